This design comes from an exercise in tuning for small area on the open sky130 flow, not from production work. Only simulation tests tie the RTL to the original design; equivalence was not proved. The runs stand in the order in which they began. Some may have run side by side, so a run need not build on the results above it, and the first need not be the original design. Not every run is shown, and edits may drop behaviour that the tests do not exercise. Power figures rest on the tool's default switching activity, not on a simulated workload.

$ cat design.v
`timescale 1ns/1ps
module EdgeDetector(
	input Signal,
	input CLOCK_50,
	output reg Edge
	);
	reg CurrentInput, OneClockDelay;
	always @(posedge CLOCK_50) begin
		CurrentInput <= Signal;
		OneClockDelay <= CurrentInput;
	end
	always @(posedge CLOCK_50) begin
	 	Edge <= (CurrentInput & ~OneClockDelay) ? 1'b1 : 1'b0;
	end
endmodule
`timescale 1ns/1ps
module HEXDisplay(
	input [3:0] HexInput,
	output reg [7:0] DisplayOut
	);
	always @(*) begin
		case(HexInput)
			4'b0000: DisplayOut = ~8'b00111111;
			4'b0001: DisplayOut = ~8'b00000110;
			4'b0010: DisplayOut = ~8'b01011011;
			4'b0011: DisplayOut = ~8'b01001111;
			4'b0100: DisplayOut = ~8'b01100110;
			4'b0101: DisplayOut = ~8'b01101101;
			4'b0110: DisplayOut = ~8'b01111101;
			4'b0111: DisplayOut = ~8'b00000111;
			4'b1000: DisplayOut = ~8'b01111111;
			4'b1001: DisplayOut = ~8'b01100111;
			4'b1010: DisplayOut = ~8'b01110111;
			4'b1011: DisplayOut = ~8'b01111100;
			4'b1100: DisplayOut = ~8'b00111001;
			4'b1101: DisplayOut = ~8'b01011110;
			4'b1110: DisplayOut = ~8'b01111001;
			4'b1111: DisplayOut = ~8'b01110001;
			default: DisplayOut = ~8'b01101010;
		endcase
	end
endmodule
`timescale 1ns/1ps
module Timer_20_48us(
	input CLOCK_50, Reset,
	output reg [25:0] Count, Rollover
	);
	always @(posedge CLOCK_50) begin
		Rollover <= 1'b0;
		if (Reset) begin
			Count <= 26'b0;
			Rollover <= 1'b0;
		end else
			Count <= Count + 26'b1;
		if (Count >= 1024) begin
			Rollover <= 1'b1;
			Count <= 26'b0;
		end
	end
endmodule
`timescale 1ns/1ps
module BouncingLED(
	input CLOCK_50,
	input [2:0] KEY,
	output reg [9:0] LEDR,
	output [7:0] HEX0,
	output [7:0] HEX1,
	output [7:0] HEX2,
	output [7:0] HEX3
	);
	reg [1:0] KEY_sync, KEY_A, KEY_B;
	wire KEY_0, KEY_1;
	assign KEY_0 = KEY_sync[0];
	assign KEY_1 = KEY_sync[1];
	reg signed [31:0] velocity;
	localparam signed [31:0] delta_velocity_low = 32'sd3355; 
	localparam signed [31:0] delta_velocity_high = 32'sd3356; 
	reg [7:0] seconds_passed;
	wire time_step;
	reg time_step_reg;
	reg delta_switch_flag;
	wire [7:0] position_msb;
	assign position_msb = position[31:24];
	wire [7:0] velocity_msb;
	assign velocity_msb = velocity[31:24];
	localparam signed [31:0] FLOOR = 32'sd0;
	localparam signed [31:0] CEIL = 32'sd10;
	reg signed [31:0] position;
	always @(posedge CLOCK_50) begin
		KEY_sync <= KEY_B;
		KEY_B <= KEY_A;
		KEY_A <= KEY;
	end
	wire KEY_1_Edge;
	always @(posedge CLOCK_50) begin
		time_step_reg <= time_step;
		if (!KEY_0) begin  
			position <= 32'sd1000;
			velocity <= 32'sh03000000;
			delta_switch_flag <= 1'b0;
		end
		if (KEY_1_Edge)  
			velocity <= (velocity <= 32'sb0) ? 32'sh03000000 : velocity + 32'sh03000000;  
		if (time_step_reg) begin
			if (delta_switch_flag) begin
				velocity <= velocity - delta_velocity_low;
				delta_switch_flag <= !delta_switch_flag;
			end else begin
				velocity <= velocity - delta_velocity_high;
				delta_switch_flag <= ~delta_switch_flag;
			end
			position <= position + (velocity >>> 16);  
			if ((position <= FLOOR) && (velocity < 0)) begin
				velocity <= -((velocity >>> 2) * 3);  
				position <= 32'sh00000100;
			end
			if (position < 32'sb0)
				position <= 32'sb0;
			if ((position_msb >= CEIL) && (velocity > 0)) begin
				velocity <= -(velocity);
				position[31:24] <= CEIL - 1'b1;
			end
		end		
	end
	always @(*) begin  
		if (position < 32'sd1677721 * 1)
			LEDR[9:0] = 10'b0000000001;
		else if (position < 32'sd1677721 * 2)
			LEDR[9:0] = 10'b0000000010;
		else if (position < 32'sd1677721 * 3)
			LEDR[9:0] = 10'b0000000100;
		else if (position < 32'sd1677721 * 4)
			LEDR[9:0] = 10'b0000001000;
		else if (position < 32'sd1677721 * 5)
			LEDR[9:0] = 10'b0000010000;
		else if (position < 32'sd1677721 * 6)
			LEDR[9:0] = 10'b0000100000;
		else if (position < 32'sd1677721 * 7)
			LEDR[9:0] = 10'b0001000000;
		else if (position < 32'sd1677721 * 8)
			LEDR[9:0] = 10'b0010000000;
		else if (position < 32'sd1677721 * 9)
			LEDR[9:0] = 10'b0100000000;
		else
			LEDR[9:0] = 10'b1000000000;
	end
	EdgeDetector Key1_EdgeDetector(
		.CLOCK_50(CLOCK_50),
		.Signal(KEY_1),
		.Edge(KEY_1_Edge)
	);
	Timer_20_48us Timer_20_48us(
		.CLOCK_50(CLOCK_50),
		.Rollover(time_step),
		.Reset(!KEY[0])
		);
	HEXDisplay HEX0Display(
		.HexInput(position_msb[3:0]),
		.DisplayOut(HEX0)
		);
	HEXDisplay HEX1Display(
		.HexInput(position_msb[7:4]),
		.DisplayOut(HEX1)
		);
	HEXDisplay HEX2Display(
		.HexInput(velocity_msb[3:0]),
		.DisplayOut(HEX2)
		);
	HEXDisplay HEX3Display(
		.HexInput(velocity_msb[7:4]),
		.DisplayOut(HEX3)
		);
endmodule
$ cat run.sh
#!/bin/bash
# synth_recipe.tcl (not shown) runs the flow's synth.tcl, then flattens the netlist and writes it again
# the make line also repeats each setting of config.mk as NAME=value (left out here)
make -C /OpenROAD-flow-scripts/flow DESIGN_CONFIG=/design/flow/config.mk WORK_HOME=/design/flow/orfs CLKGATE_MAP_FILE= SYNTH_SCRIPT=/design/flow/synth_recipe.tcl finish
$ cat config.mk
export PLATFORM = sky130hd
export DESIGN_NAME = BouncingLED
export DESIGN_NICKNAME = BouncingLED
export VERILOG_FILES = /design/flow/design.v
export SDC_FILE = /design/flow/constraint.sdc
export NUM_CORES = 4
export LEC_CHECK = 0
export CAP_MARGIN = 20
export CORE_MARGIN = 2
export CORE_UTILIZATION = 40
export SLEW_MARGIN = 20
$ cat constraint.sdc
create_clock -name core_clock -period 10.0 [get_ports {CLOCK_50}]
set_input_delay 2.0000 -clock core_clock [delete_from_list [all_inputs] [get_ports {CLOCK_50}]]
set_output_delay 2.0000 -clock core_clock [all_outputs]
set_load 0.01 [all_outputs]
==> impl_metrics.env, run 1 <==
export IMPL_setup_tns_ns=0
export IMPL_worst_pin_slew_ns=1.11
export IMPL_root_buffer="clkbuf_16"
export IMPL_cp_slowest_cell="or4b_2"
export IMPL_slew_violations=0
export IMPL_cts_buffers=17
export IMPL_grt_max_degree=45
export IMPL_grt_pass1_wl_um=53900
export IMPL_synth_compound_area_share_pct=22.5
export IMPL_ys_ff_latch=130
export IMPL_async_reset_ff_share_pct=0
export IMPL_start_util_pct=40.8
export IMPL_synth_area_mm2=0.0126
export IMPL_n_fill_cell=3017
export IMPL_ys_flop_type="edfxtp_1"
export IMPL_netlist_instances=1513
export IMPL_viasPerCell=5.63
export IMPL_rsz0062_at_grt="false"
export IMPL_yosysWarnings=5
export IMPL_syn2layout_area_growth_pct=11.3
export IMPL_synth_distinct_cells=85
export IMPL_insertion_delay_ns=0.43
export IMPL_slowest_delay_ns=0.68
export IMPL_yosys_area_share_simple_pct=18.1
export IMPL_rows=64
export IMPL_crit_type="flop to output pin"
export IMPL_track_usage_pct=20.1
export IMPL_drive_gt1_share_pct=4.82
export IMPL_register_area_mm2=0.00325
export IMPL_critPathLaunchType="flop"
export IMPL_antenna_found_initial=0
export IMPL_final_setup_skew_ns=0.0213
export IMPL_drc=0
export IMPL_crit_path_max_fanout=15
export IMPL_hold_class="flop to flop"
export IMPL_synthMuxAreaShare_pct=1.48
export IMPL_fmax_mhz=174
export IMPL_core_mm2=0.0307
export IMPL_path_common_cell="nand3_1"
export IMPL_cp_cell_sequence="or4_4 -> or2_2 -> or4b_2 -> nand3_1 -> nand3_1 -> a211oi_1 -> clkdlybuf4s50_1"
export IMPL_gr_total_overflow=0
export IMPL_max_cap_violations=0
export IMPL_num_vias=11000
export IMPL_multiInputGateArea_mm2=0.00864
export IMPL_hold_viol=0
export IMPL_finalWirelength_um=32700
export IMPL_clkSlewWorstSetupHoldPaths_ns=0.06
export IMPL_avgSynthCellArea_um2=8.30
export IMPL_io_pins=46
export IMPL_dr_first_iter_drc_count=918
export IMPL_finalNetCount=1734
export IMPL_die_w_um=181
export IMPL_synthAdderAreaFrac_pct=18.8
export IMPL_portBuffers=40
export IMPL_fin_crit_sh_pct=57.6
export IMPL_synth_edf_count=65
export IMPL_status="complete, no violations"
export IMPL_cts_max_path_buffers=2
export IMPL_ys_seq_area_share_pct=25.9
export IMPL_drtPass1Iterations=5
export IMPL_post_drt_wl_per_cell_um=16.8
export IMPL_setup_viol=0
export IMPL_diodes=0
export IMPL_postRouteAntennaNets=0
export IMPL_clock_sinks=130
export IMPL_synth_top_family_by_area="compound AO/OA/AOI/OAI gates"
export IMPL_layout_min_cycle_time_ns=5.76
export IMPL_htree_levels=4
export IMPL_relSlewSlack_pct=25.8
export IMPL_cp_end_kind="output pin"
export IMPL_die_y_um=181
export IMPL_final_cell_area_mm2=0.0140
export IMPL_routabilityCongestion=0.956
export IMPL_dieArea_mm2=0.0328
export IMPL_synthXorXnorAreaFrac_pct=7.25
export IMPL_placed_area_mm2=0.0134
export IMPL_largestRegisters="position: 32 flops, velocity: 32 flops, Timer_20_48us.Count: 26 flops"
export IMPL_cts_tree="built"
export IMPL_cts_setup_buffers=0
export IMPL_ctsHoldBuffers=0
export IMPL_arrival_ns=3.76
export IMPL_worstPathRequired_ns=8.00
export IMPL_dp_hpwl_um=24600
export IMPL_cts_resized=0
export IMPL_grt_pass1_vias=10400
## worst paths after layout
check / start / to / slack (ns) / depth (start not counted)
hold reg to reg: KEY_B[0] / KEY_sync[0] / 0.33 / 0
hold / removal: KEY_B[0] / KEY_sync[0] / 0.33 / 0
setup / recovery: position[31] / LEDR[4] / 4.24 / 7
setup reg to reg: velocity[5] / HEX2[1] / 4.48 / 18
## worst max-delay path, delay by kind of cell, from the launching register on
kind | cells | cell delay, ns
buffers and inverters | 1 | 0.57
AND/OR/NAND/NOR | 5 | 1.89
flip-flops | 1 | 0.63
AO/OA/AOI/OAI | 1 | 0.25
## cells in the final DEF, fill, tap and decap left out, types with 8 or more instances in the layout
master | netlist | routed
nor3_1 | 32 | 32
o21ai_0 | 73 | 73
o21a_1 | 17 | 17
conb_1 | 2 | 19
clkbuf_16 | 0 | 17
o211ai_1 | 21 | 21
buf_4 | 4 | 14
a211oi_1 | 26 | 26
mux2i_1 | 13 | 13
nor2_1 | 140 | 139
ha_1 | 185 | 185
o31ai_1 | 9 | 9
o21bai_1 | 11 | 11
nor2b_1 | 15 | 15
nor4_1 | 8 | 8
a21o_1 | 38 | 38
a21boi_0 | 11 | 11
and3_1 | 22 | 22
nand2_1 | 103 | 103
xnor2_1 | 75 | 75
nand4_1 | 32 | 32
and2_1 | 12 | 12
clkdlybuf4s50_1 | 0 | 40
and4_1 | 8 | 8
o221ai_1 | 8 | 8
dfxtp_1 | 65 | 65
inv_1 | 132 | 132
a31oi_1 | 20 | 20
edfxtp_1 | 65 | 65
o22ai_1 | 18 | 18
nand2b_1 | 12 | 12
a21oi_1 | 86 | 86
nand3_1 | 45 | 45
xor2_1 | 29 | 29
## area by class of cell
type,count,area share (%)
multi-input combinational,1207,61.8
sequential,130,23.3
timing repair buffer,54,3.62
inverter,133,3.57
tap,396,3.55
clock buffer,17,3.04
clock inverter,15,1.14
## cells in the mapped netlist (5+ instances only)
cell type	instances	area share, %
a211oi_1	26	1.6
a21boi_0	11	0.66
a21o_1	38	2.3
a21oi_1	86	3.4
a221oi_1	6	0.42
a31oi_1	20	1.0
and2_1	12	0.60
and3_1	22	1.1
and4_1	8	0.56
buf_2	5	0.20
clkbuf_1	47	1.4
dfxtp_1	65	10
edfxtp_1	65	16
ha_1	185	18
inv_1	132	3.9
mux2_2	5	0.45
mux2i_1	13	1.0
nand2_1	103	3.1
nand2b_1	12	0.60
nand3_1	45	1.8
nand4_1	32	1.6
nor2_1	140	4.2
nor2b_1	15	0.75
nor3_1	32	1.3
nor3b_1	6	0.36
nor4_1	8	0.40
o2111ai_1	5	0.35
o211a_1	6	0.48
o211ai_1	21	1.3
o21a_1	17	1.0
o21ai_0	73	2.9
o21bai_1	11	0.66
o221ai_1	8	0.56
o22ai_1	18	0.90
o311a_1	5	0.40
o31ai_1	9	0.54
or2_2	6	0.30
xnor2_1	75	5.2
xor2_1	29	2.0
## cell families after synthesis
logic type | after synthesis
simple gates | 464
compound gates | 415
mux | 18
fa+ha+maj | 187
flops | 130
buf+inv | 193
xor+xnor | 104
other cells | 2
## metrics by stage
step	hold WS (ns)	instances	utilization [%]	setup WS [ns]
3_3_place_gp	0.310	1920	43.6	4.58
6_report	0.326	1952	45.5	4.24
4_1_cts	0.327	1952	45.5	4.21
3_5_place_dp	0.312	1920	43.6	4.58
2_1_floorplan	0.310	1530	-	5.47
5_1_grt	0.335	1952	45.5	4.05
## routing by layer
metal / track usage, % / share of wire (%)
met1: 28.6 / 50
met4: 5.11 / 1.5
met3: 3.08 / 4.5
met2: 31.7 / 44
met5: 0 / 0
Power of run 1 is not shown: default switching activity piles up to over one toggle a cycle in this logic, so the estimate is an artifact.
==> run 2: changes to the inputs <==
==> design.v (replaced) <==
`timescale 1ns/1ps
module EdgeDetector(
	input Signal,
	input CLOCK_50,
	output reg Edge
	);
	reg CurrentInput, OneClockDelay;
	always @(posedge CLOCK_50) begin
		CurrentInput <= Signal;
		OneClockDelay <= CurrentInput;
	end
	always @(posedge CLOCK_50) begin
	 	Edge <= (CurrentInput & ~OneClockDelay) ? 1'b1 : 1'b0;
	end
endmodule
`timescale 1ns/1ps
module HEXDisplay(
	input [3:0] HexInput,
	output [7:0] DisplayOut
	);
	localparam [15:0] LUT7 = 16'hffff;
	localparam [15:0] LUT6 = 16'h1083;
	localparam [15:0] LUT5 = 16'h208e;
	localparam [15:0] LUT4 = 16'h02ba;
	localparam [15:0] LUT3 = 16'h8692;
	localparam [15:0] LUT2 = 16'hd004;
	localparam [15:0] LUT1 = 16'hd860;
	localparam [15:0] LUT0 = 16'h2812;
	assign DisplayOut[0] = LUT0[HexInput];
	assign DisplayOut[1] = LUT1[HexInput];
	assign DisplayOut[2] = LUT2[HexInput];
	assign DisplayOut[3] = LUT3[HexInput];
	assign DisplayOut[4] = LUT4[HexInput];
	assign DisplayOut[5] = LUT5[HexInput];
	assign DisplayOut[6] = LUT6[HexInput];
	assign DisplayOut[7] = LUT7[HexInput];
endmodule
`timescale 1ns/1ps
module Timer_20_48us(
	input CLOCK_50, Reset,
	output reg Rollover
	);
	reg [10:0] Count;
	always @(posedge CLOCK_50) begin
		Rollover <= Count[10];
		if (Reset | Count[10])
			Count <= 11'b0;
		else
			Count <= Count + 11'b1;
	end
endmodule
`timescale 1ns/1ps
module BouncingLED(
	input CLOCK_50,
	input [2:0] KEY,
	output reg [9:0] LEDR,
	output [7:0] HEX0,
	output [7:0] HEX1,
	output [7:0] HEX2,
	output [7:0] HEX3
	);
	reg [1:0] KEY_sync, KEY_A, KEY_B;
	wire KEY_0 = KEY_sync[0];
	wire KEY_1 = KEY_sync[1];
	reg [31:0] velocity;
	reg [28:0] position;
	reg delta_switch_flag;
	reg time_step_reg;
	wire time_step;
	wire KEY_1_Edge;
	always @(posedge CLOCK_50) begin
		KEY_sync <= KEY_B;
		KEY_B <= KEY_A;
		KEY_A <= KEY[1:0];
	end
	wire v_neg  = velocity[31];
	wire v_zero = (velocity == 32'd0);
	wire v_pos  = ~v_neg & ~v_zero;
	wire p_neg  = position[28];
	wire p_zero = (position == 29'd0);
	wire ceil   = position[27] & position[25] & v_pos;
	wire floor_ = (p_neg | p_zero) & v_neg;
	wire [31:0] v_sra2 = {{2{velocity[31]}}, velocity[31:2]};
	wire [31:0] v_floor = -((v_sra2 << 1) + v_sra2);
	wire [28:0] p_sum = position + {{13{velocity[31]}}, velocity[31:16]};
	always @(posedge CLOCK_50) begin
		time_step_reg <= time_step;
		if (time_step_reg) begin
			delta_switch_flag <= ~delta_switch_flag;
			if (ceil)
				velocity <= -velocity;
			else if (floor_)
				velocity <= v_floor;
			else
				velocity <= velocity - (delta_switch_flag ? 32'd3355 : 32'd3356);
			if (p_neg)
				position <= v_pos ? 29'h09000000 : 29'd0;
			else if (p_zero & v_neg)
				position <= 29'h100;
			else if (ceil)
				position <= {5'b01001, p_sum[23:0]};
			else
				position <= p_sum;
		end else begin
			if (KEY_1_Edge)
				velocity <= (v_neg | v_zero) ? 32'h03000000 : velocity + 32'h03000000;
			else if (!KEY_0)
				velocity <= 32'h03000000;
			if (!KEY_0) begin
				position <= 29'd1000;
				delta_switch_flag <= 1'b0;
			end
		end
	end
	always @(*) begin
		if (p_neg)
			LEDR = 10'b0000000001;
		else if (position[28:24] != 5'd0)
			LEDR = 10'b1000000000;
		else if (position[23:0] < 24'd1677721 * 1)
			LEDR = 10'b0000000001;
		else if (position[23:0] < 24'd1677721 * 2)
			LEDR = 10'b0000000010;
		else if (position[23:0] < 24'd1677721 * 3)
			LEDR = 10'b0000000100;
		else if (position[23:0] < 24'd1677721 * 4)
			LEDR = 10'b0000001000;
		else if (position[23:0] < 24'd1677721 * 5)
			LEDR = 10'b0000010000;
		else if (position[23:0] < 24'd1677721 * 6)
			LEDR = 10'b0000100000;
		else if (position[23:0] < 24'd1677721 * 7)
			LEDR = 10'b0001000000;
		else if (position[23:0] < 24'd1677721 * 8)
			LEDR = 10'b0010000000;
		else if (position[23:0] < 24'd1677721 * 9)
			LEDR = 10'b0100000000;
		else
			LEDR = 10'b1000000000;
	end
	EdgeDetector Key1_EdgeDetector(
		.CLOCK_50(CLOCK_50),
		.Signal(KEY_1),
		.Edge(KEY_1_Edge)
	);
	Timer_20_48us Timer_20_48us(
		.CLOCK_50(CLOCK_50),
		.Rollover(time_step),
		.Reset(!KEY[0])
	);
	HEXDisplay HEX0Display(.HexInput(position[27:24]), .DisplayOut(HEX0));
	HEXDisplay HEX1Display(.HexInput({4{position[28]}}), .DisplayOut(HEX1));
	HEXDisplay HEX2Display(.HexInput(velocity[27:24]), .DisplayOut(HEX2));
	HEXDisplay HEX3Display(.HexInput(velocity[31:28]), .DisplayOut(HEX3));
endmodule
==> impl_metrics.env, run 2 <==
export IMPL_gr_total_overflow=0
export IMPL_die_w_um=157
export IMPL_finalWirelength_um=24800
export IMPL_track_usage_pct=20.1
export IMPL_dr_first_iter_drc_count=709
export IMPL_drtPass1Iterations=5
export IMPL_layout_min_cycle_time_ns=5.01
export IMPL_synth_edf_count=62
export IMPL_grt_use_met3_pct=2.12
export IMPL_syn2layout_area_growth_pct=10.2
export IMPL_routabilityCongestion=0.868
export IMPL_max_flop_register="velocity"
export IMPL_arrival_ns=3.01
export IMPL_insertion_delay_ns=0.35
export IMPL_hold_slack_ns=0.329
export IMPL_min_path_cells=0
export IMPL_ctsHoldBuffers=0
export IMPL_critPathLaunchType="flop"
export IMPL_crit_path_max_fanout=7
export IMPL_layout_common_cells="ha_1 (124), nor2_1 (116), nand2_1 (82)"
export IMPL_antenna_found_initial=0
export IMPL_placed_area_mm2=0.0101
export IMPL_die_y_um=157
export IMPL_htree_levels=3
export IMPL_min_to="KEY_sync[1]"
export IMPL_cts_resized=0
export IMPL_met1_usage_pct=28.1
export IMPL_avgSynthCellArea_um2=8.21
export IMPL_setup_viol=0
export IMPL_cts_tree="built"
export IMPL_cp_end_kind="output pin"
export IMPL_largestRegisters="velocity: 32 flops, position: 29 flops, Timer_20_48us.Count: 11 flops"
export IMPL_yosys_area_top_type_share_pct=19.8
export IMPL_netlist_top_cells_count="ha_1 (124), nor2_1 (117), nand2_1 (82), a21oi_1 (77), inv_1 (68)"
export IMPL_start_util_pct=40.5
export IMPL_dp_hpwl_um=18700
export IMPL_viasPerCell=5.80
export IMPL_synth_distinct_cells=85
export IMPL_synth_area_leader_cell="edfxtp_1"
export IMPL_pwr_density_cell_mw_per_mm2=122
export IMPL_post_drt_wl_per_cell_um=16.7
export IMPL_worst_pin_slew_ns=1.07
export IMPL_clock_sinks=84
export IMPL_yosysWarnings=3
export IMPL_hold_viol=0
export IMPL_ys_ff_latch=84
export IMPL_cts_buffers=9
export IMPL_netlist_instances=1147
export IMPL_rows=56
export IMPL_rr_startpoint="velocity[26]"
export IMPL_ys_flop_type="edfxtp_1"
export IMPL_rsz0062_at_grt="false"
export IMPL_largest_register_ffs=32
export IMPL_drive_gt1_share_pct=3.76
export IMPL_grt_busiest_layer="met2"
export IMPL_drc=0
export IMPL_crit_type="flop to output pin"
export IMPL_worstPathRequired_ns=8.00
export IMPL_cts_setup_buffers=0
export IMPL_cts_max_path_buffers=2
export IMPL_synth_area_top_cells="edfxtp_1 (20%), ha_1 (16%), xnor2_1 (5.4%)"
export IMPL_fmax_mhz=200
export IMPL_finalNetCount=1295
export IMPL_ir_worst_vdd_mv=0.0808
export IMPL_layout_commonest_cell="ha_1"
export IMPL_grt_max_degree=32
export IMPL_hold_class="flop to flop"
export IMPL_power_mw=1.26
export IMPL_synth_area_mm2=0.00941
export IMPL_io_pins=46
export IMPL_grt_pass1_vias=8002
export IMPL_num_vias=8630
export IMPL_rr_worst_depth=11
export IMPL_max_cap_violations=0
export IMPL_postRouteAntennaNets=0
export IMPL_yosysMostFrequentCell="ha_1"
export IMPL_dieArea_mm2=0.0248
export IMPL_total_leakage_power_nw=4.20
export IMPL_clkSlewWorstSetupHoldPaths_ns=0.07
export IMPL_status="complete, no violations"
export IMPL_final_setup_worst_slack_ns=4.99
export IMPL_min_from="KEY_B[1]"
export IMPL_core_mm2=0.0233
export IMPL_worstReg2RegEnd="velocity[9]"
export IMPL_gr_usage_met2_pct=33.0
export IMPL_portBuffers=37
export IMPL_async_reset_ff_share_pct=0
export IMPL_final_cell_area_mm2=0.0104
export IMPL_ff2ff_setup_slack_ns=5.90
export IMPL_fin_crit_sh_pct=50.1
export IMPL_slew_violations=0
export IMPL_root_buffer="clkbuf_16"
export IMPL_ys_seq_area_share_pct=24.5
export IMPL_place_ws_ns=5.40
export IMPL_n_fill_cell=2384
export IMPL_diodes=0
export IMPL_setup_tns_ns=0
export IMPL_final_setup_skew_ns=0.00732
export IMPL_relSlewSlack_pct=28.4
export IMPL_grt_pass1_wl_um=40500
run 2: cell count changes after synthesis, moves of 8 or more:
cell      previous run  this run
inv_1              132        68
ha_1               185       124
dfxtp_1             65        22
nor2_1             140       117
nand2_1            103        82
clkbuf_1            47        28
a211oi_1            26         8
nand4_1             32        14
xnor2_1             75        58
a21oi_1             86        77
nand3_1             45        36
o211ai_1            21        13
run 2: logic make-up (layout without fill, tap and decap cells):
group | Yosys count | after routing | synth area share, %
and+or+nand+nor | 374 | 374 | 19.3
AOI/OAI and AO/OA | 352 | 352 | 25.1
adders and majority gates | 126 | 126 | 16.9
buffers and inverters | 113 | 131 | 5.01
xor gates and xnor gates | 86 | 86 | 8.00
DFF | 84 | 84 | 24.5
muxes | 10 | 10 | 1.06
other | 2 | 7 | 0.0798
run 2: layer usage:
layer / part of all wire [%] / up-vias
li1: - / 4286
met1: 48 / 4104
met2: 46 / 222
met3: 4.4 / 18
met4: 1.4 / 0
met5: 0 / -
run 2: cell type report:
| class | count | area [µm²] | area share [%] |
|---|---|---|---|
| Tap cell | 319 | 399 | 3.85 |
| Clock buffer | 11 | 275 | 2.65 |
| Timing Repair Buffer | 44 | 423 | 4.08 |
| Multi-Input combinational cell | 955 | 6660 | 64.3 |
| Sequential cell | 84 | 2300 | 22.2 |
| Inverter | 71 | 267 | 2.57 |
| Clock inverter | 5 | 38.8 | 0.374 |
run 2: critical path: stages (launching register included):
cell             delay [ns]
edfxtp_1               0.52
nor4_1                 0.54
a31oi_1                0.15
nor3_1                 0.26
o21a_1                 0.17
o21a_1                 0.14
o21ai_0                0.13
a211oi_1               0.19
clkdlybuf4s50_1        0.57
run 2: how the worst max path moves through the flow:
stage                      start  endpoint  slack, ns
floorplan           position[12]   LEDR[5]       6.08
detailed placement   position[9]   LEDR[5]       5.40
CTS                  position[9]   LEDR[5]       5.01
global route         position[9]   LEDR[3]       4.76
global placement     position[1]   LEDR[1]       5.41
finish               position[9]   LEDR[5]       4.99
run 2: per-stage QoR:
stage,cells,util [%]
after floorplan,1152,-
after global placement,1473,43.2
after detailed placement,1473,43.2
after CTS,1489,44.6
after global routing,1489,44.6
final,1489,44.6
run 2: power breakdown:
part	switching, mW	total, mW	internal, mW
Combinational	0.278	0.485	0.208
Sequential	0.0289	0.420	0.391
Clock	0.157	0.357	0.201
Total	0.463	1.26	0.799
==> run 3: changes to the inputs <==
--- a/design.v
+++ b/design.v
@@ -40,13 +40,17 @@
 	input CLOCK_50, Reset,
 	output reg Rollover
 	);
-	reg [10:0] Count;
-	always @(posedge CLOCK_50) begin
-		Rollover <= Count[10];
-		if (Reset | Count[10])
-			Count <= 11'b0;
-		else
-			Count <= Count + 11'b1;
+	localparam [10:0] POL  = 11'b01010101010;
+	localparam [10:0] LAST = 11'h2bf;
+	reg [10:0] State;
+	wire [10:0] Count = State ^ POL;
+	wire last = (Count == LAST);
+	wire clear = Reset | last;
+	wire feedback = ~(Count[10] ^ Count[8]);
+	wire [10:0] next = clear ? 11'd0 : {Count[9:0], feedback};
+	always @(posedge CLOCK_50) begin
+		Rollover <= last;
+		State <= next ^ POL;
 	end
 endmodule
 `timescale 1ns/1ps
@@ -66,6 +70,7 @@
 	reg [28:0] position;
 	reg delta_switch_flag;
 	reg time_step_reg;
+	reg v_zero_q, p_zero_q;
 	wire time_step;
 	wire KEY_1_Edge;
 	always @(posedge CLOCK_50) begin
@@ -73,44 +78,102 @@
 		KEY_B <= KEY_A;
 		KEY_A <= KEY[1:0];
 	end
+	wire ts     = time_step_reg;
+	wire kick   = KEY_1_Edge;
 	wire v_neg  = velocity[31];
-	wire v_zero = (velocity == 32'd0);
-	wire v_pos  = ~v_neg & ~v_zero;
+	wire v_zero = ~|velocity;
 	wire p_neg  = position[28];
-	wire p_zero = (position == 29'd0);
-	wire ceil   = position[27] & position[25] & v_pos;
-	wire floor_ = (p_neg | p_zero) & v_neg;
+	wire p_zero = ~|position;
+	wire v_pos_t = ~v_neg & ~v_zero_q;
+	wire ceil   = position[27] & position[25] & v_pos_t;
+	wire floor_ = (p_neg | p_zero_q) & v_neg;
+	wire bounce = ceil | floor_;
+	wire neg_b  = ts & bounce;
+	wire sel_v  = ~neg_b;
+	wire sel_x  = ts & floor_;
 	wire [31:0] v_sra2 = {{2{velocity[31]}}, velocity[31:2]};
-	wire [31:0] v_floor = -((v_sra2 << 1) + v_sra2);
-	wire [28:0] p_sum = position + {{13{velocity[31]}}, velocity[31:16]};
+	wire [31:0] add_a = ({32{sel_v}} & velocity) | ({32{sel_x}} & v_sra2);
+	wire [31:0] b_const = ts ? 32'hFFFFF2E4 : (kick ? 32'h03000000 : 32'd0);
+	wire [31:0] add_b = neg_b ? {~velocity[31:2], floor_ ? 2'b11 : ~velocity[1:0]} : b_const;
+	wire add_c = ts & (bounce | delta_switch_flag);
+	wire [31:0] na = ~add_a;
+	wire [31:0] nb = ~add_b;
+	wire [31:0] ns;
+	wire [32:0] nc;
+	assign nc[0] = ~add_c;
+	assign nc[16] = 1'b1;
+	genvar i;
+	generate
+		for (i = 0; i < 32; i = i + 1) begin : vadd
+			assign ns[i] = na[i] ^ nb[i] ^ nc[i];
+			if (i != 15)
+				assign nc[i+1] = (na[i] & nb[i]) | (nc[i] & (na[i] ^ nb[i]));
+		end
+	endgenerate
+	wire c16 = ~((na[15] & nb[15]) | (nc[15] & (na[15] ^ nb[15])));
+	wire [31:0] v_sum;
+	assign v_sum[15:0] = ~ns[15:0];
+	wire [15:0] v_ones;
+	assign v_ones[0] = 1'b1;
+	generate
+		for (i = 0; i < 16; i = i + 1) begin : vinc
+			assign v_sum[16+i] = ~ns[16+i] ^ (c16 & v_ones[i]);
+			if (i < 15)
+				assign v_ones[i+1] = v_ones[i] & ~ns[16+i];
+		end
+	endgenerate
+	wire set_3 = ~ts & (kick ? (v_neg | v_zero) : ~KEY_0);
+	wire [15:0] p_b = {16{ts}} & velocity[31:16];
+	wire [15:0] p_lo;
+	wire [16:0] p_c;
+	assign p_c[0] = 1'b0;
+	generate
+		for (i = 0; i < 16; i = i + 1) begin : padd
+			assign p_lo[i] = position[i] ^ p_b[i] ^ p_c[i];
+			assign p_c[i+1] = (position[i] & p_b[i]) | (p_c[i] & (position[i] ^ p_b[i]));
+		end
+	endgenerate
+	wire p_sign = ts & velocity[31];
+	wire p_up = p_c[16] & ~p_sign;
+	wire p_dn = ~p_c[16] & p_sign;
+	wire [13:0] p_ones, p_zeros;
+	assign p_ones[0] = 1'b1;
+	assign p_zeros[0] = 1'b1;
+	wire [12:0] p_hi;
+	generate
+		for (i = 0; i < 13; i = i + 1) begin : phi
+			assign p_hi[i] = position[16+i] ^ ((p_up & p_ones[i]) | (p_dn & p_zeros[i]));
+			assign p_ones[i+1] = p_ones[i] & position[16+i];
+			assign p_zeros[i+1] = p_zeros[i] & ~position[16+i];
+		end
+	endgenerate
+	wire [28:0] p_sum = {p_hi, p_lo};
+	reg [28:0] p_next;
+	always @(*) begin
+		if (ts) begin
+			if (p_neg)
+				p_next = v_pos_t ? 29'h09000000 : 29'd0;
+			else if (p_zero_q & v_neg)
+				p_next = 29'h100;
+			else if (ceil)
+				p_next = {5'b01001, p_sum[23:0]};
+			else
+				p_next = p_sum;
+		end else if (!KEY_0)
+			p_next = 29'd1000;
+		else
+			p_next = p_sum;
+	end
 	always @(posedge CLOCK_50) begin
 		time_step_reg <= time_step;
-		if (time_step_reg) begin
+		velocity <= set_3 ? 32'h03000000 : v_sum;
+		position <= p_next;
+		v_zero_q <= ~ts & ~kick & KEY_0 & v_zero;
+		p_zero_q <= ~ts & KEY_0 & p_zero;
+		if (ts)
 			delta_switch_flag <= ~delta_switch_flag;
-			if (ceil)
-				velocity <= -velocity;
-			else if (floor_)
-				velocity <= v_floor;
-			else
-				velocity <= velocity - (delta_switch_flag ? 32'd3355 : 32'd3356);
-			if (p_neg)
-				position <= v_pos ? 29'h09000000 : 29'd0;
-			else if (p_zero & v_neg)
-				position <= 29'h100;
-			else if (ceil)
-				position <= {5'b01001, p_sum[23:0]};
-			else
-				position <= p_sum;
-		end else begin
-			if (KEY_1_Edge)
-				velocity <= (v_neg | v_zero) ? 32'h03000000 : velocity + 32'h03000000;
-			else if (!KEY_0)
-				velocity <= 32'h03000000;
-			if (!KEY_0) begin
-				position <= 29'd1000;
-				delta_switch_flag <= 1'b0;
-			end
-		end
+		else if (!KEY_0)
+			delta_switch_flag <= 1'b0;
 	end
 	always @(*) begin
 		if (p_neg)
==> impl_metrics.env, run 3 <==
export IMPL_crit_type="flop to flop"
export IMPL_final_cell_area_mm2=0.00672
export IMPL_max_cap_violations=0
export IMPL_setup_tns_ns=0
export IMPL_final_setup_skew_ns=0.00958
export IMPL_finalNetCount=786
export IMPL_yosysWarnings=3
export IMPL_async_reset_ff_share_pct=0
export IMPL_rows=44
export IMPL_core_mm2=0.0146
export IMPL_drive_gt1_share_pct=5.68
export IMPL_avgSynthCellArea_um2=8.57
export IMPL_fin_crit_sh_pct=88.7
export IMPL_synth_area_mm2=0.00606
export IMPL_num_vias=4994
export IMPL_cp_end_kind="flop"
export IMPL_cts_max_path_buffers=2
export IMPL_portBuffers=37
export IMPL_routabilityCongestion=0.872
export IMPL_clock_sinks=86
export IMPL_grt_pass1_wl_um=24900
export IMPL_largestRegisters="velocity: 32 flops, position: 29 flops, Timer_20_48us.State: 11 flops"
export IMPL_syn2layout_area_growth_pct=10.9
export IMPL_cts_tree="built"
export IMPL_grt_pass1_vias=4982
export IMPL_yosysMostFrequentCell="nor2_1"
export IMPL_grt_max_degree=30
export IMPL_synth_edf_count=1
export IMPL_largest_register_ffs=32
export IMPL_hold_slack_ns=0.328
export IMPL_viasPerCell=5.51
export IMPL_synth_distinct_cells=62
export IMPL_hold_class="flop to flop"
export IMPL_finalWirelength_um=14600
export IMPL_arrival_ns=9.11
export IMPL_clkSlewWorstSetupHoldPaths_ns=0.07
export IMPL_synth_area_leader_cell="dfxtp_1"
export IMPL_dp_hpwl_um=10900
export IMPL_dieArea_mm2=0.0161
export IMPL_relSlewSlack_pct=41.3
export IMPL_ys_ff_latch=86
export IMPL_rsz0062_at_grt="false"
export IMPL_die_w_um=127
export IMPL_netlist_top_cells_count="nor2_1 (86), dfxtp_1 (85), nand2_1 (61), a21oi_1 (49), inv_1 (47)"
export IMPL_drc=0
export IMPL_critPathLaunchType="flop"
export IMPL_htree_levels=3
export IMPL_pwr_density_cell_mw_per_mm2=116
export IMPL_min_from="KEY_B[0]"
export IMPL_postRouteAntennaNets=0
export IMPL_total_leakage_power_nw=2.54
export IMPL_cts_buffers=9
export IMPL_insertion_delay_ns=0.36
export IMPL_ir_worst_vdd_mv=0.0851
export IMPL_io_pins=46
export IMPL_rr_startpoint="position[27]"
export IMPL_slew_violations=0
export IMPL_root_buffer="clkbuf_16"
export IMPL_synth_area_top_cells="dfxtp_1 (28%), fa_1 (15%), nor2_1 (5.3%)"
export IMPL_max_flop_register="velocity"
export IMPL_yosys_area_top_type_share_pct=28.1
export IMPL_layout_min_cycle_time_ns=8.87
export IMPL_antenna_found_initial=0
export IMPL_setup_worst_path_start="position[27]"
export IMPL_placed_area_mm2=0.00644
export IMPL_crit_path_max_fanout=26
export IMPL_track_usage_pct=19.1
export IMPL_netlist_instances=707
export IMPL_worst_pin_slew_ns=0.872
export IMPL_ys_seq_area_share_pct=28.6
export IMPL_diodes=0
export IMPL_fmax_mhz=113
export IMPL_start_util_pct=41.4
export IMPL_ctsHoldBuffers=0
export IMPL_gr_total_overflow=0
export IMPL_cts_resized=0
export IMPL_worstPathRequired_ns=10.24
export IMPL_post_drt_wl_per_cell_um=16.1
export IMPL_dr_first_iter_drc_count=292
export IMPL_setup_viol=0
export IMPL_die_y_um=127
export IMPL_final_util_pct=45.9
export IMPL_drtPass1Iterations=5
export IMPL_cts_setup_buffers=0
export IMPL_layout_common_cells="dfxtp_1 (85), nor2_1 (85), nand2_1 (61)"
export IMPL_ys_flop_type="dfxtp_1"
export IMPL_hold_viol=0
export IMPL_status="complete, no violations"
==> run 3: worst paths after layout <==
kind | to | slack [ns] | cells past startpoint
setup / recovery | velocity[31] | 1.13 | 24
hold / removal | KEY_sync[0] | 0.33 | 0
setup reg to reg | velocity[31] | 1.13 | 24
hold reg to reg | KEY_sync[0] | 0.33 | 0
==> run 3: power breakdown <==
part,internal [mW],switching (mW),total [mW]
registers,0.349,0.0120,0.361
logic,0.0429,0.0478,0.0907
clock network,0.173,0.154,0.327
total,0.565,0.214,0.779
==> run 3: critical path, stage by stage, from the launching register on <==
cell	delay (ns)
dfxtp_1	0.59
inv_1	0.24
o41ai_4	0.23
buf_4	0.34
nand2_1	0.46
a22o_1	0.40
ha_1	0.21
fa_1	0.39
fa_1	0.43
fa_1	0.41
fa_1	0.41
fa_1	0.40
fa_1	0.43
fa_1	0.41
fa_1	0.39
fa_1	0.39
fa_1	0.39
fa_1	0.39
fa_1	0.39
fa_1	0.36
inv_1	0.07
fa_1	0.46
nor4b_4	0.34
xnor2_1	0.15
nor2_1	0.05
==> run 3: cell type report <==
class                           instances  area (µm²)
Fill cell                            1428        7930
Multi-Input combinational cell        527        3860
Sequential cell                        86        1730
Timing Repair Buffer                   45         430
Tap cell                              184         230
Clock buffer                           10         229
Inverter                               48         180
Clock inverter                          6        52.6
==> run 3: kinds of logic (layout without fill, tap and decap cells) <==
group / after synthesis / in the layout / share of synthesized area [%]
compound gates: 159 / 159 / 17.6
xor+xnor: 26 / 26 / 3.76
other cells: 2 / 7 / 0.124
buf+inv: 99 / 109 / 7.95
mux: 8 / 8 / 1.32
flops: 86 / 86 / 28.6
fa+ha+maj: 65 / 65 / 19.0
simple gates: 262 / 262 / 21.6
==> run 3: per-stage QoR <==
stage                     power, mW  setup WS (ns)  std cells
after floorplan               0.424           2.26        712
after global placement        0.459           1.34        890
after detailed placement      0.460           1.22        890
after CTS                     0.789           1.13        906
after global routing          0.814          0.652        906
final                         0.779           1.13        906
==> run 3: routing by layer <==
layer / vias to the layer above / wire length (µm) / track usage (%)
li1: 2441 / - / -
met1: 2412 / 6940 / 25.5
met2: 112 / 6720 / 30.6
met3: 29 / 659 / 4.10
met4: 0 / 306 / 7.18
met5: - / 0 / 0
==> run 4: changes to the inputs <==
--- a/design.v
+++ b/design.v
@@ -18,22 +18,27 @@
 	input [3:0] HexInput,
 	output [7:0] DisplayOut
 	);
-	localparam [15:0] LUT7 = 16'hffff;
-	localparam [15:0] LUT6 = 16'h1083;
-	localparam [15:0] LUT5 = 16'h208e;
-	localparam [15:0] LUT4 = 16'h02ba;
-	localparam [15:0] LUT3 = 16'h8692;
-	localparam [15:0] LUT2 = 16'hd004;
-	localparam [15:0] LUT1 = 16'hd860;
-	localparam [15:0] LUT0 = 16'h2812;
-	assign DisplayOut[0] = LUT0[HexInput];
-	assign DisplayOut[1] = LUT1[HexInput];
-	assign DisplayOut[2] = LUT2[HexInput];
-	assign DisplayOut[3] = LUT3[HexInput];
-	assign DisplayOut[4] = LUT4[HexInput];
-	assign DisplayOut[5] = LUT5[HexInput];
-	assign DisplayOut[6] = LUT6[HexInput];
-	assign DisplayOut[7] = LUT7[HexInput];
+	assign DisplayOut[0] = ~((~HexInput[0] & ~HexInput[2]) | (HexInput[0] & HexInput[2] & ~HexInput[3]) | (HexInput[1] & HexInput[2]) | (~HexInput[1] & ~HexInput[2] & HexInput[3]) | (~HexInput[0] & HexInput[3]) | (HexInput[1] & ~HexInput[3]));
+	assign DisplayOut[1] = (~HexInput[0] & HexInput[2] & HexInput[3]) | (HexInput[0] & ~HexInput[1] & HexInput[2] & ~HexInput[3]) | (~HexInput[0] & HexInput[1] & HexInput[2]) | (HexInput[0] & HexInput[1] & HexInput[3]);
+	assign DisplayOut[2] = (~HexInput[0] & HexInput[1] & ~HexInput[2] & ~HexInput[3]) | (HexInput[1] & HexInput[2] & HexInput[3]) | (~HexInput[0] & HexInput[2] & HexInput[3]);
+	assign DisplayOut[3] = (HexInput[0] & HexInput[1] & HexInput[2]) | (~HexInput[0] & ~HexInput[1] & HexInput[2] & ~HexInput[3]) | (~HexInput[0] & HexInput[1] & ~HexInput[2] & HexInput[3]) | (HexInput[0] & ~HexInput[1] & ~HexInput[2]);
+	assign DisplayOut[4] = (HexInput[0] & ~HexInput[3]) | (~HexInput[1] & HexInput[2] & ~HexInput[3]) | (HexInput[0] & ~HexInput[1] & ~HexInput[2]);
+	assign DisplayOut[5] = ~((~HexInput[2] & HexInput[3]) | (HexInput[1] & HexInput[3]) | (~HexInput[0] & HexInput[2]) | (~HexInput[0] & ~HexInput[1]) | (~HexInput[1] & HexInput[2] & ~HexInput[3]));
+	assign DisplayOut[6] = (~HexInput[0] & ~HexInput[1] & HexInput[2] & HexInput[3]) | (HexInput[0] & HexInput[1] & HexInput[2] & ~HexInput[3]) | (~HexInput[1] & ~HexInput[2] & ~HexInput[3]);
+	assign DisplayOut[7] = 1'b1;
+endmodule
+module HEXDisplayPos(
+	input [3:0] HexInput,
+	output [7:0] DisplayOut
+	);
+	assign DisplayOut[0] = ~((HexInput[1]) | (HexInput[0] & HexInput[2]) | (~HexInput[0] & ~HexInput[2]) | (HexInput[3]));
+	assign DisplayOut[1] = ~((HexInput[0] & HexInput[1] & ~HexInput[3]) | (~HexInput[2]) | (~HexInput[0] & ~HexInput[1]));
+	assign DisplayOut[2] = (~HexInput[0] & HexInput[1] & ~HexInput[2] & ~HexInput[3]) | (HexInput[2] & HexInput[3]);
+	assign DisplayOut[3] = (HexInput[1] & HexInput[3]) | (~HexInput[0] & ~HexInput[1] & HexInput[2]) | (HexInput[0] & ~HexInput[1] & ~HexInput[2]) | (HexInput[0] & HexInput[1] & HexInput[2]);
+	assign DisplayOut[4] = (HexInput[0] & ~HexInput[1]) | (HexInput[0] & ~HexInput[3]) | (~HexInput[1] & HexInput[2]);
+	assign DisplayOut[5] = ~((~HexInput[0] & HexInput[2]) | (~HexInput[0] & ~HexInput[1]) | (HexInput[3]) | (~HexInput[1] & HexInput[2]));
+	assign DisplayOut[6] = (HexInput[0] & HexInput[1] & HexInput[2] & ~HexInput[3]) | (~HexInput[1] & ~HexInput[2] & ~HexInput[3]);
+	assign DisplayOut[7] = 1'b1;
 endmodule
 `timescale 1ns/1ps
 module Timer_20_48us(
@@ -67,7 +72,7 @@
 	wire KEY_0 = KEY_sync[0];
 	wire KEY_1 = KEY_sync[1];
 	reg [31:0] velocity;
-	reg [28:0] position;
+	reg [27:0] position;
 	reg delta_switch_flag;
 	reg time_step_reg;
 	reg v_zero_q, p_zero_q;
@@ -82,7 +87,7 @@
 	wire kick   = KEY_1_Edge;
 	wire v_neg  = velocity[31];
 	wire v_zero = ~|velocity;
-	wire p_neg  = position[28];
+	wire p_neg  = position[27] & position[26];
 	wire p_zero = ~|position;
 	wire v_pos_t = ~v_neg & ~v_zero_q;
 	wire ceil   = position[27] & position[25] & v_pos_t;
@@ -136,31 +141,31 @@
 	wire p_sign = ts & velocity[31];
 	wire p_up = p_c[16] & ~p_sign;
 	wire p_dn = ~p_c[16] & p_sign;
-	wire [13:0] p_ones, p_zeros;
+	wire [12:0] p_ones, p_zeros;
 	assign p_ones[0] = 1'b1;
 	assign p_zeros[0] = 1'b1;
-	wire [12:0] p_hi;
-	generate
-		for (i = 0; i < 13; i = i + 1) begin : phi
+	wire [11:0] p_hi;
+	generate
+		for (i = 0; i < 12; i = i + 1) begin : phi
 			assign p_hi[i] = position[16+i] ^ ((p_up & p_ones[i]) | (p_dn & p_zeros[i]));
 			assign p_ones[i+1] = p_ones[i] & position[16+i];
 			assign p_zeros[i+1] = p_zeros[i] & ~position[16+i];
 		end
 	endgenerate
-	wire [28:0] p_sum = {p_hi, p_lo};
-	reg [28:0] p_next;
+	wire [27:0] p_sum = {p_hi, p_lo};
+	reg [27:0] p_next;
 	always @(*) begin
 		if (ts) begin
 			if (p_neg)
-				p_next = v_pos_t ? 29'h09000000 : 29'd0;
+				p_next = v_pos_t ? 28'h9000000 : 28'd0;
 			else if (p_zero_q & v_neg)
-				p_next = 29'h100;
+				p_next = 28'h100;
 			else if (ceil)
-				p_next = {5'b01001, p_sum[23:0]};
+				p_next = {4'b1001, p_sum[23:0]};
 			else
 				p_next = p_sum;
 		end else if (!KEY_0)
-			p_next = 29'd1000;
+			p_next = 28'd1000;
 		else
 			p_next = p_sum;
 	end
@@ -178,7 +183,7 @@
 	always @(*) begin
 		if (p_neg)
 			LEDR = 10'b0000000001;
-		else if (position[28:24] != 5'd0)
+		else if (position[27:24] != 4'd0)
 			LEDR = 10'b1000000000;
 		else if (position[23:0] < 24'd1677721 * 1)
 			LEDR = 10'b0000000001;
@@ -211,8 +216,8 @@
 		.Rollover(time_step),
 		.Reset(!KEY[0])
 	);
-	HEXDisplay HEX0Display(.HexInput(position[27:24]), .DisplayOut(HEX0));
-	HEXDisplay HEX1Display(.HexInput({4{position[28]}}), .DisplayOut(HEX1));
+	HEXDisplayPos HEX0Display(.HexInput(position[27:24]), .DisplayOut(HEX0));
+	HEXDisplay HEX1Display(.HexInput({4{p_neg}}), .DisplayOut(HEX1));
 	HEXDisplay HEX2Display(.HexInput(velocity[27:24]), .DisplayOut(HEX2));
 	HEXDisplay HEX3Display(.HexInput(velocity[31:28]), .DisplayOut(HEX3));
 endmodule
--- a/config.mk
+++ b/config.mk
@@ -7,5 +7,6 @@
 export LEC_CHECK = 0
 export CAP_MARGIN = 20
 export CORE_MARGIN = 2
-export CORE_UTILIZATION = 40
+export CORE_UTILIZATION = 60
+export CTS_BUF_LIST = sky130_fd_sc_hd__clkbuf_8
 export SLEW_MARGIN = 20
==> impl_metrics.env, run 4 <==
export IMPL_diodes=0
export IMPL_drtPass1Iterations=6
export IMPL_avgSynthCellArea_um2=8.42
export IMPL_fmax_mhz=119
export IMPL_critPathLaunchType="flop"
export IMPL_cts_tree="built"
export IMPL_worst_pin_slew_ns=0.764
export IMPL_insertion_delay_ns=0.36
export IMPL_hold_slack_ns=0.337
export IMPL_min_to="Key1_EdgeDetector.CurrentInput"
export IMPL_cts_resized=0
export IMPL_dr_first_iter_drc_count=407
export IMPL_netlist_instances=684
export IMPL_hold_viol=0
export IMPL_fin_crit_sh_pct=84.0
export IMPL_pwr_density_cell_mw_per_mm2=108
export IMPL_placed_area_mm2=0.00605
export IMPL_cts_setup_buffers=0
export IMPL_yosys_area_top_type_share_pct=29.2
export IMPL_yosysMostFrequentCell="dfxtp_1"
export IMPL_synth_area_mm2=0.00576
export IMPL_ff2ff_setup_slack_ns=1.60
export IMPL_ys_flop_type="dfxtp_1"
export IMPL_clock_sinks=85
export IMPL_track_usage_pct=27.1
export IMPL_p_int_mw=0.480
export IMPL_rr_startpoint="position[25]"
export IMPL_yosysWarnings=3
export IMPL_ys_seq_area_share_pct=29.7
export IMPL_postRouteAntennaNets=0
export IMPL_rsz0062_at_grt="false"
export IMPL_rr_worst_depth=26
export IMPL_setup_viol=0
export IMPL_largest_register_ffs=32
export IMPL_portBuffers=37
export IMPL_synth_area_top_cells="dfxtp_1 (29%), fa_1 (16%), nor2_1 (5.0%)"
export IMPL_grt_pass1_vias=4626
export IMPL_synth_edf_count=1
export IMPL_min_from="KEY_sync[1]"
export IMPL_synth_distinct_cells=64
export IMPL_async_reset_ff_share_pct=0
export IMPL_synth_area_leader_cell="dfxtp_1"
export IMPL_layout_commonest_cell="dfxtp_1"
export IMPL_num_vias=4923
export IMPL_die_y_um=102
export IMPL_layout_min_cycle_time_ns=8.40
export IMPL_start_util_pct=62.0
export IMPL_cp_end_kind="flop"
export IMPL_drc=0
export IMPL_gr_total_overflow=0
export IMPL_finalWirelength_um=13000
export IMPL_final_setup_skew_ns=0.0117
export IMPL_dieArea_mm2=0.0104
export IMPL_n_fill_cell=819
export IMPL_layout_common_cells="dfxtp_1 (84), nor2_1 (75), nand2_1 (62)"
export IMPL_htree_levels=3
export IMPL_total_leakage_power_nw=2.39
export IMPL_syn2layout_area_growth_pct=8.61
export IMPL_ir_worst_vdd_mv=0.0914
export IMPL_crit_type="flop to flop"
export IMPL_hold_class="flop to flop"
export IMPL_root_buffer="clkbuf_8"
export IMPL_min_path_cells=0
export IMPL_p_switching_mw=0.196
export IMPL_switching_share_pct=28.9
export IMPL_crit_path_max_fanout=26
export IMPL_relSlewSlack_pct=49.1
export IMPL_pwr_share_clk_pct=36.0
export IMPL_status="complete, no violations"
export IMPL_cts_max_path_buffers=2
export IMPL_ctsHoldBuffers=0
export IMPL_worstReg2RegEnd="velocity[31]"
export IMPL_setup_tns_ns=0
export IMPL_final_cell_area_mm2=0.00625
export IMPL_slew_violations=0
export IMPL_max_cap_violations=0
export IMPL_io_pins=46
export IMPL_ys_ff_latch=85
export IMPL_routabilityCongestion=0.916
export IMPL_arrival_ns=8.64
export IMPL_worstPathRequired_ns=10.24
export IMPL_netlist_top_cells_count="dfxtp_1 (84), nor2_1 (76), nand2_1 (62), a21oi_1 (46), fa_1 (45)"
export IMPL_seqPwrFrac_pct=53.3
export IMPL_max_flop_register="velocity"
export IMPL_drive_gt1_share_pct=5.96
export IMPL_largestRegisters="velocity: 32 flops, position: 28 flops, Timer_20_48us.State: 11 flops"
export IMPL_viasPerCell=6.03
export IMPL_final_util_pct=67.3
export IMPL_clkSlewWorstSetupHoldPaths_ns=0.10
export IMPL_cts_buffers=9
export IMPL_core_mm2=0.00928
export IMPL_dp_hpwl_um=9330
export IMPL_rows=35
export IMPL_p_comb_share_pct=10.8
export IMPL_post_drt_wl_per_cell_um=15.9
export IMPL_die_w_um=102
export IMPL_finalNetCount=737
export IMPL_antenna_found_initial=0
export IMPL_grt_max_degree=37
export IMPL_grt_pass1_wl_um=22500
run 4: per-stage QoR:
stage          cells  power [mW]  worst slack, ns
3_3_place_gp     801       0.437             1.81
3_5_place_dp     801       0.440             1.69
4_1_cts          817       0.680             1.65
5_1_grt          817       0.707             1.03
6_report         817       0.676             1.60
2_1_floorplan    689       0.415             2.25
run 4: layer usage:
metal	track usage, %	part of all wire [%]	vias up
li1	-	-	2353
met1	39.6	45	2376
met2	42.3	47	179
met3	4.79	7.0	15
met4	6.26	1.2	0
met5	0	0	-
run 4: kinds of logic (layout without fill, tap and decap cells):
group,after synthesis,after routing,share of synthesized area [%]
mux,6,6,1.07
flops,85,85,29.7
buf+inv,99,98,7.74
fa+ha+maj,50,50,16.7
xor+xnor,25,25,3.80
simple gates,258,258,22.3
compound gates,159,159,18.5
other cells,2,7,0.130
run 4: how the worst max path moves through the flow:
stage          slack, ns           end           from
2_1_floorplan       2.25  position[27]  time_step_reg
3_3_place_gp        1.81  velocity[31]   position[25]
3_5_place_dp        1.69  velocity[31]   velocity[31]
4_1_cts             1.65  velocity[31]   position[25]
5_1_grt             1.03  velocity[31]   velocity[31]
6_report            1.60  velocity[31]   position[25]
run 4: power by group through the flow:
stage                     Sequential (mW)  Combinational [mW]  Clock [mW]
final                               0.360              0.0728       0.243
after global routing                0.362              0.0822       0.263
after CTS                           0.359              0.0729       0.248
after detailed placement            0.367              0.0725           0
after global placement              0.366              0.0708           0
after floorplan                     0.356              0.0595           0
run 4: cell type report:
cell class	count	area [µm²]	share of cell area (%)
clock inverters	7	76.3	1.22
repair buffers	42	408	6.52
flip-flops and latches	85	1710	27.4
clock buffers	9	124	1.98
multi-input cells	505	3620	57.9
well taps	129	161	2.58
inverters	40	150	2.40
run 4: critical path, stage by stage (launching register included):
cell,delay (ns)
dfxtp_1,0.65
nor3b_1,0.25
a21oi_1,0.07
o21ai_2,0.14
buf_4,0.30
nand2_1,0.14
a22o_1,0.20
ha_1,0.21
fa_1,0.38
fa_1,0.42
fa_1,0.41
fa_1,0.41
fa_1,0.40
fa_1,0.41
fa_1,0.43
fa_1,0.40
fa_1,0.39
fa_1,0.39
fa_1,0.41
fa_1,0.40
fa_1,0.36
inv_1,0.08
fa_1,0.43
nand2b_1,0.18
nor4_2,0.21
xnor2_1,0.15
nor2_1,0.05
==> run 5: changes to the inputs <==
==> flow/run.sh (new file) <==
#!/bin/bash
# The standard layout (standard.sh: the standard synthesis, then ORFS to
# finish) with two changes to how the layout is built: each port gets the
# smallest buffer, and clock tree synthesis adds no dummy loads.
# make's full output goes to make_finish.log in this folder; ORFS keeps each
# step's own log under orfs/logs/.
set -euo pipefail
bash standard.sh \
	"BUFFER_PORTS_ARGS=-buffer_cell sky130_fd_sc_hd__buf_1" \
	"CTS_ARGS=-sink_clustering_enable -repair_clock_nets -dont_use_dummy_load -buf_list sky130_fd_sc_hd__clkbuf_8 -sink_clustering_size 30 -sink_clustering_max_diameter 100" \
	finish > make_finish.log 2>&1
==> standard.sh (new file) <==
#!/bin/bash
# synth_recipe.tcl (not shown) runs the flow's synth.tcl, then flattens the netlist and writes it again
# the make line also repeats each setting of config.mk as NAME=value (left out here)
make -C /OpenROAD-flow-scripts/flow DESIGN_CONFIG=/design/flow/config.mk WORK_HOME=/design/flow/orfs CLKGATE_MAP_FILE= SYNTH_SCRIPT=/design/flow/synth_recipe.tcl "${@:-finish}"
--- a/config.mk
+++ b/config.mk
@@ -7,6 +7,6 @@
 export LEC_CHECK = 0
 export CAP_MARGIN = 20
 export CORE_MARGIN = 2
-export CORE_UTILIZATION = 60
+export CORE_UTILIZATION = 75
 export CTS_BUF_LIST = sky130_fd_sc_hd__clkbuf_8
 export SLEW_MARGIN = 20
removed: run.sh
==> impl_metrics.env, run 5 <==
export IMPL_max_flop_register="velocity"
export IMPL_rows=31
export IMPL_die_y_um=91.6
export IMPL_portBuffers=37
export IMPL_grt_max_degree=33
export IMPL_yosysMostFrequentCell="dfxtp_1"
export IMPL_largest_register_ffs=32
export IMPL_routabilityCongestion=0.942
export IMPL_die_w_um=91.6
export IMPL_cts_setup_buffers=0
export IMPL_slowest_delay_ns=0.83
export IMPL_ys_seq_area_share_pct=29.7
export IMPL_finalNetCount=737
export IMPL_rsz0062_at_grt="false"
export IMPL_setup_tns_ns=0
export IMPL_cts_resized=0
export IMPL_synthXorXnorAreaFrac_pct=3.80
export IMPL_ys_ff_latch=85
export IMPL_synth_edf_count=1
export IMPL_yosys_area_share_simple_pct=22.3
export IMPL_slew_violations=0
export IMPL_diodes=0
export IMPL_synth_area_mm2=0.00576
export IMPL_cts_max_path_buffers=2
export IMPL_crit_type="flop to flop"
export IMPL_root_buffer="clkbuf_8"
export IMPL_worst_pin_slew_ns=0.842
export IMPL_synth_distinct_cells=64
export IMPL_worstPathRequired_ns=10.22
export IMPL_final_setup_skew_ns=0.0262
export IMPL_path_common_cell="fa_1"
export IMPL_synthMuxAreaShare_pct=1.06
export IMPL_layout_common_cells="dfxtp_1 (84), nor2_1 (75), nand2_1 (62)"
export IMPL_grt_busiest_layer="met2"
export IMPL_avgSynthCellArea_um2=8.42
export IMPL_clkSlewWorstSetupHoldPaths_ns=0.07
export IMPL_io_pins=46
export IMPL_cts_tree="built"
export IMPL_netlist_top_cells_count="dfxtp_1 (84), nor2_1 (76), nand2_1 (62), a21oi_1 (46), fa_1 (45)"
export IMPL_synth_compound_area_share_pct=18.5
export IMPL_yosys_area_top_type_share_pct=29.2
export IMPL_cts_buffers=9
export IMPL_dr_first_iter_drc_count=452
export IMPL_hold_viol=0
export IMPL_start_util_pct=78.5
export IMPL_final_util_pct=80.6
export IMPL_drive_gt1_share_pct=4.99
export IMPL_synth_top_family_by_area="simple AND/OR/NAND/NOR gates"
export IMPL_total_leakage_power_nw=2.26
export IMPL_pwr_density_cell_mw_per_mm2=104
export IMPL_grt_pass1_vias=4906
export IMPL_relSlewSlack_pct=43.8
export IMPL_gr_total_overflow=0
export IMPL_postRouteAntennaNets=0
export IMPL_num_vias=5093
export IMPL_clock_sinks=85
export IMPL_met1_usage_pct=47.3
export IMPL_arrival_ns=8.71
export IMPL_antenna_found_initial=0
export IMPL_largestRegisters="velocity: 32 flops, position: 28 flops, Timer_20_48us.State: 11 flops"
export IMPL_ys_flop_type="dfxtp_1"
export IMPL_cp_end_kind="flop"
export IMPL_fin_crit_sh_pct=84.8
export IMPL_viasPerCell=6.53
export IMPL_ctsHoldBuffers=0
export IMPL_critPathLaunchType="flop"
export IMPL_synth_area_leader_cell="dfxtp_1"
export IMPL_post_drt_wl_per_cell_um=18.2
export IMPL_crit_path_max_fanout=31
export IMPL_dp_cells=771
export IMPL_power_mw=0.615
export IMPL_n_fill_cell=480
export IMPL_syn2layout_area_growth_pct=2.61
export IMPL_ff2ff_setup_slack_ns=1.52
export IMPL_track_usage_pct=35.2
export IMPL_status="complete, no violations"
export IMPL_setup_viol=0
export IMPL_fmax_mhz=118
export IMPL_grt_use_met3_pct=6.98
export IMPL_insertion_delay_ns=0.37
export IMPL_fin_cells=780
export IMPL_synthAdderAreaFrac_pct=16.7
export IMPL_dieArea_mm2=0.00839
export IMPL_gr_usage_met2_pct=57.0
export IMPL_core_mm2=0.00733
export IMPL_drtPass1Iterations=5
export IMPL_cp_slowest_cell="dfxtp_1"
export IMPL_yosysWarnings=3
export IMPL_hold_class="flop to flop"
export IMPL_async_reset_ff_share_pct=0
export IMPL_layout_min_cycle_time_ns=8.48
export IMPL_netlist_instances=684
export IMPL_layout_commonest_cell="dfxtp_1"
export IMPL_htree_levels=3
export IMPL_drc=0
export IMPL_grt_pass1_wl_um=23500
export IMPL_synth_area_top_cells="dfxtp_1 (29%), fa_1 (16%), nor2_1 (5.0%)"
export IMPL_hold_slack_ns=0.330
export IMPL_finalWirelength_um=14200
export IMPL_dp_hpwl_um=9970
export IMPL_ir_worst_vdd_mv=0.104
export IMPL_max_cap_violations=0
[run 5: cell counts after synthesis]
Identical to the previous run, type by type.
[run 5: through the flow]
| step | cell area (µm²) | worst slack [ns] |
|---|---|---|
| 6_report | 5910 | 1.52 |
| 3_5_place_dp | 5780 | 1.66 |
| 5_1_grt | 5910 | 1.01 |
| 2_1_floorplan | 5780 | 2.25 |
| 3_3_place_gp | 5780 | 1.94 |
| 4_1_cts | 5910 | 1.61 |
[run 5: area by class of cell]
class	instances	area, µm²	area share (%)
Tap cell	99	124	2.10
Multi-Input combinational cell	505	3620	61.3
Timing Repair Buffer	42	176	2.99
Clock buffer	9	124	2.10
Inverter	40	150	2.54
Sequential cell	85	1710	29.0
[run 5: final timing paths]
kind	depth (start not counted)	startpoint	endpoint
worst min-delay path	0	KEY_sync[1]	Key1_EdgeDetector.CurrentInput
worst min register to register	0	KEY_sync[1]	Key1_EdgeDetector.CurrentInput
worst max-delay path	32	velocity[31]	velocity[31]
worst max register to register	32	velocity[31]	velocity[31]
[run 5: logic make-up (layout without fill, tap and decap cells)]
kind of cell / after synthesis / after routing
multiplexers: 6 / 6
AO/OA/AOI/OAI: 159 / 159
XOR/XNOR: 25 / 25
adder cells (fa/ha/maj): 50 / 50
AND/OR/NAND/NOR: 258 / 258
buffers and inverters: 99 / 91
flip-flops: 85 / 85
other: 2 / 7
[run 5: report_power, final]
part           total (mW)  internal [mW]  switching, mW
logic              0.0633         0.0252         0.0381
registers           0.360          0.345         0.0145
clock network       0.192         0.0807          0.111
[run 5: critical path, delay by kind of cell, from the launching register on]
family / cells / cell delay [ns]
AOI/OAI and AO/OA: 3 / 0.45
xor gates and xnor gates: 1 / 0.16
adders and majority gates: 16 / 4.61
buffers and inverters: 6 / 0.76
DFF: 1 / 0.83
and+or+nand+nor: 6 / 1.54
[run 5: metal layers]
layer	part of all wire, %	up-vias	wire length, µm
met5	0	-	0
met1	41	2451	5850
met3	7.8	42	1110
li1	-	2345	-
met2	48	255	6830
met4	2.8	0	396
==> run 6: changes to the inputs <==
--- a/flow/run.sh
+++ b/flow/run.sh
@@ -7,5 +7,5 @@
 set -euo pipefail
 bash standard.sh \
 	"BUFFER_PORTS_ARGS=-buffer_cell sky130_fd_sc_hd__buf_1" \
-	"CTS_ARGS=-sink_clustering_enable -repair_clock_nets -dont_use_dummy_load -buf_list sky130_fd_sc_hd__clkbuf_8 -sink_clustering_size 30 -sink_clustering_max_diameter 100" \
+	"CTS_ARGS=-sink_clustering_enable -repair_clock_nets -dont_use_dummy_load -root_buf sky130_fd_sc_hd__clkbuf_8 -buf_list sky130_fd_sc_hd__clkbuf_4 -sink_clustering_size 12 -sink_clustering_max_diameter 60" \
 	finish > make_finish.log 2>&1
--- a/config.mk
+++ b/config.mk
@@ -7,6 +7,6 @@
 export LEC_CHECK = 0
 export CAP_MARGIN = 20
 export CORE_MARGIN = 2
-export CORE_UTILIZATION = 75
+export CORE_UTILIZATION = 60
 export CTS_BUF_LIST = sky130_fd_sc_hd__clkbuf_8
 export SLEW_MARGIN = 20
==> impl_metrics.env, run 6 <==
export IMPL_portBuffers=37
export IMPL_dieArea_mm2=0.0104
export IMPL_synth_edf_count=1
export IMPL_max_cap_violations=0
export IMPL_fin_crit_sh_pct=83.5
export IMPL_power_mw=0.612
export IMPL_layout_min_cycle_time_ns=8.35
export IMPL_synth_area_top_cells="dfxtp_1 (29%), fa_1 (16%), nor2_1 (5.0%)"
export IMPL_synth_area_leader_cell="dfxtp_1"
export IMPL_post_drt_wl_per_cell_um=16.3
export IMPL_cp_slowest_cell="dfxtp_1"
export IMPL_min_path_cells=0
export IMPL_fmax_mhz=120
export IMPL_cts_resized=0
export IMPL_fin_cells=810
export IMPL_num_vias=4859
export IMPL_min_from="KEY_A[0]"
export IMPL_worstPathRequired_ns=10.22
export IMPL_postRouteAntennaNets=0
export IMPL_netlist_top_cells_count="dfxtp_1 (84), nor2_1 (76), nand2_1 (62), a21oi_1 (46), fa_1 (45)"
export IMPL_relSlewSlack_pct=46.8
export IMPL_cp_cell_sequence="a21oi_1 -> o21ai_2 -> nand2_1 -> a22o_1 -> ha_1 -> fa_1 -> fa_1 -> fa_1 -> fa_1 -> fa_1 -> fa_1 -> fa_1 -> fa_1 -> fa_1 -> fa_1 -> fa_1 -> fa_1 -> fa_1 -> inv_1 -> fa_1 -> nand2b_1 -> nor4_2 -> xnor2_1 -> nor2_1"
export IMPL_dp_hpwl_um=9450
export IMPL_finalWirelength_um=13200
export IMPL_n_fill_cell=820
export IMPL_rr_startpoint="velocity[31]"
export IMPL_die_w_um=102
export IMPL_finalNetCount=737
export IMPL_routabilityCongestion=0.940
export IMPL_diodes=0
export IMPL_dp_cells=801
export IMPL_die_y_um=102
export IMPL_track_usage_pct=26.6
export IMPL_insertion_delay_ns=0.36
export IMPL_async_reset_ff_share_pct=0
export IMPL_pwr_density_cell_mw_per_mm2=103
export IMPL_slew_violations=0
export IMPL_rr_worst_depth=24
export IMPL_max_flop_register="velocity"
export IMPL_io_pins=46
export IMPL_worst_pin_slew_ns=0.799
export IMPL_synth_area_mm2=0.00576
export IMPL_antenna_found_initial=0
export IMPL_syn2layout_area_growth_pct=3.26
export IMPL_status="complete, no violations"
export IMPL_setup_tns_ns=0
export IMPL_slowest_delay_ns=0.81
export IMPL_dr_first_iter_drc_count=312
export IMPL_yosysWarnings=3
export IMPL_ys_ff_latch=85
export IMPL_cts_buffers=9
export IMPL_yosysMostFrequentCell="dfxtp_1"
export IMPL_cp_end_kind="flop"
export IMPL_critPathLaunchType="flop"
export IMPL_viasPerCell=6.00
export IMPL_cts_setup_buffers=0
export IMPL_crit_type="flop to flop"
export IMPL_synth_distinct_cells=64
export IMPL_netlist_instances=684
export IMPL_rsz0062_at_grt="false"
export IMPL_largestRegisters="velocity: 32 flops, position: 28 flops, Timer_20_48us.State: 11 flops"
export IMPL_worstReg2RegEnd="velocity[31]"
export IMPL_setup_viol=0
export IMPL_layout_common_cells="dfxtp_1 (84), nor2_1 (75), nand2_1 (62)"
export IMPL_hold_class="flop to flop"
export IMPL_hold_viol=0
export IMPL_rows=35
export IMPL_cts_tree="built"
export IMPL_yosys_area_top_type_share_pct=29.2
export IMPL_ff2ff_setup_slack_ns=1.65
export IMPL_ys_flop_type="dfxtp_1"
export IMPL_path_common_cell="fa_1"
export IMPL_setup_worst_path_start="velocity[31]"
export IMPL_grt_pass1_wl_um=22000
export IMPL_drive_gt1_share_pct=4.99
export IMPL_ir_worst_vdd_mv=0.0953
export IMPL_min_to="KEY_B[0]"
export IMPL_avgSynthCellArea_um2=8.42
export IMPL_clock_sinks=85
export IMPL_crit_path_max_fanout=22
export IMPL_drtPass1Iterations=5
export IMPL_grt_max_degree=33
export IMPL_htree_levels=3
export IMPL_total_leakage_power_nw=2.26
export IMPL_largest_register_ffs=32
export IMPL_drc=0
export IMPL_layout_commonest_cell="dfxtp_1"
export IMPL_cts_max_path_buffers=2
export IMPL_grt_pass1_vias=4537
export IMPL_clkSlewWorstSetupHoldPaths_ns=0.10
export IMPL_arrival_ns=8.57
export IMPL_final_setup_skew_ns=0.0308
export IMPL_start_util_pct=62.0
export IMPL_root_buffer="clkbuf_8"
export IMPL_core_mm2=0.00928
export IMPL_gr_total_overflow=0
export IMPL_ctsHoldBuffers=0
export IMPL_ys_seq_area_share_pct=29.7
[run 6: cell counts in the layout (fill, tap and decap cells not counted)]
Identical to the previous run, type by type.
[run 6: final cells by class]
cell class	count	area (µm²)	share of cell area (%)
clock buffers	9	124	2.08
inverters	40	150	2.53
multi-input cells	505	3620	60.9
flip-flops and latches	85	1710	28.8
well taps	129	161	2.72
repair buffers	42	176	2.97
[run 6: worst max path at each step]
stage / cells after the start / to
final: 24 / velocity[31]
after global routing: 32 / velocity[31]
after CTS: 24 / velocity[31]
after detailed placement: 32 / velocity[31]
after global placement: 24 / velocity[31]
after floorplan: 30 / position[27]
[run 6: metal layers]
| layer | routed length, µm | share of wire, % | global-route usage (%) |
|---|---|---|---|
| met1 | 6040 | 46 | 38.3 |
| met2 | 6230 | 47 | 42.8 |
| met3 | 832 | 6.3 | 4.51 |
| met4 | 110 | 0.83 | 5.54 |
| met5 | 0 | 0 | 0 |
[run 6: metrics by stage]
step	utilization [%]	setup WS, ns	hold slack, ns	area, µm²
6_report	64.0	1.65	0.313	5940
5_1_grt	64.0	1.16	0.314	5940
4_1_cts	64.0	1.72	0.320	5940
3_5_place_dp	62.7	1.76	0.314	5820
3_3_place_gp	62.7	1.87	0.311	5820
2_1_floorplan	-	2.25	0.310	5780
[run 6: critical path: cells and delay by family (launching register included)]
family / cells / cell delay, ns
AO/OA/AOI/OAI: 3 / 0.63
XOR/XNOR: 1 / 0.16
adder cells (fa/ha/maj): 15 / 5.85
buffers and inverters: 1 / 0.08
flip-flops: 1 / 0.81
AND/OR/NAND/NOR: 4 / 0.66
[run 6: cells by family after synthesis]
group	after synthesis	synth area share (%)
adders and majority gates	50	16.7
xor gates and xnor gates	25	3.80
muxes	6	1.07
AOI/OAI and AO/OA	159	18.5
other	2	0.130
DFF	85	29.7
and+or+nand+nor	258	22.3
buffers and inverters	99	7.74
[run 6: report_power, final]
part	total, mW	switching (mW)	leakage (nW)	internal [mW]
Sequential	0.360	0.0150	0.692	0.345
Clock	0.190	0.109	0.0647	0.0807
Combinational	0.0619	0.0368	1.50	0.0251
Total	0.612	0.161	2.26	0.451
==> run 7: changes to the inputs <==
--- a/flow/run.sh
+++ b/flow/run.sh
@@ -7,5 +7,5 @@
 set -euo pipefail
 bash standard.sh \
 	"BUFFER_PORTS_ARGS=-buffer_cell sky130_fd_sc_hd__buf_1" \
-	"CTS_ARGS=-sink_clustering_enable -repair_clock_nets -dont_use_dummy_load -root_buf sky130_fd_sc_hd__clkbuf_8 -buf_list sky130_fd_sc_hd__clkbuf_4 -sink_clustering_size 12 -sink_clustering_max_diameter 60" \
+	"CTS_ARGS=-sink_clustering_enable -repair_clock_nets -dont_use_dummy_load -buf_list sky130_fd_sc_hd__clkbuf_8" \
 	finish > make_finish.log 2>&1
==> impl_metrics.env, run 7 <==
export IMPL_yosys_area_top_type_share_pct=29.2
export IMPL_ff2ff_setup_slack_ns=1.65
export IMPL_grt_busiest_layer="met2"
export IMPL_final_util_pct=64.0
export IMPL_slew_violations=0
export IMPL_worstPathRequired_ns=10.22
export IMPL_synth_area_leader_cell="dfxtp_1"
export IMPL_status="complete, no violations"
export IMPL_synth_distinct_cells=64
export IMPL_track_usage_pct=26.6
export IMPL_fmax_mhz=120
export IMPL_die_y_um=102
export IMPL_dp_hpwl_um=9450
export IMPL_min_to="KEY_B[0]"
export IMPL_finalWirelength_um=13200
export IMPL_synth_area_mm2=0.00576
export IMPL_rows=35
export IMPL_core_mm2=0.00928
export IMPL_critPathLaunchType="flop"
export IMPL_max_cap_violations=0
export IMPL_multiInputGateArea_mm2=0.00362
export IMPL_io_pins=46
export IMPL_relSlewSlack_pct=46.8
export IMPL_yosysWarnings=3
export IMPL_place_ws_ns=1.76
export IMPL_yosysMostFrequentCell="dfxtp_1"
export IMPL_cts_setup_buffers=0
export IMPL_ys_seq_area_share_pct=29.7
export IMPL_drive_gt1_share_pct=4.99
export IMPL_min_from="KEY_A[0]"
export IMPL_drtPass1Iterations=5
export IMPL_worst_pin_slew_ns=0.799
export IMPL_synth_area_top_cells="dfxtp_1 (29%), fa_1 (16%), nor2_1 (5.0%)"
export IMPL_largestRegisters="velocity: 32 flops, position: 28 flops, Timer_20_48us.State: 11 flops"
export IMPL_layout_min_cycle_time_ns=8.35
export IMPL_gr_total_overflow=0
export IMPL_grt_pass1_vias=4537
export IMPL_cp_end_kind="flop"
export IMPL_cts_tree="built"
export IMPL_synth_edf_count=1
export IMPL_async_reset_ff_share_pct=0
export IMPL_cts_buffers=9
export IMPL_insertion_delay_ns=0.36
export IMPL_rr_worst_depth=24
export IMPL_rr_startpoint="velocity[31]"
export IMPL_largest_register_ffs=32
export IMPL_start_util_pct=62.0
export IMPL_clkSlewWorstSetupHoldPaths_ns=0.10
export IMPL_drc=0
export IMPL_worstReg2RegEnd="velocity[31]"
export IMPL_power_mw=0.612
export IMPL_setup_tns_ns=0
export IMPL_layout_common_cells="dfxtp_1 (84), nor2_1 (75), nand2_1 (62)"
export IMPL_clock_sinks=85
export IMPL_hold_viol=0
export IMPL_fin_crit_sh_pct=83.5
export IMPL_dieArea_mm2=0.0104
export IMPL_viasPerCell=6.00
export IMPL_ys_flop_type="dfxtp_1"
export IMPL_post_drt_wl_per_cell_um=16.3
export IMPL_crit_type="flop to flop"
export IMPL_setup_viol=0
export IMPL_htree_levels=3
export IMPL_cts_resized=0
export IMPL_portBuffers=37
export IMPL_grt_use_met3_pct=4.51
export IMPL_avgSynthCellArea_um2=8.42
export IMPL_gr_usage_met2_pct=42.8
export IMPL_cts_max_path_buffers=2
export IMPL_syn2layout_area_growth_pct=3.26
export IMPL_max_flop_register="velocity"
export IMPL_netlist_instances=684
export IMPL_hold_class="flop to flop"
export IMPL_n_fill_cell=820
export IMPL_antenna_found_initial=0
export IMPL_grt_pass1_wl_um=22000
export IMPL_hold_slack_ns=0.313
export IMPL_final_setup_skew_ns=0.0308
export IMPL_routabilityCongestion=0.940
export IMPL_arrival_ns=8.57
export IMPL_finalNetCount=737
export IMPL_ys_ff_latch=85
export IMPL_diodes=0
export IMPL_rsz0062_at_grt="false"
export IMPL_min_path_cells=0
export IMPL_ctsHoldBuffers=0
export IMPL_num_vias=4859
export IMPL_register_area_mm2=0.00171
export IMPL_met1_usage_pct=38.3
export IMPL_total_leakage_power_nw=2.26
export IMPL_crit_path_max_fanout=22
export IMPL_root_buffer="clkbuf_8"
export IMPL_grt_max_degree=33
export IMPL_final_setup_worst_slack_ns=1.65
export IMPL_pwr_density_cell_mw_per_mm2=103
export IMPL_layout_commonest_cell="dfxtp_1"
export IMPL_postRouteAntennaNets=0
export IMPL_die_w_um=102
export IMPL_ir_worst_vdd_mv=0.0953
export IMPL_dr_first_iter_drc_count=312
export IMPL_netlist_top_cells_count="dfxtp_1 (84), nor2_1 (76), nand2_1 (62), a21oi_1 (46), fa_1 (45)"
run 7: cell counts in the layout (fill, tap and decap cells not counted):
No cell type changed its count.
run 7: worst max path at each step:
stage                       start      endpoint  slack (ns)  cells after the start
global placement     velocity[31]  velocity[31]        1.87                     24
finish               velocity[31]  velocity[31]        1.65                     24
CTS                  velocity[31]  velocity[31]        1.72                     24
detailed placement   velocity[31]  velocity[31]        1.76                     32
global route         velocity[31]  velocity[31]        1.16                     32
floorplan           time_step_reg  position[27]        2.25                     30
run 7: cell type report:
| type | instances | share of cell area [%] |
|---|---|---|
| multi-input combinational | 505 | 60.9 |
| sequential | 85 | 28.8 |
| timing repair buffer | 42 | 2.97 |
| tap | 129 | 2.72 |
| inverter | 40 | 2.53 |
| clock buffer | 9 | 2.08 |
run 7: through the flow:
stage	instances	area (µm²)
2_1_floorplan	689	5780
3_3_place_gp	801	5820
4_1_cts	810	5940
6_report	810	5940
3_5_place_dp	801	5820
5_1_grt	810	5940
run 7: worst max-delay path, stage by stage (launching register included):
cell and delay, ns:
dfxtp_1 0.81, a21oi_1 0.17, o21ai_2 0.21, nand2_1 0.23, a22o_1 0.25, ha_1 0.21
fa_1 0.39, fa_1 0.41, fa_1 0.39, fa_1 0.41, fa_1 0.42, fa_1 0.41
fa_1 0.43, fa_1 0.40, fa_1 0.40, fa_1 0.39, fa_1 0.40, fa_1 0.40
fa_1 0.37, inv_1 0.08, fa_1 0.42, nand2b_1 0.16, nor4_2 0.22, xnor2_1 0.16
nor2_1 0.05
run 7: kinds of logic after synthesis:
group	share of synthesized area, %
xor+xnor	3.80
buf+inv	7.74
fa+ha+maj	16.7
compound gates	18.5
mux	1.07
other cells	0.130
simple gates	22.3
flops	29.7
run 7: routing by layer:
| metal | routed length (µm) | vias to the layer above |
|---|---|---|
| met5 | 0 | - |
| met4 | 110 | 0 |
| met3 | 832 | 12 |
| met2 | 6230 | 163 |
| met1 | 6040 | 2333 |
| li1 | - | 2351 |
run 7: power breakdown:
part / switching (mW) / total [mW] / internal [mW]
Combinational: 0.0368 / 0.0619 / 0.0251
Clock: 0.109 / 0.190 / 0.0807
Sequential: 0.0150 / 0.360 / 0.345
==> run 8: changes to the inputs <==
==> flow/run.sh (replaced) <==
#!/bin/bash
# The standard layout (standard.sh) with three changes to how the layout
# is built:
#  - after the standard synthesis, its combinational cells are mapped again
#    for area (flow/remap.sh); flip-flops, adders and tie cells are kept as
#    they are, with their names;
#  - each port gets the smallest buffer;
#  - clock tree synthesis adds no dummy loads.
# Each tool's full output goes to a log file of its own in this folder
# (make_synth.log, remap_yosys.log, make_finish.log); ORFS keeps each
# step's own log under orfs/logs/.
set -euo pipefail
results=$PWD/orfs/results/$FLOW_PLATFORM/BouncingLED/base
bash standard.sh "$results/1_2_yosys.v" > make_synth.log 2>&1
bash flow/remap.sh "$results/1_2_yosys.v" > remap_yosys.log 2>&1
bash standard.sh \
	"BUFFER_PORTS_ARGS=-buffer_cell sky130_fd_sc_hd__buf_1" \
	"CTS_ARGS=-sink_clustering_enable -repair_clock_nets -dont_use_dummy_load -buf_list sky130_fd_sc_hd__clkbuf_8" \
	finish > make_finish.log 2>&1
==> flow/remap.sh (new file) <==
#!/bin/bash
# remap.sh NETLIST: maps the combinational cells of the synthesized netlist
# again, for area, in place. Flip-flops, full and half adders and tie cells
# stay as they are. The standard netlist is kept beside it as *.standard.v.
set -euo pipefail
net=$1
lib=$FLOW_HOME/platforms/$FLOW_PLATFORM/lib/sky130_fd_sc_hd__tt_025C_1v80.lib
yosys=$FLOW_HOME/../tools/install/yosys/bin/yosys
cp "$net" "${net%.v}.standard.v"
dont_use=""
for c in sky130_fd_sc_hd__probe_p_8 sky130_fd_sc_hd__probec_p_8 sky130_fd_sc_hd__lpflow_bleeder_1 sky130_fd_sc_hd__lpflow_clkbufkapwr_1 sky130_fd_sc_hd__lpflow_clkbufkapwr_16 sky130_fd_sc_hd__lpflow_clkbufkapwr_2 sky130_fd_sc_hd__lpflow_clkbufkapwr_4 sky130_fd_sc_hd__lpflow_clkbufkapwr_8 sky130_fd_sc_hd__lpflow_clkinvkapwr_1 sky130_fd_sc_hd__lpflow_clkinvkapwr_16 sky130_fd_sc_hd__lpflow_clkinvkapwr_2 sky130_fd_sc_hd__lpflow_clkinvkapwr_4 sky130_fd_sc_hd__lpflow_clkinvkapwr_8 sky130_fd_sc_hd__lpflow_decapkapwr_12 sky130_fd_sc_hd__lpflow_decapkapwr_3 sky130_fd_sc_hd__lpflow_decapkapwr_4 sky130_fd_sc_hd__lpflow_decapkapwr_6 sky130_fd_sc_hd__lpflow_decapkapwr_8 sky130_fd_sc_hd__lpflow_inputiso0n_1 sky130_fd_sc_hd__lpflow_inputiso0p_1 sky130_fd_sc_hd__lpflow_inputiso1n_1 sky130_fd_sc_hd__lpflow_inputiso1p_1 sky130_fd_sc_hd__lpflow_inputisolatch_1 sky130_fd_sc_hd__lpflow_isobufsrc_1 sky130_fd_sc_hd__lpflow_isobufsrc_16 sky130_fd_sc_hd__lpflow_isobufsrc_2 sky130_fd_sc_hd__lpflow_isobufsrc_4 sky130_fd_sc_hd__lpflow_isobufsrc_8 sky130_fd_sc_hd__lpflow_isobufsrckapwr_16 sky130_fd_sc_hd__lpflow_lsbuf_lh_hl_isowell_tap_1 sky130_fd_sc_hd__lpflow_lsbuf_lh_hl_isowell_tap_2 sky130_fd_sc_hd__lpflow_lsbuf_lh_hl_isowell_tap_4 sky130_fd_sc_hd__lpflow_lsbuf_lh_isowell_4 sky130_fd_sc_hd__lpflow_lsbuf_lh_isowell_tap_1 sky130_fd_sc_hd__lpflow_lsbuf_lh_isowell_tap_2 sky130_fd_sc_hd__lpflow_lsbuf_lh_isowell_tap_4 sky130_fd_sc_hd__fill_1 sky130_fd_sc_hd__fill_2 sky130_fd_sc_hd__fill_4 sky130_fd_sc_hd__fill_8 ; do dont_use="$dont_use -dont_use $c"; done
printf 'strash\n&get -n\n&deepsyn -T 60\n&put\ndch -f\nmap -a\ntopo\n' > remap.abc
$yosys -p "
read_liberty -ignore_miss_func $lib
read_verilog ${net%.v}.standard.v
hierarchy -top $FLOW_TOP
setattr -mod -set keep_hierarchy 1 sky130_fd_sc_hd__fa_1 sky130_fd_sc_hd__ha_1 sky130_fd_sc_hd__dfxtp_1 sky130_fd_sc_hd__edfxtp_1 sky130_fd_sc_hd__conb_1
flatten
opt_clean
opt -purge
abc -liberty $lib $dont_use -script remap.abc
opt_clean -purge
insbuf -buf sky130_fd_sc_hd__buf_1 A X
splitnets
opt_clean -purge
stat -liberty $lib
select $FLOW_TOP
write_verilog -selected -noattr -noexpr -nohex -nodec $net
"
==> impl_metrics.env, run 8 <==
export IMPL_rr_startpoint="velocity[31]"
export IMPL_finalWirelength_um=12300
export IMPL_cts_buffers=9
export IMPL_grt_max_degree=28
export IMPL_pwr_share_clk_pct=31.6
export IMPL_switching_share_pct=26.4
export IMPL_postRouteAntennaNets=0
export IMPL_dieArea_mm2=0.00944
export IMPL_finalNetCount=802
export IMPL_largestRegisters="velocity: 32 flops, position: 28 flops, Timer_20_48us.State: 11 flops"
export IMPL_htree_levels=3
export IMPL_total_leakage_power_nw=2.02
export IMPL_syn2layout_area_growth_pct=8.19
export IMPL_setup_viol=0
export IMPL_rr_worst_depth=54
export IMPL_io_pins=46
export IMPL_status="complete, no violations"
export IMPL_start_util_pct=62.8
export IMPL_post_drt_wl_per_cell_um=14.5
export IMPL_hold_viol=0
export IMPL_relSlewSlack_pct=51.5
export IMPL_layout_commonest_cell="nor2_1"
export IMPL_clock_sinks=85
export IMPL_crit_path_max_fanout=16
export IMPL_netlist_instances=698
export IMPL_die_y_um=97.2
export IMPL_p_int_mw=0.445
export IMPL_setup_tns_ns=0
export IMPL_worstPathRequired_ns=10.22
export IMPL_rows=33
export IMPL_p_comb_share_pct=10.0
export IMPL_grt_pass1_wl_um=21300
export IMPL_insertion_delay_ns=0.37
export IMPL_avgSynthCellArea_um2=7.46
export IMPL_critPathLaunchType="flop"
export IMPL_pwr_density_cell_mw_per_mm2=107
export IMPL_fin_crit_sh_pct=91.8
export IMPL_num_vias=4801
export IMPL_cts_tree="built"
export IMPL_track_usage_pct=27.2
export IMPL_rsz0062_at_grt="false"
export IMPL_hold_class="flop to flop"
export IMPL_hold_slack_ns=0.333
export IMPL_final_setup_skew_ns=0.0448
export IMPL_layout_common_cells="nor2_1 (134), clkinv_1 (123), nand2_1 (88)"
export IMPL_path_common_cell="clkinv_1"
export IMPL_cp_end_kind="flop"
export IMPL_dr_first_iter_drc_count=232
export IMPL_drc=0
export IMPL_ff2ff_setup_slack_ns=0.82
export IMPL_worst_pin_slew_ns=0.721
export IMPL_slowest_delay_ns=0.42
export IMPL_grt_pass1_vias=4753
export IMPL_min_path_cells=0
export IMPL_cts_max_path_buffers=2
export IMPL_cp_endpoint="velocity[31]"
export IMPL_dp_cells=842
export IMPL_setup_worst_path_start="velocity[31]"
export IMPL_ir_worst_vdd_mv=0.0741
export IMPL_fin_cells=851
export IMPL_routabilityCongestion=0.980
export IMPL_max_flop_register="velocity"
export IMPL_drive_gt1_share_pct=3.35
export IMPL_diodes=0
export IMPL_yosysWarnings=3
export IMPL_clkSlewWorstSetupHoldPaths_ns=0.08
export IMPL_drtPass1Iterations=5
export IMPL_n_fill_cell=737
export IMPL_portBuffers=37
export IMPL_worstReg2RegEnd="velocity[31]"
export IMPL_gr_total_overflow=0
export IMPL_ctsHoldBuffers=0
export IMPL_dp_hpwl_um=9590
export IMPL_layout_min_cycle_time_ns=9.18
export IMPL_synth_area_mm2=0.00521
export IMPL_core_mm2=0.00830
export IMPL_slew_violations=0
export IMPL_p_switching_mw=0.160
export IMPL_seqPwrFrac_pct=58.4
export IMPL_arrival_ns=9.39
export IMPL_viasPerCell=5.64
export IMPL_die_w_um=97.2
export IMPL_root_buffer="clkbuf_8"
export IMPL_largest_register_ffs=32
export IMPL_max_cap_violations=0
export IMPL_fmax_mhz=109
export IMPL_antenna_found_initial=0
export IMPL_cp_slowest_cell="dfxtp_1"
export IMPL_crit_type="flop to flop"
-- run 8: critical path, delay by kind of cell, from the launching register on --
kind,cells,cell delay (ns)
DFF,1,0.42
and+or+nand+nor,17,1.60
xor gates and xnor gates,1,0.14
AOI/OAI and AO/OA,1,0.22
buffers and inverters,19,2.09
adders and majority gates,16,4.59
-- run 8: how the worst min path moves through the flow --
stage / startpoint / endpoint / slack [ns]
floorplan: KEY_A[0] / KEY_B[0] / 0.31
global placement: KEY_B[0] / KEY_sync[0] / 0.31
detailed placement: Timer_20_48us.Rollover / time_step_reg / 0.31
CTS: KEY_B[0] / KEY_sync[0] / 0.33
global route: KEY_B[0] / KEY_sync[0] / 0.35
finish: KEY_B[0] / KEY_sync[0] / 0.33
-- run 8: final cells by class --
cell class	instances	area (µm²)	share of cell area, %
inverter	123	462	8.19
clock buffer	9	124	2.20
sequential	85	1710	30.4
multi-input combinational	486	3020	53.6
timing repair buffer	43	184	3.26
tap	105	131	2.33
-- run 8: per-stage QoR --
| step | cell area, µm² | utilization (%) | power, mW | setup WS, ns |
|---|---|---|---|---|
| global placement | 5510 | 66.4 | 0.420 | 1.01 |
| CTS | 5630 | 67.9 | 0.608 | 0.722 |
| floorplan | 5230 | - | 0.402 | 0.617 |
| detailed placement | 5510 | 66.4 | 0.421 | 0.724 |
| finish | 5640 | 67.9 | 0.605 | 0.822 |
| global route | 5640 | 67.9 | 0.633 | 0.0264 |
-- run 8: layer usage --
metal | vias up | track usage, % | share of wire, %
met3 | 34 | 4.17 | 4.5
met4 | 0 | 11.1 | 2.8
li1 | 2356 | - | -
met2 | 142 | 46.5 | 50
met5 | - | 0 | 0
met1 | 2269 | 34.6 | 43
-- run 8: power by group through the flow --
| stage | registers, mW | clock network, mW | logic, mW |
|---|---|---|---|
| 6_report | 0.353 | 0.191 | 0.0602 |
| 5_1_grt | 0.354 | 0.209 | 0.0700 |
| 3_3_place_gp | 0.361 | 0 | 0.0586 |
| 2_1_floorplan | 0.358 | 0 | 0.0444 |
| 4_1_cts | 0.353 | 0.194 | 0.0599 |
| 3_5_place_dp | 0.361 | 0 | 0.0598 |
-- run 8: repair_timing --
| action | 4_1_cts | 5_1_grt |
|---|---|---|
| buffers inserted | 0 | 0 |
| resized for setup | 0 | 1 |
| setup endpoints to repair | 0 | 2 |
==> run 9: changes to the inputs <==
--- a/flow/remap.sh
+++ b/flow/remap.sh
@@ -18,7 +18,7 @@
 flatten
 opt_clean
 opt -purge
-abc -liberty $lib $dont_use -script remap.abc
+abc -liberty $lib $dont_use -script remap.abc $FLOW_TOP
 opt_clean -purge
 insbuf -buf sky130_fd_sc_hd__buf_1 A X
 splitnets
==> impl_metrics.env, run 9 <==
export IMPL_final_setup_skew_ns=0.0448
export IMPL_hold_class="flop to flop"
export IMPL_status="complete, no violations"
export IMPL_switching_share_pct=26.4
export IMPL_cts_max_path_buffers=2
export IMPL_worstPathRequired_ns=10.22
export IMPL_cp_slowest_cell="dfxtp_1"
export IMPL_slew_violations=0
export IMPL_arrival_ns=9.39
export IMPL_setup_viol=0
export IMPL_die_w_um=97.2
export IMPL_largest_register_ffs=32
export IMPL_clkSlewWorstSetupHoldPaths_ns=0.08
export IMPL_fin_cells=851
export IMPL_core_mm2=0.00830
export IMPL_io_pins=46
export IMPL_diodes=0
export IMPL_finalNetCount=802
export IMPL_grt_pass1_vias=4753
export IMPL_rows=33
export IMPL_setup_tns_ns=0
export IMPL_antenna_found_initial=0
export IMPL_largestRegisters="velocity: 32 flops, position: 28 flops, Timer_20_48us.State: 11 flops"
export IMPL_layout_min_cycle_time_ns=9.18
export IMPL_pwr_density_cell_mw_per_mm2=107
export IMPL_grt_max_degree=28
export IMPL_hold_viol=0
export IMPL_track_usage_pct=27.2
export IMPL_insertion_delay_ns=0.37
export IMPL_drtPass1Iterations=5
export IMPL_p_int_mw=0.445
export IMPL_slowest_delay_ns=0.42
export IMPL_postRouteAntennaNets=0
export IMPL_viasPerCell=5.64
export IMPL_layout_common_cells="nor2_1 (134), clkinv_1 (123), nand2_1 (88)"
export IMPL_root_buffer="clkbuf_8"
export IMPL_syn2layout_area_growth_pct=8.19
export IMPL_cts_tree="built"
export IMPL_htree_levels=3
export IMPL_final_cell_area_mm2=0.00564
export IMPL_dp_hpwl_um=9590
export IMPL_portBuffers=37
export IMPL_total_leakage_power_nw=2.02
export IMPL_max_cap_violations=0
export IMPL_crit_path_max_fanout=16
export IMPL_layout_commonest_cell="nor2_1"
export IMPL_grt_pass1_wl_um=21300
export IMPL_num_vias=4801
export IMPL_post_drt_wl_per_cell_um=14.5
export IMPL_worst_pin_slew_ns=0.721
export IMPL_clock_sinks=85
export IMPL_netlist_instances=698
export IMPL_seqPwrFrac_pct=58.4
export IMPL_fin_crit_sh_pct=91.8
export IMPL_yosysWarnings=3
export IMPL_die_y_um=97.2
export IMPL_dp_cells=842
export IMPL_cts_buffers=9
export IMPL_critPathLaunchType="flop"
export IMPL_max_flop_register="velocity"
export IMPL_pwr_share_clk_pct=31.6
export IMPL_placed_area_mm2=0.00551
export IMPL_cp_end_kind="flop"
export IMPL_drc=0
export IMPL_start_util_pct=62.8
export IMPL_dr_first_iter_drc_count=232
export IMPL_crit_type="flop to flop"
export IMPL_ir_worst_vdd_mv=0.0741
export IMPL_p_comb_share_pct=10.0
export IMPL_synth_area_mm2=0.00521
export IMPL_avgSynthCellArea_um2=7.46
export IMPL_final_util_pct=67.9
export IMPL_gr_total_overflow=0
export IMPL_path_common_cell="clkinv_1"
export IMPL_p_switching_mw=0.160
export IMPL_routabilityCongestion=0.980
export IMPL_fmax_mhz=109
export IMPL_rsz0062_at_grt="false"
export IMPL_dieArea_mm2=0.00944
export IMPL_relSlewSlack_pct=51.5
export IMPL_drive_gt1_share_pct=3.35
export IMPL_finalWirelength_um=12300
[run 9: worst paths after layout]
path | end | slack [ns] | startpoint | cells past startpoint
setup / recovery | velocity[31] | 0.82 | velocity[31] | 54
hold / removal | KEY_sync[0] | 0.33 | KEY_B[0] | 0
setup reg to reg | velocity[31] | 0.82 | velocity[31] | 54
hold reg to reg | KEY_sync[0] | 0.33 | KEY_B[0] | 0
[run 9: area by class of cell]
| cell class | instances | area, µm² |
|---|---|---|
| Sequential cell | 85 | 1710 |
| Inverter | 123 | 462 |
| Timing Repair Buffer | 43 | 184 |
| Clock buffer | 9 | 124 |
| Multi-Input combinational cell | 486 | 3020 |
| Fill cell | 737 | 2660 |
| Tap cell | 105 | 131 |
[run 9: power groups by stage]
stage	combinational, mW	clock (mW)	sequential [mW]
global placement	0.0586	0	0.361
global route	0.0700	0.209	0.354
detailed placement	0.0598	0	0.361
floorplan	0.0444	0	0.358
finish	0.0602	0.191	0.353
CTS	0.0599	0.194	0.353
[run 9: timing repair]
| action | 4_1_cts | 5_1_grt |
|---|---|---|
| resized for setup | 0 | 1 |
| setup buffers | 0 | 0 |
| setup endpoints to repair | 0 | 2 |
| hold buffers | 0 | 0 |
[run 9: critical path: cells and delay by family, from the launching register on]
family / cells / cell delay (ns)
fa+ha+maj: 16 / 4.59
buf+inv: 19 / 2.09
simple gates: 17 / 1.60
flops: 1 / 0.42
compound gates: 1 / 0.22
xor+xnor: 1 / 0.14
[run 9: through the flow]
step / hold slack, ns / setup slack, ns / power (mW)
2_1_floorplan: 0.310 / 0.617 / 0.402
3_3_place_gp: 0.310 / 1.01 / 0.420
3_5_place_dp: 0.313 / 0.724 / 0.421
4_1_cts: 0.333 / 0.722 / 0.608
5_1_grt: 0.349 / 0.0264 / 0.633
6_report: 0.333 / 0.822 / 0.605
[run 9: routing by layer]
layer	vias to the layer above	global-route usage (%)	part of all wire, %
li1	2356	-	-
met1	2269	34.6	43
met2	142	46.5	50
met3	34	4.17	4.5
met4	0	11.1	2.8
met5	-	0	0
==> run 10: changes to the inputs <==
--- a/design.v
+++ b/design.v
@@ -94,11 +94,12 @@
 	wire floor_ = (p_neg | p_zero_q) & v_neg;
 	wire bounce = ceil | floor_;
 	wire neg_b  = ts & bounce;
-	wire sel_v  = ~neg_b;
+	wire set_3  = ~ts & (kick ? (v_neg | v_zero) : ~KEY_0);
+	wire sel_v  = ~neg_b & ~set_3;
 	wire sel_x  = ts & floor_;
 	wire [31:0] v_sra2 = {{2{velocity[31]}}, velocity[31:2]};
 	wire [31:0] add_a = ({32{sel_v}} & velocity) | ({32{sel_x}} & v_sra2);
-	wire [31:0] b_const = ts ? 32'hFFFFF2E4 : (kick ? 32'h03000000 : 32'd0);
+	wire [31:0] b_const = ts ? 32'hFFFFF2E4 : ((kick | ~KEY_0) ? 32'h03000000 : 32'd0);
 	wire [31:0] add_b = neg_b ? {~velocity[31:2], floor_ ? 2'b11 : ~velocity[1:0]} : b_const;
 	wire add_c = ts & (bounce | delta_switch_flag);
 	wire [31:0] na = ~add_a;
@@ -127,7 +128,6 @@
 				assign v_ones[i+1] = v_ones[i] & ~ns[16+i];
 		end
 	endgenerate
-	wire set_3 = ~ts & (kick ? (v_neg | v_zero) : ~KEY_0);
 	wire [15:0] p_b = {16{ts}} & velocity[31:16];
 	wire [15:0] p_lo;
 	wire [16:0] p_c;
@@ -171,7 +171,7 @@
 	end
 	always @(posedge CLOCK_50) begin
 		time_step_reg <= time_step;
-		velocity <= set_3 ? 32'h03000000 : v_sum;
+		velocity <= v_sum;
 		position <= p_next;
 		v_zero_q <= ~ts & ~kick & KEY_0 & v_zero;
 		p_zero_q <= ~ts & KEY_0 & p_zero;
==> impl_metrics.env, run 10 <==
export IMPL_status="complete, no violations"
export IMPL_pwr_density_cell_mw_per_mm2=122
export IMPL_clkSlewWorstSetupHoldPaths_ns=0.11
export IMPL_postRouteAntennaNets=0
export IMPL_cp_end_kind="flop"
export IMPL_fmax_mhz=111
export IMPL_layout_commonest_cell="clkinv_1"
export IMPL_gr_total_overflow=0
export IMPL_switching_share_pct=30.0
export IMPL_cts_buffers=9
export IMPL_cts_resized=0
export IMPL_htree_levels=3
export IMPL_hold_viol=0
export IMPL_path_buf_inv=10
export IMPL_netlist_instances=657
export IMPL_die_y_um=96.1
export IMPL_crit_path_max_fanout=12
export IMPL_largestRegisters="velocity: 32 flops, position: 28 flops, Timer_20_48us.State: 11 flops"
export IMPL_routabilityCongestion=0.953
export IMPL_cts_setup_buffers=0
export IMPL_grt_max_degree=28
export IMPL_cts_max_path_buffers=2
export IMPL_drc=0
export IMPL_relSlewSlack_pct=53.3
export IMPL_die_w_um=96.1
export IMPL_insertion_delay_ns=0.37
export IMPL_max_cap_violations=0
export IMPL_viasPerCell=5.56
export IMPL_seqPwrFrac_pct=54.1
export IMPL_cts_tree="built"
export IMPL_portBuffers=37
export IMPL_cp_endpoint="velocity[31]"
export IMPL_total_leakage_power_nw=2.04
export IMPL_p_int_mw=0.471
export IMPL_p_switching_mw=0.201
export IMPL_cp_slowest_cell="dfxtp_1"
export IMPL_rows=33
export IMPL_root_buffer="clkbuf_8"
export IMPL_path_common_cell="fa_1"
export IMPL_start_util_pct=61.9
export IMPL_worstReg2RegEnd="velocity[31]"
export IMPL_core_mm2=0.00822
export IMPL_io_pins=46
export IMPL_track_usage_pct=26.8
export IMPL_rr_startpoint="velocity[31]"
export IMPL_avgSynthCellArea_um2=7.74
export IMPL_dieArea_mm2=0.00923
export IMPL_ctsHoldBuffers=0
export IMPL_worst_pin_slew_ns=0.693
export IMPL_min_path_cells=0
export IMPL_syn2layout_area_growth_pct=8.04
export IMPL_hold_class="flop to flop"
export IMPL_crit_type="flop to flop"
export IMPL_worstPathRequired_ns=10.27
export IMPL_crit_family="adder cells"
export IMPL_cp_num_cells=40
export IMPL_num_vias=4495
export IMPL_final_setup_skew_ns=0.0402
export IMPL_synth_area_mm2=0.00509
export IMPL_dr_first_iter_drc_count=219
export IMPL_finalNetCount=759
export IMPL_rsz0062_at_grt="false"
export IMPL_ir_worst_vdd_mv=0.0940
export IMPL_finalWirelength_um=11400
export IMPL_critPathLaunchType="flop"
export IMPL_layout_common_cells="clkinv_1 (114), nor2_1 (108), dfxtp_1 (84)"
export IMPL_post_drt_wl_per_cell_um=14.1
export IMPL_clock_sinks=85
export IMPL_pwr_share_clk_pct=28.1
export IMPL_drive_gt1_share_pct=3.56
export IMPL_slowest_delay_ns=0.51
export IMPL_ff2ff_setup_slack_ns=1.03
export IMPL_arrival_ns=9.24
export IMPL_setup_viol=0
export IMPL_largest_register_ffs=32
export IMPL_yosysWarnings=3
export IMPL_slew_violations=0
export IMPL_drtPass1Iterations=6
export IMPL_p_comb_share_pct=17.8
export IMPL_max_flop_register="velocity"
export IMPL_setup_tns_ns=0
export IMPL_setup_worst_path_start="velocity[31]"
export IMPL_grt_pass1_wl_um=19000
export IMPL_diodes=0
export IMPL_power_mw=0.673
export IMPL_fin_crit_sh_pct=89.7
export IMPL_antenna_found_initial=0
export IMPL_layout_min_cycle_time_ns=8.97
export IMPL_rr_worst_depth=40
export IMPL_grt_pass1_vias=4156
export IMPL_dp_hpwl_um=8960
-- run 10: worst min-delay path by stage --
stage / from / to / slack (ns)
global placement: KEY_sync[1] / Key1_EdgeDetector.CurrentInput / 0.31
global route: KEY_B[1] / KEY_sync[1] / 0.33
finish: KEY_B[1] / KEY_sync[1] / 0.32
CTS: KEY_B[1] / KEY_sync[1] / 0.33
detailed placement: Timer_20_48us.Rollover / time_step_reg / 0.31
floorplan: KEY_A[0] / KEY_B[0] / 0.31
-- run 10: area by class of cell --
type | instances | area, µm²
timing repair buffer | 41 | 169
clock buffer | 9 | 124
tap | 105 | 131
inverter | 114 | 428
fill | 725 | 2720
multi-input combinational | 454 | 2930
sequential | 85 | 1710
-- run 10: worst reg2reg max path: cells and delay by family (launching register included) --
| kind | cells | cell delay, ns |
|---|---|---|
| AOI/OAI and AO/OA | 1 | 0.13 |
| xor gates and xnor gates | 1 | 0.13 |
| adders and majority gates | 16 | 4.60 |
| and+or+nand+nor | 12 | 2.25 |
| DFF | 1 | 0.51 |
| buffers and inverters | 10 | 1.26 |
-- run 10: power by group through the flow --
stage | Combinational, mW | Clock, mW | Sequential (mW)
floorplan | 0.0864 | 0 | 0.366
global placement | 0.115 | 0 | 0.371
detailed placement | 0.119 | 0 | 0.370
CTS | 0.119 | 0.195 | 0.363
global route | 0.136 | 0.206 | 0.366
finish | 0.120 | 0.189 | 0.364
-- run 10: through the flow --
| stage | worst slack, ns | hold slack [ns] | std cells | utilization, % | instance area [µm²] |
|---|---|---|---|---|---|
| final | 1.03 | 0.322 | 808 | 66.9 | 5500 |
| after global routing | 0.302 | 0.326 | 808 | 66.9 | 5500 |
| after CTS | 0.991 | 0.326 | 808 | 66.9 | 5500 |
| after detailed placement | 1.01 | 0.315 | 799 | 65.4 | 5370 |
| after global placement | 1.17 | 0.311 | 799 | 65.4 | 5370 |
| after floorplan | 1.29 | 0.310 | 662 | - | 5110 |
-- run 10: routing by layer --
layer / track usage, % / wire length [µm] / vias to the layer above
met5: 0 / 0 / -
met4: 8.33 / 167 / 0
met3: 4.23 / 615 / 17
met2: 42.6 / 5310 / 132
met1: 37.9 / 5330 / 2102
li1: - / - / 2244
==> run 11: changes to the inputs <==
--- a/flow/run.sh
+++ b/flow/run.sh
@@ -15,5 +15,5 @@
 bash flow/remap.sh "$results/1_2_yosys.v" > remap_yosys.log 2>&1
 bash standard.sh \
 	"BUFFER_PORTS_ARGS=-buffer_cell sky130_fd_sc_hd__buf_1" \
-	"CTS_ARGS=-sink_clustering_enable -repair_clock_nets -dont_use_dummy_load -buf_list sky130_fd_sc_hd__clkbuf_8" \
+	"CTS_ARGS=-sink_clustering_enable -repair_clock_nets -dont_use_dummy_load -buf_list sky130_fd_sc_hd__clkbuf_8 -sink_clustering_size 40 -sink_clustering_max_diameter 500" \
 	finish > make_finish.log 2>&1
==> impl_metrics.env, run 11 <==
export IMPL_status="complete, no violations"
export IMPL_ctsHoldBuffers=0
export IMPL_max_flop_register="velocity"
export IMPL_grt_pass1_wl_um=19000
export IMPL_power_mw=0.673
export IMPL_setup_tns_ns=0
export IMPL_n_fill_cell=725
export IMPL_grt_max_degree=28
export IMPL_dr_first_iter_drc_count=219
export IMPL_final_setup_skew_ns=0.0402
export IMPL_max_cap_violations=0
export IMPL_grt_pass1_vias=4156
export IMPL_ir_worst_vdd_mv=0.0940
export IMPL_root_buffer="clkbuf_8"
export IMPL_setup_worst_path_start="velocity[31]"
export IMPL_layout_common_cells="clkinv_1 (114), nor2_1 (108), dfxtp_1 (84)"
export IMPL_die_y_um=96.1
export IMPL_finalNetCount=759
export IMPL_fmax_mhz=111
export IMPL_avgSynthCellArea_um2=7.74
export IMPL_rsz0062_at_grt="false"
export IMPL_largest_register_ffs=32
export IMPL_path_buf_inv=10
export IMPL_cts_setup_buffers=0
export IMPL_worst_pin_slew_ns=0.693
export IMPL_crit_path_max_fanout=12
export IMPL_post_drt_wl_per_cell_um=14.1
export IMPL_arrival_ns=9.24
export IMPL_drc=0
export IMPL_insertion_delay_ns=0.37
export IMPL_cp_end_kind="flop"
export IMPL_setup_viol=0
export IMPL_hold_slack_ns=0.322
export IMPL_clkSlewWorstSetupHoldPaths_ns=0.11
export IMPL_postRouteAntennaNets=0
export IMPL_total_leakage_power_nw=2.04
export IMPL_cp_slowest_cell="dfxtp_1"
export IMPL_hold_class="flop to flop"
export IMPL_layout_commonest_cell="clkinv_1"
export IMPL_drive_gt1_share_pct=3.56
export IMPL_diodes=0
export IMPL_dieArea_mm2=0.00923
export IMPL_syn2layout_area_growth_pct=8.04
export IMPL_rows=33
export IMPL_largestRegisters="velocity: 32 flops, position: 28 flops, Timer_20_48us.State: 11 flops"
export IMPL_cts_buffers=9
export IMPL_hold_viol=0
export IMPL_fin_crit_sh_pct=89.7
export IMPL_core_mm2=0.00822
export IMPL_placed_area_mm2=0.00537
export IMPL_gr_total_overflow=0
export IMPL_min_from="KEY_B[1]"
export IMPL_portBuffers=37
export IMPL_finalWirelength_um=11400
export IMPL_yosysWarnings=3
export IMPL_grt_busiest_layer="met2"
export IMPL_critPathLaunchType="flop"
export IMPL_gr_usage_met2_pct=42.6
export IMPL_worstPathRequired_ns=10.27
export IMPL_die_w_um=96.1
export IMPL_path_common_cell="fa_1"
export IMPL_layout_min_cycle_time_ns=8.97
export IMPL_synth_area_mm2=0.00509
export IMPL_relSlewSlack_pct=53.3
export IMPL_viasPerCell=5.56
export IMPL_rr_startpoint="velocity[31]"
export IMPL_slowest_delay_ns=0.51
export IMPL_cts_tree="built"
export IMPL_cts_max_path_buffers=2
export IMPL_dp_hpwl_um=8960
export IMPL_routabilityCongestion=0.953
export IMPL_track_usage_pct=26.8
export IMPL_cts_resized=0
export IMPL_clock_sinks=85
export IMPL_start_util_pct=61.9
export IMPL_antenna_found_initial=0
export IMPL_final_util_pct=66.9
export IMPL_drtPass1Iterations=6
export IMPL_htree_levels=3
export IMPL_io_pins=46
export IMPL_netlist_instances=657
export IMPL_crit_family="adder cells"
export IMPL_met1_usage_pct=37.9
export IMPL_final_cell_area_mm2=0.00550
export IMPL_pwr_density_cell_mw_per_mm2=122
export IMPL_slew_violations=0
export IMPL_num_vias=4495
export IMPL_crit_type="flop to flop"
export IMPL_grt_use_met3_pct=4.23
run 11: final cells by class:
class	count	area [µm²]	area share (%)
clock buffer	9	124	2.25
timing repair buffer	41	169	3.07
inverter	114	428	7.79
tap	105	131	2.39
sequential	85	1710	31.1
multi-input combinational	454	2930	53.4
run 11: final timing paths:
kind	end	slack (ns)	depth (start not counted)
worst max-delay path	velocity[31]	1.03	40
worst min-delay path	KEY_sync[1]	0.32	0
worst max register to register	velocity[31]	1.03	40
worst min register to register	KEY_sync[1]	0.32	0
run 11: power breakdown:
group	internal, mW	switching, mW	leakage (nW)	total [mW]
registers	0.349	0.0144	0.693	0.364
logic	0.0411	0.0788	1.28	0.120
clock network	0.0807	0.108	0.0647	0.189
total	0.471	0.201	2.04	0.673
run 11: stage by stage:
stage / worst slack [ns] / cells
2_1_floorplan: 1.29 / 662
3_3_place_gp: 1.17 / 799
3_5_place_dp: 1.01 / 799
4_1_cts: 0.991 / 808
5_1_grt: 0.302 / 808
6_report: 1.03 / 808
run 11: routing by layer:
| layer | share of wire (%) | vias to the layer above |
|---|---|---|
| met5 | 0 | - |
| met4 | 1.5 | 0 |
| met3 | 5.4 | 17 |
| met2 | 46 | 132 |
| met1 | 47 | 2102 |
| li1 | - | 2244 |
==> run 12: changes to the inputs <==
--- a/design.v
+++ b/design.v
@@ -75,7 +75,6 @@
 	reg [27:0] position;
 	reg delta_switch_flag;
 	reg time_step_reg;
-	reg v_zero_q, p_zero_q;
 	wire time_step;
 	wire KEY_1_Edge;
 	always @(posedge CLOCK_50) begin
@@ -89,9 +88,9 @@
 	wire v_zero = ~|velocity;
 	wire p_neg  = position[27] & position[26];
 	wire p_zero = ~|position;
-	wire v_pos_t = ~v_neg & ~v_zero_q;
+	wire v_pos_t = ~v_neg & ~v_zero;
 	wire ceil   = position[27] & position[25] & v_pos_t;
-	wire floor_ = (p_neg | p_zero_q) & v_neg;
+	wire floor_ = (p_neg | p_zero) & v_neg;
 	wire bounce = ceil | floor_;
 	wire neg_b  = ts & bounce;
 	wire set_3  = ~ts & (kick ? (v_neg | v_zero) : ~KEY_0);
@@ -158,7 +157,7 @@
 		if (ts) begin
 			if (p_neg)
 				p_next = v_pos_t ? 28'h9000000 : 28'd0;
-			else if (p_zero_q & v_neg)
+			else if (p_zero & v_neg)
 				p_next = 28'h100;
 			else if (ceil)
 				p_next = {4'b1001, p_sum[23:0]};
@@ -173,8 +172,6 @@
 		time_step_reg <= time_step;
 		velocity <= v_sum;
 		position <= p_next;
-		v_zero_q <= ~ts & ~kick & KEY_0 & v_zero;
-		p_zero_q <= ~ts & KEY_0 & p_zero;
 		if (ts)
 			delta_switch_flag <= ~delta_switch_flag;
 		else if (!KEY_0)
--- a/flow/run.sh
+++ b/flow/run.sh
@@ -15,5 +15,5 @@
 bash flow/remap.sh "$results/1_2_yosys.v" > remap_yosys.log 2>&1
 bash standard.sh \
 	"BUFFER_PORTS_ARGS=-buffer_cell sky130_fd_sc_hd__buf_1" \
-	"CTS_ARGS=-sink_clustering_enable -repair_clock_nets -dont_use_dummy_load -buf_list sky130_fd_sc_hd__clkbuf_8 -sink_clustering_size 40 -sink_clustering_max_diameter 500" \
+	"CTS_ARGS=-sink_clustering_enable -repair_clock_nets -dont_use_dummy_load -buf_list sky130_fd_sc_hd__clkbuf_8" \
 	finish > make_finish.log 2>&1
==> impl_metrics.env, run 12 <==
export IMPL_worst_pin_slew_ns=0.708
export IMPL_slowest_delay_ns=0.44
export IMPL_rr_startpoint="position[25]"
export IMPL_syn2layout_area_growth_pct=9.37
export IMPL_track_usage_pct=28.7
export IMPL_largestRegisters="velocity: 32 flops, position: 28 flops, Timer_20_48us.State: 11 flops"
export IMPL_p_comb_share_pct=18.9
export IMPL_cts_max_path_buffers=2
export IMPL_power_mw=0.677
export IMPL_crit_type="flop to flop"
export IMPL_hold_class="flop to flop"
export IMPL_setup_viol=0
export IMPL_total_leakage_power_nw=2.01
export IMPL_finalWirelength_um=12300
export IMPL_htree_levels=3
export IMPL_relSlewSlack_pct=52.3
export IMPL_grt_pass1_wl_um=20200
export IMPL_status="complete, no violations"
export IMPL_setup_worst_path_start="position[25]"
export IMPL_pwr_density_cell_mw_per_mm2=122
export IMPL_diodes=0
export IMPL_cts_tree="built"
export IMPL_gr_total_overflow=0
export IMPL_viasPerCell=5.62
export IMPL_max_flop_register="velocity"
export IMPL_routabilityCongestion=0.928
export IMPL_finalNetCount=766
export IMPL_avgSynthCellArea_um2=7.69
export IMPL_drive_gt1_share_pct=4.23
export IMPL_place_ws_ns=0.103
export IMPL_crit_path_max_fanout=8
export IMPL_dieArea_mm2=0.00918
export IMPL_io_pins=46
export IMPL_clock_sinks=83
export IMPL_insertion_delay_ns=0.38
export IMPL_hold_slack_ns=0.329
export IMPL_p_int_mw=0.465
export IMPL_drc=0
export IMPL_die_w_um=95.8
export IMPL_max_cap_violations=0
export IMPL_ff2ff_setup_slack_ns=0.66
export IMPL_clkSlewWorstSetupHoldPaths_ns=0.08
export IMPL_fin_crit_sh_pct=93.4
export IMPL_post_drt_wl_per_cell_um=15.1
export IMPL_final_setup_skew_ns=0.0349
export IMPL_antenna_found_initial=0
export IMPL_p_switching_mw=0.212
export IMPL_root_buffer="clkbuf_8"
export IMPL_seqPwrFrac_pct=52.7
export IMPL_rr_worst_depth=49
export IMPL_worstPathRequired_ns=10.25
export IMPL_drtPass1Iterations=5
export IMPL_postRouteAntennaNets=0
export IMPL_die_y_um=95.8
export IMPL_slew_violations=0
export IMPL_cp_slowest_cell="fa_1"
export IMPL_grt_pass1_vias=4268
export IMPL_cts_buffers=9
export IMPL_portBuffers=37
export IMPL_fin_cells=815
export IMPL_path_common_cell="fa_1"
export IMPL_arrival_ns=9.59
export IMPL_layout_common_cells="clkinv_1 (120), nor2_1 (112), dfxtp_1 (82)"
export IMPL_worstReg2RegEnd="velocity[31]"
export IMPL_num_vias=4584
export IMPL_synth_area_mm2=0.00506
export IMPL_layout_commonest_cell="clkinv_1"
export IMPL_layout_min_cycle_time_ns=9.34
export IMPL_placed_area_mm2=0.00538
export IMPL_final_setup_worst_slack_ns=0.657
export IMPL_switching_share_pct=31.3
export IMPL_hold_viol=0
export IMPL_critPathLaunchType="flop"
export IMPL_core_mm2=0.00818
export IMPL_dp_hpwl_um=9400
export IMPL_cp_endpoint="velocity[31]"
export IMPL_dr_first_iter_drc_count=266
export IMPL_start_util_pct=61.9
export IMPL_pwr_share_clk_pct=28.4
export IMPL_yosysWarnings=3
export IMPL_ir_worst_vdd_mv=0.0817
export IMPL_dp_cells=805
export IMPL_cp_end_kind="flop"
export IMPL_grt_max_degree=30
export IMPL_ctsHoldBuffers=0
export IMPL_rows=33
export IMPL_final_cell_area_mm2=0.00553
export IMPL_fmax_mhz=107
export IMPL_largest_register_ffs=32
export IMPL_netlist_instances=658
-- run 12: final cells by class --
type	instances	area, µm²
Multi-Input combinational cell	450	2940
Fill cell	744	2640
Sequential cell	83	1670
Inverter	121	454
Timing Repair Buffer	47	214
Tap cell	105	131
Clock buffer	9	124
-- run 12: per-layer routing --
layer / routed length [µm] / GRT usage, %
met5: 0 / 0
met4: 204 / 8.81
met3: 748 / 4.46
met2: 6020 / 47.3
met1: 5310 / 39.1
-- run 12: power groups by stage --
stage               Combinational, mW  Clock (mW)  Sequential, mW
global placement                0.119           0           0.364
global route                    0.142       0.209           0.358
detailed placement              0.124           0           0.363
CTS                             0.124       0.195           0.356
floorplan                      0.0877           0           0.358
finish                          0.128       0.192           0.357
-- run 12: how the worst min path moves through the flow --
stage	from	endpoint	slack (ns)	cells after the start
finish	KEY_B[1]	KEY_sync[1]	0.33	0
global route	KEY_B[0]	KEY_sync[0]	0.34	0
CTS	KEY_B[0]	KEY_sync[0]	0.33	0
detailed placement	KEY_B[0]	KEY_sync[0]	0.31	0
global placement	Timer_20_48us.Rollover	time_step_reg	0.31	0
floorplan	KEY_A[0]	KEY_B[0]	0.31	0
-- run 12: stage by stage --
stage / setup TNS, ns / util (%)
after floorplan: 0 / -
after global placement: 0 / 65.8
final: 0 / 67.7
after global routing: -0.0258 / 67.7
after detailed placement: 0 / 65.8
after CTS: 0 / 67.4
-- run 12: critical path: cells and delay by family, from the launching register on --
family,cells,cell delay [ns]
flip-flops,1,0.39
buffers and inverters,12,1.12
AO/OA/AOI/OAI,2,0.41
XOR/XNOR,1,0.12
AND/OR/NAND/NOR,18,2.65
adder cells (fa/ha/maj),16,4.56
-- run 12: what timing repair did --
item / in CTS / in global routing
gates resized for setup: 0 / 6
buffers inserted: 0 / 1
endpoints found under the setup margin: 0 / 6
==> run 13: changes to the inputs <==
--- a/design.v
+++ b/design.v
@@ -75,6 +75,7 @@
 	reg [27:0] position;
 	reg delta_switch_flag;
 	reg time_step_reg;
+	reg v_zero_q, p_zero_q;
 	wire time_step;
 	wire KEY_1_Edge;
 	always @(posedge CLOCK_50) begin
@@ -88,9 +89,9 @@
 	wire v_zero = ~|velocity;
 	wire p_neg  = position[27] & position[26];
 	wire p_zero = ~|position;
-	wire v_pos_t = ~v_neg & ~v_zero;
+	wire v_pos_t = ~v_neg & ~v_zero_q;
 	wire ceil   = position[27] & position[25] & v_pos_t;
-	wire floor_ = (p_neg | p_zero) & v_neg;
+	wire floor_ = (p_neg | p_zero_q) & v_neg;
 	wire bounce = ceil | floor_;
 	wire neg_b  = ts & bounce;
 	wire set_3  = ~ts & (kick ? (v_neg | v_zero) : ~KEY_0);
@@ -157,7 +158,7 @@
 		if (ts) begin
 			if (p_neg)
 				p_next = v_pos_t ? 28'h9000000 : 28'd0;
-			else if (p_zero & v_neg)
+			else if (p_zero_q & v_neg)
 				p_next = 28'h100;
 			else if (ceil)
 				p_next = {4'b1001, p_sum[23:0]};
@@ -172,6 +173,8 @@
 		time_step_reg <= time_step;
 		velocity <= v_sum;
 		position <= p_next;
+		v_zero_q <= ~ts & ~kick & KEY_0 & v_zero;
+		p_zero_q <= ~ts & KEY_0 & p_zero;
 		if (ts)
 			delta_switch_flag <= ~delta_switch_flag;
 		else if (!KEY_0)
--- a/flow/run.sh
+++ b/flow/run.sh
@@ -15,5 +15,5 @@
 bash flow/remap.sh "$results/1_2_yosys.v" > remap_yosys.log 2>&1
 bash standard.sh \
 	"BUFFER_PORTS_ARGS=-buffer_cell sky130_fd_sc_hd__buf_1" \
-	"CTS_ARGS=-sink_clustering_enable -repair_clock_nets -dont_use_dummy_load -buf_list sky130_fd_sc_hd__clkbuf_8" \
+	"CTS_ARGS=-sink_clustering_enable -repair_clock_nets -dont_use_dummy_load -buf_list sky130_fd_sc_hd__clkbuf_8 -sink_clustering_size 30 -sink_clustering_max_diameter 400 -sink_clustering_levels 1" \
 	finish > make_finish.log 2>&1
==> impl_metrics.env, run 13 <==
export IMPL_layout_min_cycle_time_ns=8.97
export IMPL_avgSynthCellArea_um2=7.74
export IMPL_ctsHoldBuffers=0
export IMPL_drive_gt1_share_pct=3.56
export IMPL_setup_tns_ns=0
export IMPL_fmax_mhz=111
export IMPL_cp_slowest_cell="dfxtp_1"
export IMPL_relSlewSlack_pct=53.3
export IMPL_fin_crit_sh_pct=89.7
export IMPL_final_cell_area_mm2=0.00550
export IMPL_core_mm2=0.00822
export IMPL_final_util_pct=66.9
export IMPL_syn2layout_area_growth_pct=8.04
export IMPL_cts_max_path_buffers=2
export IMPL_num_vias=4495
export IMPL_dp_hpwl_um=8960
export IMPL_max_cap_violations=0
export IMPL_drtPass1Iterations=6
export IMPL_dr_first_iter_drc_count=219
export IMPL_total_leakage_power_nw=2.04
export IMPL_gr_total_overflow=0
export IMPL_largest_register_ffs=32
export IMPL_start_util_pct=61.9
export IMPL_cp_end_kind="flop"
export IMPL_final_setup_skew_ns=0.0402
export IMPL_arrival_ns=9.24
export IMPL_yosysWarnings=3
export IMPL_status="complete, no violations"
export IMPL_pwr_density_cell_mw_per_mm2=122
export IMPL_drc=0
export IMPL_grt_max_degree=28
export IMPL_antenna_found_initial=0
export IMPL_dieArea_mm2=0.00923
export IMPL_clock_sinks=85
export IMPL_cts_tree="built"
export IMPL_path_common_cell="fa_1"
export IMPL_power_mw=0.673
export IMPL_worst_pin_slew_ns=0.693
export IMPL_ff2ff_setup_slack_ns=1.03
export IMPL_layout_common_cells="clkinv_1 (114), nor2_1 (108), dfxtp_1 (84)"
export IMPL_synth_area_mm2=0.00509
export IMPL_netlist_instances=657
export IMPL_die_w_um=96.1
export IMPL_slew_violations=0
export IMPL_layout_commonest_cell="clkinv_1"
export IMPL_finalWirelength_um=11400
export IMPL_viasPerCell=5.56
export IMPL_worstReg2RegEnd="velocity[31]"
export IMPL_rows=33
export IMPL_clkSlewWorstSetupHoldPaths_ns=0.11
export IMPL_largestRegisters="velocity: 32 flops, position: 28 flops, Timer_20_48us.State: 11 flops"
export IMPL_track_usage_pct=26.8
export IMPL_postRouteAntennaNets=0
export IMPL_hold_viol=0
export IMPL_cts_buffers=9
export IMPL_slowest_delay_ns=0.51
export IMPL_max_flop_register="velocity"
export IMPL_min_from="KEY_B[1]"
export IMPL_root_buffer="clkbuf_8"
export IMPL_ir_worst_vdd_mv=0.0940
export IMPL_finalNetCount=759
export IMPL_grt_pass1_vias=4156
export IMPL_setup_viol=0
export IMPL_worstPathRequired_ns=10.27
export IMPL_cts_setup_buffers=0
export IMPL_min_path_cells=0
export IMPL_post_drt_wl_per_cell_um=14.1
export IMPL_grt_pass1_wl_um=19000
export IMPL_rr_startpoint="velocity[31]"
export IMPL_critPathLaunchType="flop"
export IMPL_routabilityCongestion=0.953
export IMPL_hold_class="flop to flop"
export IMPL_rsz0062_at_grt="false"
export IMPL_crit_type="flop to flop"
export IMPL_cts_resized=0
export IMPL_min_to="KEY_sync[1]"
export IMPL_die_y_um=96.1
export IMPL_diodes=0
export IMPL_io_pins=46
export IMPL_htree_levels=3
export IMPL_portBuffers=37
export IMPL_rr_worst_depth=40
export IMPL_placed_area_mm2=0.00537
export IMPL_crit_path_max_fanout=12
export IMPL_insertion_delay_ns=0.37
[run 13: changes by cell type in the layout (fill, tap and decap cells not counted), sizes merged, moves of 3 or more]
cell / before / now
o21ai: 39 / 35
nor3: 22 / 16
nor2: 115 / 108
nand4: 9 / 12
buf: 47 / 41
nand2: 68 / 80
a31oi: 2 / 6
or2: 3 / 7
xnor2: 6 / 3
clkinv: 120 / 114
[run 13: stage by stage]
| stage | hold slack [ns] | cells | worst slack [ns] |
|---|---|---|---|
| 4_1_cts | 0.326 | 808 | 0.991 |
| 6_report | 0.322 | 808 | 1.03 |
| 3_3_place_gp | 0.311 | 799 | 1.17 |
| 3_5_place_dp | 0.315 | 799 | 1.01 |
| 5_1_grt | 0.326 | 808 | 0.302 |
| 2_1_floorplan | 0.310 | 662 | 1.29 |
[run 13: final cells by class]
class	count	area (µm²)
multi-input cells	454	2930
clock buffers	9	124
fillers	725	2720
well taps	105	131
flip-flops and latches	85	1710
repair buffers	41	169
inverters	114	428
[run 13: metal layers]
metal  GRT usage, %  routed length (µm)
met2           42.6                5310
met3           4.23                 615
met1           37.9                5330
met5              0                   0
met4           8.33                 167
[run 13: worst max-delay path, delay by kind of cell, from the launching register on]
| kind | cells | cell delay (ns) |
|---|---|---|
| XOR/XNOR | 1 | 0.13 |
| flip-flops | 1 | 0.51 |
| buffers and inverters | 10 | 1.26 |
| adder cells (fa/ha/maj) | 16 | 4.58 |
| AND/OR/NAND/NOR | 12 | 2.25 |
| AO/OA/AOI/OAI | 1 | 0.13 |
[run 13: how the worst max path moves through the flow]
stage                              from      endpoint  slack, ns  cells after the start
final                      velocity[31]  velocity[31]       1.03                     40
after global routing       position[26]  velocity[31]       0.30                     41
after CTS                  velocity[31]  velocity[31]       0.99                     40
after detailed placement   velocity[31]  velocity[31]       1.01                     40
after global placement     velocity[31]  velocity[31]       1.17                     40
after floorplan           time_step_reg  velocity[31]       1.29                     39
[run 13: report_power, final]
part | switching, mW | internal (mW)
clock | 0.108 | 0.0807
combinational | 0.0788 | 0.0411
sequential | 0.0144 | 0.349
total | 0.201 | 0.471
==> run 14: changes to the inputs <==
--- a/flow/run.sh
+++ b/flow/run.sh
@@ -15,5 +15,5 @@
 bash flow/remap.sh "$results/1_2_yosys.v" > remap_yosys.log 2>&1
 bash standard.sh \
 	"BUFFER_PORTS_ARGS=-buffer_cell sky130_fd_sc_hd__buf_1" \
-	"CTS_ARGS=-sink_clustering_enable -repair_clock_nets -dont_use_dummy_load -buf_list sky130_fd_sc_hd__clkbuf_8 -sink_clustering_size 30 -sink_clustering_max_diameter 400 -sink_clustering_levels 1" \
+	"CTS_ARGS=-sink_clustering_enable -repair_clock_nets -dont_use_dummy_load -buf_list sky130_fd_sc_hd__clkbuf_16 -sink_clustering_size 40 -sink_clustering_max_diameter 500 -sink_clustering_levels 1" \
 	finish > make_finish.log 2>&1
==> impl_metrics.env, run 14 <==
export IMPL_rr_startpoint="velocity[31]"
export IMPL_setup_worst_path_start="velocity[31]"
export IMPL_layout_commonest_cell="clkinv_1"
export IMPL_cp_num_cells=40
export IMPL_relSlewSlack_pct=53.3
export IMPL_final_setup_skew_ns=0.0260
export IMPL_min_path_cells=0
export IMPL_fmax_mhz=112
export IMPL_grt_max_degree=28
export IMPL_hold_class="flop to flop"
export IMPL_ff2ff_setup_slack_ns=1.06
export IMPL_total_leakage_power_nw=2.08
export IMPL_power_mw=0.762
export IMPL_final_setup_worst_slack_ns=1.06
export IMPL_postRouteAntennaNets=0
export IMPL_status="complete, no violations"
export IMPL_drtPass1Iterations=5
export IMPL_hold_viol=0
export IMPL_path_common_cell="fa_1"
export IMPL_grt_pass1_wl_um=19200
export IMPL_path_buf_inv=10
export IMPL_arrival_ns=9.19
export IMPL_die_y_um=96.1
export IMPL_max_flop_register="velocity"
export IMPL_start_util_pct=61.9
export IMPL_dieArea_mm2=0.00923
export IMPL_crit_type="flop to flop"
export IMPL_htree_levels=3
export IMPL_largestRegisters="velocity: 32 flops, position: 28 flops, Timer_20_48us.State: 11 flops"
export IMPL_post_drt_wl_per_cell_um=14.2
export IMPL_rsz0062_at_grt="false"
export IMPL_portBuffers=37
export IMPL_avgSynthCellArea_um2=7.74
export IMPL_worstPathRequired_ns=10.26
export IMPL_cts_buffers=9
export IMPL_dr_first_iter_drc_count=241
export IMPL_num_vias=4497
export IMPL_yosysWarnings=3
export IMPL_cts_tree="built"
export IMPL_fin_cells=808
export IMPL_rr_worst_depth=40
export IMPL_slowest_delay_ns=0.51
export IMPL_insertion_delay_ns=0.35
export IMPL_ir_worst_vdd_mv=0.0828
export IMPL_layout_common_cells="clkinv_1 (114), nor2_1 (108), dfxtp_1 (84)"
export IMPL_netlist_instances=657
export IMPL_cp_end_kind="flop"
export IMPL_critPathLaunchType="flop"
export IMPL_cts_setup_buffers=0
export IMPL_setup_viol=0
export IMPL_io_pins=46
export IMPL_pwr_density_cell_mw_per_mm2=136
export IMPL_cts_max_path_buffers=2
export IMPL_syn2layout_area_growth_pct=10.0
export IMPL_finalNetCount=759
export IMPL_viasPerCell=5.57
export IMPL_clock_sinks=85
export IMPL_core_mm2=0.00822
export IMPL_worst_pin_slew_ns=0.693
export IMPL_synth_area_mm2=0.00509
export IMPL_finalWirelength_um=11500
export IMPL_fin_crit_sh_pct=89.4
export IMPL_die_w_um=96.1
export IMPL_root_buffer="clkbuf_16"
export IMPL_rows=33
export IMPL_antenna_found_initial=0
export IMPL_slew_violations=0
export IMPL_hold_slack_ns=0.327
export IMPL_crit_family="adder cells"
export IMPL_max_cap_violations=0
export IMPL_place_ws_ns=1.01
export IMPL_diodes=0
export IMPL_dp_hpwl_um=8960
export IMPL_largest_register_ffs=32
export IMPL_cp_slowest_cell="dfxtp_1"
export IMPL_drc=0
export IMPL_routabilityCongestion=0.953
export IMPL_gr_total_overflow=0
export IMPL_ctsHoldBuffers=0
export IMPL_min_from="KEY_A[0]"
export IMPL_track_usage_pct=27.1
export IMPL_crit_path_max_fanout=12
export IMPL_drive_gt1_share_pct=3.56
export IMPL_cts_resized=0
export IMPL_setup_tns_ns=0
export IMPL_layout_min_cycle_time_ns=8.94
export IMPL_grt_pass1_vias=4161
export IMPL_clkSlewWorstSetupHoldPaths_ns=0.06
export IMPL_dp_cells=799
==> run 14: area by class of cell <==
cell class	count	area (µm²)
tap	105	131
clock buffer	9	225
inverter	114	428
timing repair buffer	41	169
sequential	85	1710
fill	715	2620
multi-input combinational	454	2930
==> run 14: final timing paths <==
kind | end
worst max-delay path | velocity[31]
worst min-delay path | KEY_B[0]
worst max register to register | velocity[31]
worst min register to register | KEY_B[0]
==> run 14: per-stage QoR <==
stage,util (%),area (µm²)
2_1_floorplan,-,5110
5_1_grt,68.1,5600
3_5_place_dp,65.4,5370
4_1_cts,68.1,5600
6_report,68.1,5600
3_3_place_gp,65.4,5370
==> run 14: worst register-to-register path: cells and delay by family (launching register included) <==
family / cells / cell delay, ns
AO/OA/AOI/OAI: 1 / 0.13
XOR/XNOR: 1 / 0.13
adder cells (fa/ha/maj): 16 / 4.60
buffers and inverters: 10 / 1.25
flip-flops: 1 / 0.51
AND/OR/NAND/NOR: 12 / 2.24
==> run 14: routing by layer <==
metal | global-route usage (%) | vias to the layer above | routed length, µm
li1 | - | 2231 | -
met3 | 3.99 | 21 | 619
met1 | 37.8 | 2109 | 5330
met2 | 43.3 | 136 | 5350
met4 | 9.64 | 0 | 212
met5 | 0 | - | 0
==> run 14: power by group <==
group | switching, mW | internal [mW]
clock | 0.120 | 0.158
sequential | 0.0143 | 0.350
combinational | 0.0785 | 0.0411
total | 0.213 | 0.549

## re-timing with driven ports
How much do the figures lean on ideal ports? The routed layouts below were timed once more, with nothing changed but the port constraints. Step 1 assumes that a clkbuf_16 drives the clock port and a buf_2 every other input. Step 2 moves the port delays by t, midway between the first and last clock arrival at a register: inputs arrive t later, outputs are due t later. That takes back most of the time a late clock gives input paths. a / b / c = ideal ports / drivers / drivers and shift; a / b = the first two.
| run | shift t [ns] | slack for setup (ns) | worst setup path at the end |
|---|---|---|---|
| run 1 | 0.471 | 4.240 / 4.190 / 4.484 | register to register |
| run 2 | 0.393 | 4.988 / 4.943 / 5.336 | register to output |
| run 3 | 0.391 | 1.130 / 1.130 / 1.130 | register to register |
| run 4 | 0.390 | 1.599 / 1.599 / 1.599 | register to register |
| run 5 | 0.388 | 1.519 / 1.519 / 1.519 | register to register |
| run 6 | 0.381 | 1.649 / 1.649 / 1.649 | register to register |
| run 7 | 0.381 | 1.649 / 1.649 / 1.649 | register to register |
| run 8 | 0.377 | 0.822 / 0.822 / 0.822 | register to register |
| run 9 | 0.377 | 0.822 / 0.822 / 0.822 | register to register |
| run 10 | 0.383 | 1.031 / 1.031 / 1.031 | register to register |
| run 11 | 0.383 | 1.031 / 1.031 / 1.031 | register to register |
| run 12 | 0.392 | 0.657 / 0.657 / 0.657 | register to register |
| run 13 | 0.383 | 1.031 / 1.031 / 1.031 | register to register |
| run 14 | 0.368 | 1.064 / 1.064 / 1.064 | register to register |
After both steps setup and hold are still met in every run listed.
